Background: an optimization exercise with open tools, aiming at small area, a short achievable clock period and few clock cycles. Do not read the settings as production practice.
Only simulation tests tie the RTL to the original design; equivalence was not proved.
The runs stand in the order in which they began. Some may have run side by side, so a run need not build on the results above it, and the first need not be the original design.
Some runs may be left out. An edit can pass the tests and still lose a function that they never use.
No activity file was given, so power comes from the tool's default toggle rates.

[flow/run.sh]
#!/bin/bash
# synth_recipe.tcl (not shown) runs the flow's synth.tcl, then flattens the netlist and writes it again
# the make line also repeats each setting of config.mk as NAME=value (left out here)
make -C /OpenROAD-flow-scripts/flow DESIGN_CONFIG=/design/flow/config.mk WORK_HOME=/design/flow/orfs CLKGATE_MAP_FILE= SYNTH_SCRIPT=/design/flow/synth_recipe.tcl finish
[flow/config.mk]
export PLATFORM = sky130hd
export DESIGN_NAME = scc
export DESIGN_NICKNAME = scc
export VERILOG_FILES = /design/flow/design.v
export SDC_FILE = /design/flow/constraint.sdc
export NUM_CORES = 4
export LEC_CHECK = 0
export CAP_MARGIN = 20
export CORE_MARGIN = 2
export CORE_UTILIZATION = 40
export SETUP_SLACK_MARGIN = 0.2
export SLEW_MARGIN = 20
[flow/constraint.sdc]
create_clock -name core_clock -period 12.0 [get_ports {clk}]
set_input_delay 2.4000 -clock core_clock [delete_from_list [all_inputs] [get_ports {clk}]]
set_output_delay 2.4000 -clock core_clock [all_outputs]
set_load 0.01 [all_outputs]
[flow/design.v]
module alu (
    input  [31:0] operand1,          
    input  [31:0] operand2,          
    input  [2:0]  alu_Instruction,   
    output reg [31:0] result,        
    output zero,                     
    output reg overflow,             
    output reg carry,                
    output negative                  
);
    localparam ADD = 1;
    localparam SUB = 2;
    localparam AND = 3;
    localparam OR  = 4;
    localparam XOR = 5;
    localparam NOT = 6;
    reg [32:0] temp_result;
    always @(*) begin
        carry = 1'b0;  
        overflow = 1'b0;
        temp_result = 33'd0;
        case (alu_Instruction)
            ADD: begin
                temp_result = {1'b0, operand1} + {1'b0, operand2};
                result = temp_result[31:0];
                carry = temp_result[32];   
                overflow = (operand1[31] == operand2[31]) && (result[31] != operand1[31]);
            end
            SUB: begin
                temp_result = {1'b0, operand1} - {1'b0, operand2};
                result = temp_result[31:0];
                carry = ~temp_result[32];   
                overflow = (operand1[31] != operand2[31]) && (result[31] != operand1[31]);
            end
            AND: result = operand1 & operand2;
            OR:  result = operand1 | operand2;
            XOR: result = operand1 ^ operand2;
            NOT: result = ~operand1;
            default: result = 32'd0;
        endcase
    end
    assign zero = (result == 32'd0);   
    assign negative = result[31];      
endmodule
module regs(
    input clk,
    input rst,
    input write_to_reg_Flag,
    input [3:0] write_reg,
    input [3:0] read_reg_1,
    input [3:0] read_reg_2,
    input [3:0] read_reg_3,
    input [31:0] write_data,
    output [31:0] read_data_1,
    output [31:0] read_data_2,
    output [31:0] read_data_3
    );
reg [31:0] rf[0:13];
integer k;
assign read_data_1 = (read_reg_1 < 4'd14) ? rf[read_reg_1] : 32'd0;
assign read_data_2 = (read_reg_2 < 4'd14) ? rf[read_reg_2] : 32'd0;
assign read_data_3 = (read_reg_3 < 4'd14) ? rf[read_reg_3] : 32'd0;
always @(posedge clk) begin
    if (rst) begin
        for (k = 0; k < 14; k = k + 1)
            rf[k] <= 32'd0;  
    end
    else if (write_to_reg_Flag && write_reg < 4'd14) begin
        rf[write_reg] <= write_data;
    end
end
endmodule
module mul_unit(
    input clk,
    input rst,
    input start,             
    input [31:0] a,          
    input [31:0] b,          
    output reg busy,         
    output done,             
    output [31:0] product
);
reg [31:0] acc;
reg [31:0] mcand;
reg [31:0] mplier;
assign done = busy && (mplier == 32'd0);
assign product = acc;
always @(posedge clk) begin
    if (rst) begin
        busy <= 1'b0;
        acc <= 32'd0;
        mcand <= 32'd0;
        mplier <= 32'd0;
    end
    else if (!busy) begin
        if (start) begin
            busy <= 1'b1;
            acc <= 32'd0;
            mcand <= a;
            mplier <= b;
        end
    end
    else if (mplier == 32'd0) begin
        busy <= 1'b0;
    end
    else begin
        if (mplier[0]) acc <= acc + mcand;
        mcand <= {mcand[30:0], 1'b0};
        mplier <= {1'b0, mplier[31:1]};
    end
end
endmodule
module scc(
    input clk,
    input rst,
    output halt_f,
    output data_memory_read,
    output data_memory_write,
    input [31:0] instruction_memory_v,
    input [31:0] data_memory_in_v,
    output [31:0] data_memory_out_v,
    output [31:0] data_memory_a,
    output [31:0] programCounter
);
reg [31:0] pc;
reg halted;
reg [3:0] nzcv;  
assign programCounter = pc;
assign halt_f = halted;
wire [31:0] instruction = instruction_memory_v;
wire [1:0] iclass = instruction[31:30];
wire alu_class_bit = instruction[29];
wire s_bit = instruction[28];
wire [2:0] op = instruction[27:25];
wire [3:0] destination_reg = instruction[24:21];
wire [3:0] op1_reg = instruction[20:17];
wire [3:0] op2_reg = instruction[16:13];
wire [15:0] immediate = instruction[15:0];
wire [31:0] immediate_extended = {{16{immediate[15]}}, immediate};
wire is_alu_imm  = (iclass == 2'd0) && alu_class_bit;
wire is_special  = (iclass == 2'd0) && !alu_class_bit;
wire is_alu_reg  = (iclass == 2'd1);
wire is_alu      = is_alu_imm || is_alu_reg;
wire is_mul      = is_alu && (op == 3'd0);
wire is_load     = (iclass == 2'd2) && !instruction[25];
wire is_store    = (iclass == 2'd2) && instruction[25];
wire is_sys      = (iclass == 2'd3);
wire is_halt     = is_sys && s_bit;
wire is_branchy  = is_sys && !s_bit && !instruction[27];
wire is_b        = is_branchy && (instruction[26:25] == 2'd0);
wire is_bcond    = is_branchy && (instruction[26:25] == 2'd1);
wire is_br       = is_branchy && (instruction[26:25] == 2'd2);
wire is_savf     = is_special && (op == 3'd6) && s_bit;
wire is_movf     = is_special && (op == 3'd6) && !s_bit;
wire [31:0] read_data_1, read_data_2, read_data_3;
wire [31:0] write_data;
wire write_to_reg_Flag;
wire write_reg_en;
regs registers(
    .clk(clk),
    .rst(rst),
    .write_to_reg_Flag(write_reg_en),
    .write_reg(destination_reg),
    .read_reg_1(op1_reg),
    .read_reg_2(op2_reg),
    .read_reg_3(destination_reg),
    .write_data(write_data),
    .read_data_1(read_data_1),
    .read_data_2(read_data_2),
    .read_data_3(read_data_3)
);
wire [31:0] operand1 = is_br ? read_data_3 : read_data_1;
wire [31:0] operand2 = is_alu_reg ? read_data_2 : immediate_extended;
wire [2:0] alu_op = (is_load || is_store) ? 3'd1 : (is_br ? 3'd2 : op);
wire [31:0] alu_Result;
wire zero, overflow, carry, negative;
alu alu_epic(
    .operand1(operand1),
    .operand2(operand2),
    .alu_Instruction(alu_op),
    .result(alu_Result),
    .zero(zero),
    .overflow(overflow),
    .carry(carry),
    .negative(negative)
);
wire [31:0] shift_Result = (op == 3'd4) ? (read_data_1 << operand2) : (read_data_1 >> operand2);
wire mul_busy, mul_done;
wire [31:0] mul_product;
wire run = !halted;
wire mul_stall = is_mul && !mul_done;
mul_unit multiplier(
    .clk(clk),
    .rst(rst),
    .start(run && is_mul),
    .a(read_data_1),
    .b(operand2),
    .busy(mul_busy),
    .done(mul_done),
    .product(mul_product)
);
reg branchTaken;
always @(*) begin
    case (destination_reg)  
        4'd0:  branchTaken = nzcv[2];                       
        4'd1:  branchTaken = ~nzcv[2];                      
        4'd2:  branchTaken = nzcv[1];                       
        4'd3:  branchTaken = ~nzcv[1];                      
        4'd4:  branchTaken = nzcv[3];                       
        4'd5:  branchTaken = ~nzcv[3];                      
        4'd6:  branchTaken = nzcv[0];                       
        4'd7:  branchTaken = ~nzcv[0];                      
        4'd8:  branchTaken = nzcv[1] & ~nzcv[2];            
        4'd9:  branchTaken = ~nzcv[1] | nzcv[2];            
        4'd10: branchTaken = (nzcv[3] == nzcv[0]);          
        4'd11: branchTaken = (nzcv[3] != nzcv[0]);          
        4'd12: branchTaken = ~nzcv[2] & (nzcv[3] == nzcv[0]);  
        4'd13: branchTaken = nzcv[2] | (nzcv[3] != nzcv[0]);   
        4'd14: branchTaken = 1'b1;                          
        default: branchTaken = 1'b0;                        
    endcase
end
reg [31:0] wb_data;
always @(*) begin
    wb_data = alu_Result;
    if (is_load) wb_data = data_memory_in_v;
    else if (is_mul) wb_data = mul_product;
    else if (is_special) begin
        case (op)
            3'd0: wb_data = {16'd0, immediate};                   
            3'd1: wb_data = {immediate, read_data_3[15:0]};       
            3'd2: wb_data = 32'd0;                                
            3'd3: wb_data = 32'hFFFFFFFF;                         
            3'd4: wb_data = shift_Result;                         
            3'd5: wb_data = shift_Result;                         
            3'd6: wb_data = {28'd0, nzcv};                        
            default: wb_data = 32'd0;
        endcase
    end
end
assign write_data = wb_data;
assign write_to_reg_Flag = is_load || (is_alu && !mul_stall) || (is_special && !is_savf);
assign write_reg_en = run && write_to_reg_Flag;
assign data_memory_a = alu_Result;
assign data_memory_out_v = read_data_3;
assign data_memory_read = !rst && run && is_load;
assign data_memory_write = !rst && run && is_store;
reg [31:0] next_pc;
always @(*) begin
    next_pc = pc + 32'd4;
    if (mul_stall || is_halt)
        next_pc = pc;
    else if (write_to_reg_Flag && destination_reg == 4'd15)
        next_pc = write_data;
    else if (is_br)
        next_pc = alu_Result;
    else if (is_b || (is_bcond && branchTaken))
        next_pc = pc + immediate_extended;
end
always @(posedge clk) begin
    if (rst) begin
        pc <= 32'd0;
        halted <= 1'b0;
        nzcv <= 4'd0;
    end
    else if (run) begin
        pc <= next_pc;
        if (is_halt) halted <= 1'b1;
        if (is_savf)
            nzcv <= read_data_3[3:0];
        else if (is_mul && mul_done && s_bit)
            nzcv <= {mul_product[31], (mul_product == 32'd0), 2'b00};
        else if (is_alu && !is_mul && s_bit)
            nzcv <= {negative, zero, carry, overflow};
    end
end
endmodule
==> flow_summary.ini, run 1 <==
[yosys]
ys_ff_latch = 582
synth-simple-area-share_pct = 15.6
muxShareOfSynthArea_pct = 19.6
synth-main-ff-cell = edfxtp_1
yosys.area_share.adder_pct = 4.34
ys_seq_area_share_pct = 33.4
synth_compound_area_share_pct = 19.9
yosys_warnings = 4
netlist_instances = 5183
synth_top_family_by_area = compound AO/OA/AOI/OAI gates
syn-mean-instance-area_um2 = 9.32
synthesis.area_um2 = 48300
synth_xor_area_share_pct = 1.61
synth_edf_count = 448
synthDistinctLibCells = 108
async_reset_ff_share_pct = 0

[grt]
grt_antenna_before_repair = 14
grt_pass1_wl_um = 353000
grt-ovfl-total = 0
grt_pass1_vias = 44500
track_usage_pct = 40.8
grt_max_degree = 66

[worst_setup_path]
critPathMaxFanout = 8
path_cells = clkdlybuf4s50_1 > buf_4 > nor2b_1 > a222oi_1 > buf_4 > nand2_1 > o21ai_0 > inv_1 > ha_1 > inv_1 > fa_1 > nand2b_1 > a21oi_1 > o31ai_1 > a21oi_1 > o21ai_0 > a2111oi_0 > buf_4 > or4_1 > a21oi_1 > nor3_1 > inv_1 > clkdlybuf4s50_1
critPathLaunchType = primary input
cpMaxStageDelayCell = nor2b_1
slowest_delay_ps = 740
path_class = primary input to primary output
endpoint = data_memory_a[26]
reg2regPathDepth = 22
regToRegSetupSlack_ps = 4590
worst_setup_path_end_kind = primary output
cp.arrival_ps = 8990
setup.worst_path.start = instruction_memory_v[20]
worst_ep_required_time_ps = 9600
rr_startpoint = registers.rf[7][0]
timing.rr.end = registers.rf[9][18]

[power_and_ir_drop]
intPower_mw = 4.54
cellPowerDensity_nw_per_um2 = 136
clkPwrFrac_pct = 33.1
p_leak_nw = 20.9
power_frac_comb_pct = 35.1
pwr-share-seq_pct = 31.8
p_sw_mw = 2.88
switching_share_pct = 38.9
max-vdd-ir-drop_mv = 0.116

[sta]
slew_headroom_pct = 16.8
period_share_pct = 94.9
maxSlewViolCount = 0
skew_ps = 45.8
hold-worst-slack_ps = 472
fmax_ghz = 0.0878
fin_setup_tns_ps = 0
setup_viol = 0
final_hold_viol_count = 0
worstMarginPinSlew_ps = 1250
final.min_clock_period_ps = 11390
rsz0062_at_grt = no

[clock_network]
htree_levels = 3
cts_root_buffer = clkbuf_16
cts.repair.resized = 0
ctsHoldBuffers = 0
postCtsSetupBuffers = 0
clock_sink_count = 582
cts_tree = built
clockBufferDepth = 3
clk_pin_slew_ps = 60
numCtsBuffers = 72
clk_latency_ps = 730

[detailed_routing]
ant_nets = 0
post-route-drc-count = 0
routed_via_density = 6.86
vias = 47400
post_drt_wl_per_cell_um = 37.2
drtIter0Drc = 7268
dr.pass1.iters = 9
routed_wl_um = 257000

[floorplanning]
fp.dieW_um = 351
coreArea_um2 = 120000
dieArea_um2 = 124000
dieHeight_um = 351
pin_count = 165
rows = 127
start_util_pct = 40.3

[place]
dp_hpwl_um = 186000
gp_congestion = 1.05
port_buffers = 164

[final_layout]
final_cell_mix = nor2_1 (733), edfxtp_1 (448), mux2i_1 (400), nand2_1 (359), a21oi_1 (309)
drive_above_1_share_pct = 15.0
final_common_cell = nor2_1
area_delta_synth_final_pct = 13.3
layout.nets = 5470

[job]
cap_violations = 0

[worst_hold_path]
hp-start = multiplier.mplier[27]
hold_class = register to register

[outcome]
status = complete, no violations
[kinds of logic after synthesis]
family | count (synthesis)
and+or+nand+nor | 1677
xor gates and xnor gates | 89
buffers and inverters | 591
DFF | 582
adders and majority gates | 165
AOI/OAI and AO/OA | 1413
muxes | 666
[state kept, by name (all words and copies together) (netlist names)]
register	cells
registers.rf	448
multiplier.acc	32
multiplier.mcand	32
multiplier.mplier	32
pc	32
nzcv	4
halted	1
multiplier.busy	1
[critical path, delay by kind of cell]
kind	cells	cell delay, ps
AOI/OAI and AO/OA	8	2130
buffers and inverters	8	2220
adders and majority gates	2	710
and+or+nand+nor	5	1510
[final cells by class]
type	count	area, um^2
Fill cell	11600	65100
Multi-Input combinational cell	4010	29700
Sequential cell	582	16100
Timing Repair Buffer	423	3680
Tap cell	1612	2020
Clock buffer	90	1920
Clock inverter	44	719
Inverter	150	567
Antenna cell	3	7.51
[cells in the mapped netlist (14+ instances only)]
cell | count | share of area, %
o21a_1 | 17 | 0.26
inv_1 | 139 | 1.1
o22a_1 | 14 | 0.25
o31a_1 | 16 | 0.29
nand4_1 | 33 | 0.43
xor2_1 | 34 | 0.62
nor2b_1 | 59 | 0.76
o31ai_1 | 29 | 0.45
buf_2 | 88 | 0.91
a211oi_1 | 96 | 1.5
nor3_1 | 105 | 1.1
nor2_1 | 735 | 5.7
a31oi_1 | 48 | 0.62
buf_1 | 49 | 0.38
mux2_2 | 44 | 1.0
buf_6 | 28 | 0.65
edfxtp_1 | 448 | 28
mux4_2 | 218 | 10
a211o_1 | 15 | 0.27
or2_2 | 18 | 0.23
nand3_1 | 118 | 1.2
o21ai_0 | 274 | 2.8
dfxtp_1 | 134 | 5.6
o22ai_1 | 92 | 1.2
buf_4 | 45 | 0.70
a221oi_1 | 43 | 0.78
a221o_1 | 26 | 0.54
mux2i_1 | 400 | 8.3
a22oi_1 | 29 | 0.45
o211ai_1 | 98 | 1.5
a21oi_1 | 311 | 3.2
xnor2_1 | 55 | 1.0
clkbuf_1 | 230 | 1.8
o221ai_1 | 56 | 1.0
ha_1 | 161 | 4.2
o21bai_1 | 19 | 0.30
and3_1 | 41 | 0.53
nand2_1 | 385 | 3.0
nand2b_1 | 36 | 0.47
or3_1 | 20 | 0.26
a21o_1 | 54 | 0.84
and2_1 | 27 | 0.35
nor4_1 | 47 | 0.61
[per-stage QoR]
stage | std cells | total power, mW | utilization (%) | area, um^2 | setup slack (ps)
finish | 6914 | 7.42 | 45.7 | 54700 | 614
global route | 6911 | 7.58 | 45.7 | 54700 | 408
CTS | 6908 | 7.31 | 45.6 | 54700 | 828
detailed placement | 6774 | 4.86 | 43.4 | 52000 | 865
global placement | 6769 | 4.87 | 43.4 | 51900 | 379
floorplan | 5183 | 3.74 | - | 48300 | 1810
[layer usage]
layer	wire (um)	global-route usage (%)
met5	175	0.706
met4	18700	25.1
met3	32100	12.9
met2	107000	59.0
met1	99400	52.8
[worst min-delay path by stage]
stage          depth (start not counted)                     to  slack [ps]
2_1_floorplan                          2  multiplier.mplier[26]         440
3_3_place_gp                           2  multiplier.mplier[27]         460
3_5_place_dp                           2  multiplier.mplier[27]         460
4_1_cts                                2  multiplier.mplier[27]         470
5_1_grt                                2  multiplier.mplier[26]         490
6_report                               2  multiplier.mplier[27]         470
[power groups by stage]
stage                     clock network (mW)  registers (mW)  logic [mW]
final                                   2.46            2.36        2.61
after floorplan                            0            2.36        1.38
after detailed placement                   0            2.39        2.47
after CTS                               2.48            2.35        2.48
after global routing                    2.55            2.36        2.67
after global placement                     0            2.39        2.48
Testbench counts, summed over its fixed seeds: cycles 82,680.
==> run 2, diff against run 1 <==
==> flow/design.v (replaced) <==
module alu(
    input  [31:0] a,
    input  [31:0] b,
    input         sub,
    output [31:0] sum,
    output        n,
    output        z,
    output        c,
    output        v
);
    wire [31:0] bx = sub ? ~b : b;
    wire [32:0] s = {1'b0, a} + {1'b0, bx} + {32'd0, sub};
    assign sum = s[31:0];
    assign c = s[32];
    assign n = s[31];
    assign v = (a[31] == bx[31]) && (s[31] != a[31]);
    wire [31:0] cin_if_zero = {a[30:0] | bx[30:0], sub};
    assign z = &(~(a ^ bx ^ cin_if_zero));
endmodule
module shifter(
    input  [31:0] a,
    input  [15:0] amt,
    input         left,
    output [31:0] y
);
    function [31:0] rev(input [31:0] x);
        integer i;
        for (i = 0; i < 32; i = i + 1) rev[i] = x[31 - i];
    endfunction
    wire [31:0] x = left ? rev(a) : a;
    wire [31:0] r = x >> amt[4:0];
    wire big = |amt[15:5];
    wire [31:0] o = left ? rev(r) : r;
    assign y = big ? 32'd0 : o;
endmodule
module regs(
    input clk,
    input rst,
    input we,
    input [3:0] wa,
    input [31:0] wd,
    input [3:0] ra1,
    input [3:0] ra2,
    output [31:0] rd1,
    output [31:0] rd2
);
reg [31:0] rf[0:13];
wire [31:0] wd_r = rst ? 32'd0 : wd;
integer k;
always @(posedge clk) begin
    for (k = 0; k < 14; k = k + 1)
        if (rst || (we && wa == k[3:0]))
            rf[k] <= wd_r;
end
assign rd1 = (ra1 < 4'd14) ? rf[ra1] : 32'd0;
assign rd2 = (ra2 < 4'd14) ? rf[ra2] : 32'd0;
endmodule
module mul_unit(
    input  [31:0] acc,
    input  [31:0] mcand,
    input  [31:0] mplier,
    input         prev,
    output [31:0] sum,
    output        last
);
    wire b1 = mplier[1], b0 = mplier[0];
    wire one = b0 ^ prev;
    wire two = (b1 & ~b0 & ~prev) | (~b1 & b0 & prev);
    wire neg = b1;
    wire [31:0] pp = one ? mcand : (two ? {mcand[30:0], 1'b0} : 32'd0);
    assign sum = acc + (pp ^ {32{neg}}) + {31'd0, neg};
    assign last = (mplier[31:1] == 31'd0) || (mplier[31:1] == {31{1'b1}});
endmodule
module scc(
    input clk,
    input rst,
    output halt_f,
    output data_memory_read,
    output data_memory_write,
    input [31:0] instruction_memory_v,
    input [31:0] data_memory_in_v,
    output [31:0] data_memory_out_v,
    output [31:0] data_memory_a,
    output [31:0] programCounter
);
reg [31:0] pc;
reg        halted;
reg [3:0]  nzcv;             
reg        ex_v;
reg        ex_add, ex_sub, ex_and, ex_or, ex_xor, ex_not, ex_mul;
reg        ex_lsl, ex_lsr, ex_pass, ex_movt, ex_movf, ex_savf;
reg        ex_ld, ex_st, ex_br, ex_halt, ex_aluS, ex_mulS;
reg        ex_wr;            
reg        ex_wpc;           
reg [3:0]  ex_rd;
reg [31:0] opA, opB;
reg [15:0] imm_ex;
reg [31:0] acc;
reg        bprev;
reg        mem_ld, mem_st, mem_we, mem_ldpc;
reg [3:0]  mem_rd;
reg [31:0] mem_res, mem_data;
assign programCounter    = pc;
assign halt_f            = halted;
assign data_memory_read  = mem_ld;
assign data_memory_write = mem_st;
assign data_memory_a     = mem_res;
assign data_memory_out_v = mem_data;
wire [31:0] ins = instruction_memory_v;
wire [1:0]  cls = ins[31:30];
wire        A   = ins[29];
wire        S   = ins[28];
wire [2:0]  op  = ins[27:25];
wire [3:0]  rd  = ins[24:21];
wire [3:0]  rn  = ins[20:17];
wire [3:0]  rm  = ins[16:13];
wire [15:0] imm = ins[15:0];
wire [31:0] simm = {{16{imm[15]}}, imm};
wire c_aluimm = (cls == 2'd0) & A;
wire c_spec   = (cls == 2'd0) & ~A;
wire c_alureg = (cls == 2'd1);
wire c_alu    = c_aluimm | c_alureg;
wire c_mem    = (cls == 2'd2);
wire c_sys    = (cls == 2'd3);
wire d_mul   = c_alu & (op == 3'd0);
wire d_add   = c_alu & (op == 3'd1);
wire d_sub   = c_alu & (op == 3'd2);
wire d_and   = c_alu & (op == 3'd3);
wire d_or    = c_alu & (op == 3'd4);
wire d_xor   = c_alu & (op == 3'd5);
wire d_not   = c_alu & (op == 3'd6);
wire d_mov   = c_spec & (op == 3'd0);
wire d_movt  = c_spec & (op == 3'd1);
wire d_set   = c_spec & (op == 3'd3);
wire d_lsl   = c_spec & (op == 3'd4);
wire d_lsr   = c_spec & (op == 3'd5);
wire d_savf  = c_spec & (op == 3'd6) & S;
wire d_movf  = c_spec & (op == 3'd6) & ~S;
wire d_pass  = c_spec & ((op == 3'd0) | (op == 3'd2) | (op == 3'd3) | (op == 3'd7));
wire d_ld    = c_mem & ~ins[25];
wire d_st    = c_mem & ins[25];
wire d_halt  = c_sys & S;
wire d_br    = c_sys & ~S & ~ins[27] & (ins[26:25] == 2'd2);
wire d_b     = c_sys & ~S & ~ins[27] & (ins[26:25] == 2'd0);
wire d_bcond = c_sys & ~S & ~ins[27] & (ins[26:25] == 2'd1);
wire d_issue = c_alu | c_spec | c_mem | d_halt | d_br;
wire d_wrd   = c_alu | (c_spec & ~d_savf) | d_ld;
wire [3:0] rb = c_alureg ? rm : rd;
wire useA = c_alu | d_lsl | d_lsr | c_mem;
wire useB = c_alureg | d_st | d_movt | d_savf | d_br;
wire [31:0] rfA, rfB;
wire [31:0] wb_data = mem_ld ? data_memory_in_v : mem_res;
regs registers(
    .clk(clk), .rst(rst),
    .we(mem_we), .wa(mem_rd), .wd(wb_data),
    .ra1(rn), .ra2(rb),
    .rd1(rfA), .rd2(rfB)
);
wire [31:0] sum;
wire an, az, ac, av;
alu alu0(.a(opA), .b(opB), .sub(ex_sub), .sum(sum), .n(an), .z(az), .c(ac), .v(av));
wire [31:0] shres;
shifter sh0(.a(opA), .amt(imm_ex), .left(ex_lsl), .y(shres));
wire [31:0] mul_sum;
wire mul_last;
mul_unit mu0(.acc(acc), .mcand(opA), .mplier(opB), .prev(bprev), .sum(mul_sum), .last(mul_last));
wire [31:0] lres = ({32{ex_and}} & (opA & opB)) |
                   ({32{ex_or}}  & (opA | opB)) |
                   ({32{ex_xor}} & (opA ^ opB)) |
                   ({32{ex_not}} & ~opA);
wire ex_arith = ex_add | ex_sub;
wire [31:0] ex_result =
    ({32{ex_arith}} & sum) |
    lres |
    ({32{ex_lsl | ex_lsr}} & shres) |
    ({32{ex_pass}} & opB) |
    ({32{ex_movt}} & {imm_ex, opB[15:0]}) |
    ({32{ex_movf}} & {28'd0, nzcv}) |
    ({32{ex_mul}}  & mul_sum);
wire        lz = ~|lres;
wire [3:0]  alu_flags = ex_arith ? {an, az, ac, av} : {lres[31], lz, 2'b00};
wire [31:0] agu_base = ex_br ? opB : opA;
wire [31:0] agu_off  = {{16{imm_ex[15]}}, imm_ex} ^ {32{ex_br}};
wire [31:0] agu      = agu_base + agu_off + {31'd0, ex_br};
wire mem_redirect = mem_ldpc;
wire mul_busy     = ex_v & ex_mul & ~mul_last;
wire ex_commit    = ex_v & ~mul_busy & ~mem_redirect;
wire ex_redirect  = ex_commit & (ex_br | ex_wpc);
wire ex_halting   = ex_commit & ex_halt;
wire [31:0] ex_target = ex_br ? agu : ex_result;
wire fa_ex  = ex_wr & (ex_rd == rn);
wire fa_mem = mem_we & (mem_rd == rn);
wire fb_ex  = ex_wr & (ex_rd == rb);
wire fb_mem = mem_we & (mem_rd == rb);
wire [31:0] fwdA = fa_ex ? ex_result : (fa_mem ? wb_data : rfA);
wire [31:0] immB = c_aluimm ? simm : (d_mov ? {16'd0, imm} : (d_set ? 32'hFFFFFFFF : 32'd0));
wire [31:0] selB = useB ? rfB : immB;
wire [31:0] fwdB = (useB & fb_ex) ? ex_result : ((useB & fb_mem) ? wb_data : selB);
wire [3:0] fl = (ex_v & ex_savf) ? opB[3:0] : ((ex_v & ex_aluS) ? alu_flags : nzcv);
reg cond;
always @(*) begin
    case (rd)
        4'd0:  cond = fl[2];
        4'd1:  cond = ~fl[2];
        4'd2:  cond = fl[1];
        4'd3:  cond = ~fl[1];
        4'd4:  cond = fl[3];
        4'd5:  cond = ~fl[3];
        4'd6:  cond = fl[0];
        4'd7:  cond = ~fl[0];
        4'd8:  cond = fl[1] & ~fl[2];
        4'd9:  cond = ~fl[1] | fl[2];
        4'd10: cond = (fl[3] == fl[0]);
        4'd11: cond = (fl[3] != fl[0]);
        4'd12: cond = ~fl[2] & (fl[3] == fl[0]);
        4'd13: cond = fl[2] | (fl[3] != fl[0]);
        4'd14: cond = 1'b1;
        default: cond = 1'b0;
    endcase
end
wire fd_taken = d_b | (d_bcond & cond);
wire load_use = ex_v & ex_ld & ex_wr &
                ((useA & (rn == ex_rd)) | (useB & (rb == ex_rd)));
wire branch_wait = d_bcond & ex_v & ex_mulS;
wire stall = mul_busy | load_use | branch_wait;
wire run = ~halted;
wire fd_go = run & ~stall & ~ex_redirect & ~mem_redirect & ~ex_halting;
wire issue = fd_go & d_issue;
wire [31:0] pc_plus4  = pc + 32'd4;
wire [31:0] pc_target = pc + simm;
reg  [31:0] pc_next;
always @(*) begin
    if (!run)                    pc_next = pc;
    else if (mem_redirect)       pc_next = data_memory_in_v;
    else if (ex_redirect)        pc_next = ex_target;
    else if (!fd_go)             pc_next = pc;
    else if (fd_taken)           pc_next = pc_target;
    else                         pc_next = pc_plus4;
end
always @(posedge clk) begin
    if (rst) begin
        pc     <= 32'd0;
        halted <= 1'b0;
        nzcv   <= 4'd0;
        ex_v   <= 1'b0;
        ex_wr  <= 1'b0;
        mem_ld <= 1'b0;
        mem_st <= 1'b0;
        mem_we <= 1'b0;
        mem_ldpc <= 1'b0;
    end else begin
        pc <= pc_next;
        if (ex_halting) halted <= 1'b1;
        if (ex_commit) begin
            if (ex_savf)
                nzcv <= opB[3:0];
            else if (ex_aluS)
                nzcv <= alu_flags;
            else if (ex_mulS)
                nzcv <= {mul_sum[31], ~|mul_sum, 2'b00};
        end
        if (!mul_busy || mem_redirect) begin
            ex_v  <= issue;
            ex_wr <= issue & d_wrd & (rd < 4'd14);
        end
        mem_ld   <= ex_commit & ex_ld;
        mem_st   <= ex_commit & ex_st;
        mem_we   <= ex_commit & ex_wr;
        mem_ldpc <= ex_commit & ex_ld & (ex_rd == 4'd15);
    end
end
always @(posedge clk) begin
    if (!mul_busy) begin
        ex_add  <= d_add;
        ex_sub  <= d_sub;
        ex_and  <= d_and;
        ex_or   <= d_or;
        ex_xor  <= d_xor;
        ex_not  <= d_not;
        ex_mul  <= d_mul;
        ex_lsl  <= d_lsl;
        ex_lsr  <= d_lsr;
        ex_pass <= d_pass;
        ex_movt <= d_movt;
        ex_movf <= d_movf;
        ex_savf <= d_savf;
        ex_ld   <= d_ld;
        ex_st   <= d_st;
        ex_br   <= d_br;
        ex_halt <= d_halt;
        ex_aluS <= c_alu & S & ~d_mul;
        ex_mulS <= d_mul & S;
        ex_wpc  <= d_wrd & (rd == 4'd15) & ~d_ld;
        ex_rd   <= rd;
        imm_ex  <= imm;
        opA     <= fwdA;
        opB     <= fwdB;
        acc     <= 32'd0;
        bprev   <= 1'b0;
    end else begin
        opA   <= {opA[29:0], 2'b00};
        opB   <= {{2{opB[31]}}, opB[31:2]};
        acc   <= mul_sum;
        bprev <= opB[1];
    end
end
always @(posedge clk) begin
    mem_rd   <= ex_rd;
    mem_res  <= (ex_ld | ex_st) ? agu : ex_result;
    mem_data <= opB;
end
endmodule
==> run 2 against run 1 <==
Compared with the run above:
- synthesized cell count down 11%
- wire length fell by 20%
- utilization grew 0.086 points
- final cell count shrank 11%
==> flow_summary.ini, run 2 <==
[sta]
fmax_ghz = 0.139
final_hold_viol_count = 0
rsz0062_at_grt = no
period_share_pct = 59.9
skew_ps = 46.4
maxSlewViolCount = 0
slew_headroom_pct = 14.5
setup_viol = 0
worstMarginPinSlew_ps = 1280
setup_ws_ps = 4820
final.min_clock_period_ps = 7180
fin_setup_tns_ps = 0

[worst_setup_path]
critPathLaunchType = primary input
cpMaxStageDelayCell = nor2b_1
slowest_delay_ps = 910
critPathMaxFanout = 16
path_cells = clkdlybuf4s50_1 > nor2b_1 > mux2i_1 > xnor2_1 > nor4_2 > a32oi_1 > o21ai_1 > nand2_1 > nand2b_1 > nor2_1 > and3_1 > a221o_1 > a211oi_1
worst_ep_required_time_ps = 12580
worst_setup_path_end_kind = register
path_class = primary input to register
setup.worst_path.start = instruction_memory_v[30]
rr_startpoint = bprev
cp.arrival_ps = 7770

[final_layout]
finalNonFillerCells = 6175
antenna_cells = 0
largest_register_ffs = 448
final_common_cell = edfxtp_1
area_delta_synth_final_pct = 13.6
fin_util_pct = 45.8
drive_above_1_share_pct = 9.22
layout.nets = 4914
final_cell_mix = edfxtp_1 (489), nand2_1 (351), nor2_1 (334), a22oi_1 (304), o21ai_0 (245)
regMostFlops = registers.rf

[yosys]
synthTopCellsByArea = edfxtp_1 (33%), dfxtp_1 (9.3%), ha_1 (6.1%), a22oi_1 (5.1%), a221oi_1 (3.0%)
syn-mean-instance-area_um2 = 9.65
yosys_warnings = 4
ys_seq_area_share_pct = 42.2
synth_edf_count = 489
synth-main-ff-cell = edfxtp_1
ys_ff_latch = 696
synth_most_common_cell = edfxtp_1
netlist_instances = 4619
yosys-top-cells-count = edfxtp_1 (489), nor2_1 (358), nand2_1 (352)
synthesis.area_um2 = 44600
synth_largest_area_cell = edfxtp_1
synth_top_area_share_pct = 32.9
synthDistinctLibCells = 96
async_reset_ff_share_pct = 0

[detailed_routing]
routed_wl_um = 205000
dr.pass1.iters = 6
post_drt_wl_per_cell_um = 33.1
post-route-drc-count = 0
vias = 42200
drtIter0Drc = 7020
ant_nets = 0
routed_via_density = 6.83

[place]
pre_cts_slack_ps = 4150
dp_cells = 6034
gp_congestion = 1.04
port_buffers = 164
dp_hpwl_um = 139000

[worst_hold_path]
hp-start = pc[0]
hold_class = register to register

[power_and_ir_drop]
cellPowerDensity_nw_per_um2 = 176
max-vdd-ir-drop_mv = 0.126
p_leak_nw = 18.7
finalPower_mw = 8.91

[clock_network]
postCtsSetupBuffers = 0
numCtsBuffers = 78
cts_tree = built
clk_pin_slew_ps = 60
clock_sink_count = 696
ctsHoldBuffers = 0
clockBufferDepth = 3
clk_latency_ps = 680
htree_levels = 3
cts.repair.resized = 0
cts_root_buffer = clkbuf_16

[grt]
track_usage_pct = 34.7
grt-ovfl-total = 0
grt_antenna_before_repair = 5
grt_pass1_vias = 38800
grt_max_degree = 78
grt_pass1_wl_um = 285000

[floorplanning]
start_util_pct = 40.3
dieArea_um2 = 114000
fp.dieW_um = 338
coreArea_um2 = 111000
rows = 122
pin_count = 165
dieHeight_um = 338

[outcome]
status = complete, no violations

[job]
cap_violations = 0
[run 2: changes by cell type after synthesis, sizes merged, moves of 81 or more]
cell    delta
buf      -158
nor2     -383
mux4     -177
a221oi   +108
xor2     +101
clkbuf    +81
a22oi    +274
mux2i    -309
[run 2: routing by layer]
metal / share of wire, % / vias to the layer above / global-route usage [%]
met4: 7.3 / 2 / 21.8
met1: 38 / 20400 / 45.7
met5: 0.0064 / - / 0
met2: 42 / 3208 / 50.7
li1: - / 17800 / -
met3: 12 / 778 / 8.72
[run 2: layout make-up]
cell class	instances	area, um^2
fill	10500	60000
multi-input combinational	3398	24200
sequential	696	18800
timing repair buffer	291	2590
clock buffer	96	2100
tap	1488	1860
inverter	161	609
clock inverter	45	490
[run 2: cells by family after synthesis]
group                      synth area share (%)
AOI/OAI and AO/OA                          24.5
and+or+nand+nor                            12.9
DFF                                        42.2
buffers and inverters                      4.50
xor gates and xnor gates                   4.58
adders and majority gates                  6.30
muxes                                      4.99
[run 2: path summary, 6_finish.rpt]
check	endpoint	slack [ps]	cells past startpoint
setup / recovery	pc[31]	4820	13
hold / removal	pc[0]	480	2
setup reg to reg	nzcv[2]	4910	18
hold reg to reg	pc[0]	480	2
[run 2: through the flow]
step	hold slack [ps]	area (um^2)
3_3_place_gp	471	48000
4_1_cts	481	50600
2_1_floorplan	354	44600
3_5_place_dp	471	48000
5_1_grt	505	50600
6_report	483	50600
[run 2: power by group]
group / switching (mW) / leakage, nW / internal (mW)
Clock: 1.08 / 1.27 / 1.39
Combinational: 1.95 / 10.7 / 1.05
Sequential: 0.435 / 6.78 / 3.01
[run 2: worst max-delay path: cells and delay by family]
family,cells,cell delay [ps]
compound gates,4,950
xor+xnor,1,160
buf+inv,1,640
mux,1,740
simple gates,6,2870
Testbench counts for the RTL of run 2, summed over its fixed seeds: cycles 68,332.
==> run 3, diff against run 2 <==
==> flow/design.v (replaced) <==
module rstgate #(parameter W = 1) (
    input rst,
    input [W-1:0] d,
    output [W-1:0] q
);
    assign q = rst ? {W{1'b0}} : d;
endmodule
module pcsel(
    input  [31:0] pc,
    input  [15:0] pc_hi_inc,
    input  [15:0] pc_hi_dec,
    input  [31:0] pc_plus4,
    input  [31:0] pc_other,
    input  [15:0] imm,
    input         take_target,
    input         take_seq,
    output [31:0] pc_next,
    output [31:0] target
);
    wire [16:0] lo = {1'b0, pc[15:0]} + {1'b0, imm};
    wire same = lo[16] == imm[15];
    wire inc  = lo[16] & ~imm[15];
    wire dec  = ~lo[16] & imm[15];
    wire [15:0] hi = ({16{same}} & pc[31:16]) | ({16{inc}} & pc_hi_inc) | ({16{dec}} & pc_hi_dec);
    assign target  = {hi, lo[15:0]};
    assign pc_next = take_target ? target : (take_seq ? pc_plus4 : pc_other);
endmodule
module add32(
    input  [31:0] a,
    input  [31:0] b,
    input         cin,
    output [31:0] s,
    output        c31,
    output        c32
);
    wire [33:0] t = {1'b0, a, cin} + {1'b0, b, cin};
    assign s   = t[32:1];
    assign c32 = t[33];
    assign c31 = s[31] ^ a[31] ^ b[31];
endmodule
module rdport(
    input  [447:0] regs,
    input  [3:0]   ra,
    output [31:0]  q
);
    assign q = (ra < 4'd14) ? regs[ra*32 +: 32] : 32'd0;
endmodule
module fdctl(
    input  [31:0] ins,
    input         fl_cond,       
    input         pend,          
    input         ex_ldw,        
    input  [3:0]  ex_rd,
    input         rdr_now,       
    input         ex_muls,
    input         mem_muls,
    input         override,
    output        fd_go,
    output        issue,
    output        take_target,
    output        take_seq
);
    wire [1:0] cls = ins[31:30];
    wire [2:0] op  = ins[27:25];
    wire [3:0] rn  = ins[20:17];
    wire [3:0] rm  = ins[16:13];
    wire c_alu    = (cls == 2'd1) | ((cls == 2'd0) & ins[29]);
    wire c_alureg = (cls == 2'd1);
    wire c_spec   = (cls == 2'd0) & ~ins[29];
    wire c_mem    = (cls == 2'd2);
    wire c_sys    = (cls == 2'd3);
    wire useA     = c_alu | (c_spec & ((op == 3'd4) | (op == 3'd5))) | c_mem;
    wire d_movf   = c_spec & (op == 3'd6) & ~ins[28];
    wire d_halt   = c_sys & ins[28];
    wire d_br     = c_sys & ~ins[28] & ~ins[27] & (ins[26:25] == 2'd2);
    wire d_b      = c_sys & ~ins[28] & ~ins[27] & (ins[26:25] == 2'd0);
    wire d_bcond  = c_sys & ~ins[28] & ~ins[27] & (ins[26:25] == 2'd1);
    wire d_issue  = c_alu | c_spec | c_mem | d_halt | d_br;
    wire load_use    = ex_ldw & ((useA & (rn == ex_rd)) | (c_alureg & (rm == ex_rd)));
    wire port_b_busy = rdr_now & c_alureg;
    wire branch_wait = (d_bcond & (ex_muls | mem_muls)) | (d_movf & ex_muls);
    wire taken = d_b | (d_bcond & (pend ? ins[15] : fl_cond));
    assign fd_go = ~override & ~load_use & ~port_b_busy & ~branch_wait;
    assign issue = fd_go & d_issue;
    assign take_target = fd_go & taken;
    assign take_seq    = fd_go & ~taken;
endmodule
module scc(
    input clk,
    input rst,
    output halt_f,
    output data_memory_read,
    output data_memory_write,
    input [31:0] instruction_memory_v,
    input [31:0] data_memory_in_v,
    output [31:0] data_memory_out_v,
    output [31:0] data_memory_a,
    output [31:0] programCounter
);
reg [31:0] pc;
reg        halted;
reg [3:0]  nzcv;             
reg        ex_v;
reg        ex_add, ex_sub, ex_and, ex_or, ex_xor, ex_not, ex_mul;
reg        ex_lsl, ex_lsr, ex_pass, ex_movt, ex_movf, ex_savf;
reg        ex_ld, ex_st, ex_br, ex_halt, ex_aluS, ex_mulS;
reg        ex_rdr;           
reg        ex_rd2;           
reg        ex_ph;            
reg        ex_wr;            
reg        ex_wpc;           
reg [3:0]  ex_rd;
reg [31:0] opA, opB;         
reg        fA_q, fB_q;       
reg        mul_started;      
reg        mul_last;         
reg        bprev;
reg  [1:0] bq_n;             
reg        mem_ld, mem_st, mem_we, mem_jmp;
reg        mem_muls;         
reg [3:0]  mem_rd;
reg [31:0] mem_res, mem_data;
assign programCounter    = pc;
assign halt_f            = halted;
assign data_memory_read  = mem_ld;
assign data_memory_write = mem_st;
assign data_memory_a     = mem_res;
assign data_memory_out_v = mem_data;
wire [31:0] ins = instruction_memory_v;
wire [1:0]  cls = ins[31:30];
wire        A   = ins[29];
wire        S   = ins[28];
wire [2:0]  op  = ins[27:25];
wire [3:0]  rd  = ins[24:21];
wire [3:0]  rn  = ins[20:17];
wire [3:0]  rm  = ins[16:13];
wire [15:0] imm = ins[15:0];
wire [31:0] simm = {{16{imm[15]}}, imm};
wire c_aluimm = (cls == 2'd0) & A;
wire c_spec   = (cls == 2'd0) & ~A;
wire c_alureg = (cls == 2'd1);
wire c_alu    = c_aluimm | c_alureg;
wire c_mem    = (cls == 2'd2);
wire c_sys    = (cls == 2'd3);
wire d_mul   = c_alu & (op == 3'd0);
wire d_add   = c_alu & (op == 3'd1);
wire d_sub   = c_alu & (op == 3'd2);
wire d_and   = c_alu & (op == 3'd3);
wire d_or    = c_alu & (op == 3'd4);
wire d_xor   = c_alu & (op == 3'd5);
wire d_not   = c_alu & (op == 3'd6);
wire d_mov   = c_spec & (op == 3'd0);
wire d_movt  = c_spec & (op == 3'd1);
wire d_set   = c_spec & (op == 3'd3);
wire d_lsl   = c_spec & (op == 3'd4);
wire d_lsr   = c_spec & (op == 3'd5);
wire d_savf  = c_spec & (op == 3'd6) & S;
wire d_movf  = c_spec & (op == 3'd6) & ~S;
wire d_pass  = c_spec & ((op == 3'd0) | (op == 3'd2) | (op == 3'd3) | (op == 3'd7));
wire d_ld    = c_mem & ~ins[25];
wire d_st    = c_mem & ins[25];
wire d_halt  = c_sys & S;
wire d_br    = c_sys & ~S & ~ins[27] & (ins[26:25] == 2'd2);
wire d_b     = c_sys & ~S & ~ins[27] & (ins[26:25] == 2'd0);
wire d_bcond = c_sys & ~S & ~ins[27] & (ins[26:25] == 2'd1);
wire d_issue = c_alu | c_spec | c_mem | d_halt | d_br;
wire d_wrd   = c_alu | (c_spec & ~d_savf) | d_ld;
wire useA = c_alu | d_lsl | d_lsr | c_mem;
wire d_rdr = d_st | d_movt | d_savf | d_br;
wire [31:0] rfA, rfB;
wire [31:0] wb_data = mem_ld ? data_memory_in_v : mem_res;
wire        rdr_now = ex_v & ex_rdr & ~ex_ph;
wire [3:0]  rb = rdr_now ? ex_rd : rm;
reg  [31:0] rf[0:13];
wire [31:0] wd_r;
rstgate #(32) wd_gate(.rst(rst), .d(wb_data), .q(wd_r));
integer k;
always @(posedge clk) begin
    for (k = 0; k < 14; k = k + 1)
        if (rst || (mem_we && mem_rd == k[3:0]))
            rf[k] <= wd_r;
end
wire [447:0] rf_flat;
genvar gi;
generate
    for (gi = 0; gi < 14; gi = gi + 1) begin : rf_pack
        assign rf_flat[gi*32 +: 32] = rf[gi];
    end
endgenerate
rdport rdA(.regs(rf_flat), .ra(rn), .q(rfA));
rdport rdB(.regs(rf_flat), .ra(rb), .q(rfB));
wire [31:0] xA = fA_q ? mem_res : opA;
wire [31:0] xB = fB_q ? mem_res : opB;
wire [31:0] xC = (mem_we & (mem_rd == ex_rd)) ? wb_data : rfB;
wire [31:0] bx = ex_sub ? ~xB : xB;
wire [31:0] sum;
wire        c31, ac;
add32 alu_add(.a(xA), .b(bx), .cin(ex_sub), .s(sum), .c31(c31), .c32(ac));
wire an = sum[31];
wire av = c31 ^ ac;
wire az = &(~(xA ^ bx ^ {xA[30:0] | bx[30:0], ex_sub}));
function [31:0] rev32(input [31:0] x);
    integer i;
    for (i = 0; i < 32; i = i + 1) rev32[i] = x[31 - i];
endfunction
wire [31:0] sh_in  = ex_lsl ? rev32(xA) : xA;
wire [31:0] sh_r   = sh_in >> xB[4:0];
wire [31:0] sh_out = ex_lsl ? rev32(sh_r) : sh_r;
wire [31:0] shres  = (|xB[31:5]) ? 32'd0 : sh_out;
wire [31:0] acc   = mul_started ? mem_res : 32'd0;
wire [1:0]  bq    = ~bq_n;
wire        b_one = bq[0] ^ bprev;
wire        b_two = (bq[1] & ~bq[0] & ~bprev) | (~bq[1] & bq[0] & bprev);
wire        b_neg = bq[1];
wire [31:0] b_pp  = b_one ? xA : (b_two ? {xA[30:0], 1'b0} : 32'd0);
wire [31:0] mul_sum;
wire        mul_c31, mul_c32;
add32 mul_add(.a(acc), .b(b_pp ^ {32{b_neg}}), .cin(b_neg), .s(mul_sum), .c31(mul_c31), .c32(mul_c32));
wire        last_after_p0   = (xB[31:1] == 31'd0) || (xB[31:1] == {31{1'b1}});
wire        last_after_step = (xB[31:3] == 29'd0) || (xB[31:3] == {29{1'b1}});
wire [31:0] lres = ({32{ex_and}} & (xA & xB)) |
                   ({32{ex_or}}  & (xA | xB)) |
                   ({32{ex_xor}} & (xA ^ xB)) |
                   ({32{ex_not}} & ~xA);
wire ex_arith = ex_add | ex_sub;
wire [31:0] ex_result =
    ({32{ex_arith}} & sum) |
    lres |
    ({32{ex_lsl | ex_lsr}} & shres) |
    ({32{ex_pass}} & xB) |
    ({32{ex_movt}} & {xB[15:0], xA[15:0]}) |
    ({32{ex_movf}} & {28'd0, nzcv}) |
    ({32{ex_mul}}  & mul_sum);
wire        lz = ~|lres;
wire [3:0]  alu_flags = ex_arith ? {an, az, ac, av} : {lres[31], lz, 2'b00};
wire mem_redirect = mem_jmp;
wire mul_busy     = ex_v & ex_mul & ~mul_last;
wire rd2_busy     = ex_v & ex_rd2 & ~ex_ph;
wire mul_p0       = ex_v & ex_mul & fB_q;
wire ex_hold      = mul_busy | rd2_busy | mul_p0;
wire ex_commit    = ex_v & ~ex_hold & ~mem_redirect;
wire ex_halting   = ex_commit & ex_halt;
wire fa_mem = mem_we & (mem_rd == rn);
wire fb_mem = mem_we & (mem_rd == rm);
wire fa_ex  = ex_wr & (ex_rd == rn);
wire fb_ex  = c_alureg & ex_wr & (ex_rd == rm);
wire [31:0] fwdA = fa_mem ? wb_data : rfA;
wire [31:0] immB = (c_aluimm | c_mem | d_br | d_movt | d_lsl | d_lsr) ? simm :
                   (d_mov ? {16'd0, imm} : (d_set ? 32'hFFFFFFFF : 32'd0));
wire [31:0] fwdB = c_alureg ? (fb_mem ? wb_data : rfB) : immB;
function condf(input [3:0] c, input [3:0] f);    
    case (c)
        4'd0:  condf = f[2];
        4'd1:  condf = ~f[2];
        4'd2:  condf = f[1];
        4'd3:  condf = ~f[1];
        4'd4:  condf = f[3];
        4'd5:  condf = ~f[3];
        4'd6:  condf = f[0];
        4'd7:  condf = ~f[0];
        4'd8:  condf = f[1] & ~f[2];
        4'd9:  condf = ~f[1] | f[2];
        4'd10: condf = (f[3] == f[0]);
        4'd11: condf = (f[3] != f[0]);
        4'd12: condf = ~f[2] & (f[3] == f[0]);
        4'd13: condf = f[2] | (f[3] != f[0]);
        4'd14: condf = 1'b1;
        default: condf = 1'b0;
    endcase
endfunction
wire [3:0] fl   = (ex_v & ex_savf) ? xA[3:0] : nzcv;
wire       pend = d_bcond & ex_v & ex_aluS & (rd[3:1] != 3'b111);
wire       pred = imm[15];
wire fl_cond = condf(rd, fl);
reg        bp_v, bp_pred;
reg  [3:0] bp_cond;
reg [31:0] bp_alt;           
wire       bp_miss = bp_v & (condf(bp_cond, nzcv) != bp_pred);
wire run = ~halted;
wire override = ~run | mem_redirect | bp_miss | ex_hold | ex_halting;
wire fd_go, issue, take_target, take_seq;
fdctl fdctl0(
    .ins(ins), .fl_cond(fl_cond), .pend(pend),
    .ex_ldw(ex_v & ex_ld & ex_wr), .ex_rd(ex_rd), .rdr_now(rdr_now),
    .ex_muls(ex_v & ex_mulS), .mem_muls(mem_muls), .override(override),
    .fd_go(fd_go), .issue(issue), .take_target(take_target), .take_seq(take_seq)
);
wire [31:0] pc_plus4  = pc + 32'd4;
wire [15:0] pc_hi_inc = pc[31:16] + 16'd1;
wire [15:0] pc_hi_dec = pc[31:16] - 16'd1;
wire [31:0] pc_other  = ~run ? pc : (mem_redirect ? wb_data : (bp_miss ? bp_alt : pc));
wire [31:0] pc_target;
wire [31:0] pc_next;
pcsel pcsel0(
    .pc(pc), .pc_hi_inc(pc_hi_inc), .pc_hi_dec(pc_hi_dec), .pc_plus4(pc_plus4),
    .pc_other(pc_other), .imm(imm),
    .take_target(take_target), .take_seq(take_seq),
    .pc_next(pc_next), .target(pc_target)
);
reg  [3:0] nzcv_n;
always @(*) begin
    nzcv_n = nzcv;
    if (ex_commit & ex_savf)
        nzcv_n = xA[3:0];
    else if (ex_commit & ex_aluS)
        nzcv_n = alu_flags;
    else if (mem_muls)
        nzcv_n = {mem_res[31], ~|mem_res, 2'b00};
end
wire ex_load  = ~ex_hold | mem_redirect;
wire ex_v_n   = ex_load ? issue : ex_v;
wire ex_wr_n  = ex_load ? (issue & d_wrd & (rd < 4'd14)) : ex_wr;
wire [44:0] st_n = {ex_commit & ex_mulS, fd_go & pend, pc_next, halted | ex_halting, nzcv_n, ex_v_n, ex_wr_n,
                    ex_commit & ex_ld, ex_commit & ex_st, ex_commit & ex_wr,
                    ex_commit & ex_wpc};
wire [44:0] st_d;
rstgate #(45) st_gate(.rst(rst), .d(st_n), .q(st_d));
always @(posedge clk) begin
    {mem_muls, bp_v, pc, halted, nzcv, ex_v, ex_wr, mem_ld, mem_st, mem_we, mem_jmp} <= st_d;
end
always @(posedge clk) begin
    bp_pred <= pred;
    bp_cond <= rd;
    bp_alt  <= pred ? pc_plus4 : pc_target;
end
always @(posedge clk) begin
    if (!ex_hold) begin
        ex_add  <= d_add | c_mem;        
        ex_sub  <= d_sub | d_br;         
        ex_and  <= d_and;
        ex_or   <= d_or;
        ex_xor  <= d_xor;
        ex_not  <= d_not;
        ex_mul  <= d_mul;
        ex_lsl  <= d_lsl;
        ex_lsr  <= d_lsr;
        ex_pass <= d_pass;
        ex_movt <= d_movt;
        ex_movf <= d_movf;
        ex_savf <= d_savf;
        ex_ld   <= d_ld;
        ex_st   <= d_st;
        ex_br   <= d_br;
        ex_halt <= d_halt;
        ex_rdr  <= d_rdr;
        ex_rd2  <= d_movt | d_savf | d_br;
        ex_ph   <= 1'b0;
        ex_aluS <= c_alu & S & ~d_mul;
        ex_mulS <= d_mul & S;
        ex_wpc  <= (d_wrd & (rd == 4'd15)) | d_br;
        ex_rd   <= rd;
        opA     <= fwdA;
        opB     <= fwdB;
        fA_q    <= fa_ex;
        fB_q    <= fb_ex;
        bq_n    <= ~fwdB[1:0];
        mul_started <= 1'b0;
        mul_last <= 1'b0;
        bprev   <= 1'b0;
    end else if (rd2_busy) begin
        opA   <= xC;
        fA_q  <= 1'b0;
        ex_ph <= 1'b1;
    end else if (mul_p0) begin
        opA   <= xA;
        opB   <= xB;
        fA_q  <= 1'b0;
        fB_q  <= 1'b0;
        bq_n  <= ~xB[1:0];
        mul_last <= last_after_p0;
    end else begin
        opA   <= {xA[29:0], 2'b00};
        opB   <= {{2{xB[31]}}, xB[31:2]};
        fA_q  <= 1'b0;
        fB_q  <= 1'b0;
        bq_n  <= ~xB[3:2];
        mul_started <= 1'b1;
        mul_last <= last_after_step;
        bprev <= xB[1];
    end
end
always @(posedge clk) begin
    mem_rd   <= ex_rd;
    mem_res  <= ex_result;
    mem_data <= xC;
end
endmodule
==> flow/flow/run.sh (new file) <==
#!/bin/bash
set -euo pipefail
bash standard.sh SETUP_SLACK_MARGIN=7.4 finish > flow_make.log 2>&1
==> flow/standard.sh (new file) <==
#!/bin/bash
# synth_recipe.tcl (not shown) runs the flow's synth.tcl, then flattens the netlist and writes it again
# the make line also repeats each setting of config.mk as NAME=value (left out here)
make -C /OpenROAD-flow-scripts/flow DESIGN_CONFIG=/design/flow/config.mk WORK_HOME=/design/flow/orfs CLKGATE_MAP_FILE= SYNTH_SCRIPT=/design/flow/synth_recipe.tcl "${@:-finish}"
--- a/flow/config.mk
+++ b/flow/config.mk
@@ -10,3 +10,5 @@
 export CORE_UTILIZATION = 40
 export SETUP_SLACK_MARGIN = 0.2
 export SLEW_MARGIN = 20
+export SYNTH_HIERARCHICAL = 1
+export SYNTH_MINIMUM_KEEP_SIZE = 0
removed: flow/run.sh
==> run 3 against run 2 <==
Compared with the run above:
- register-to-register slack improved by 2500 ps
- clock power about the same
- largest cell class unchanged
- design area increased by 15%
- critical path type unchanged
- hold slack improved by 20 ps
- combinational power increased by 99%
- utilization increased by 2.5 points
- flip-flop and latch count decreased by 1
- total power increased by 37%
- clock skew decreased by 9.3 ps
==> flow_summary.ini, run 3 <==
[final_layout]
final_cell_mix = mux2i_1 (583), edfxtp_1 (508), nand2_1 (319), o22ai_1 (281), nor2_1 (276)
largest_register_ffs = 448
regArea_um2 = 19000
finalNonFillerCells = 6830
final_common_cell = mux2i_1
regMostFlops = rf
fill_cells = 11100
multi_input_area_um2 = 28400
drive_above_1_share_pct = 16.8
area_delta_synth_final_pct = 19.4
layout.nets = 5402

[worst_setup_path]
cpMaxStageDelayCell = a21oi_1
crit_top_cell = nor2_1
worst_ep_required_time_ps = 12590
critPathMaxFanout = 7
critPathBufInv = 5
reg2regPathDepth = 15
cp.arrival_ps = 5280
slowest_delay_ps = 670
cp_top_family = simple AND/OR/NAND/NOR gates
critPathLaunchType = primary input
timing.rr.end = mem_res[31]
regToRegSetupSlack_ps = 7370
worst_setup_path_end_kind = register
rr_startpoint = mem_res[27]
path_class = primary input to register
setup.worst_path.start = instruction_memory_v[13]
path_cells = buf_6 > buf_12 > mux2_4 > buf_12 > buf_2 > or3b_4 > clkbuf_16 > o22ai_1 > or4_1 > nor2_1 > a21oi_1 > nor2_1 > nor2_1

[sta]
period_share_pct = 39.0
final.min_clock_period_ps = 4680
rsz0062_at_grt = yes
final_hold_viol_count = 0
fin_setup_tns_ps = 0
slew_headroom_pct = 21.9
skew_ps = 37.1
fmax_ghz = 0.213
setup_ws_ps = 7320
maxSlewViolCount = 0
worstMarginPinSlew_ps = 1170
setup_viol = 0

[grt]
grt-ovfl-total = 0
track_usage_pct = 33.7
grt_max_degree = 91
grt_antenna_before_repair = 15
grt_pass1_wl_um = 307000
grt_pass1_vias = 41300

[yosys]
netlist_instances = 4973
syn-mean-instance-area_um2 = 9.77
synthesis.area_um2 = 48600
yosys_warnings = 8

[detailed_routing]
routed_wl_um = 223000
routed_via_density = 6.63
post_drt_wl_per_cell_um = 32.6
dr.pass1.iters = 12
vias = 45300
ant_nets = 0
drtIter0Drc = 6723
post-route-drc-count = 0

[floorplanning]
fp.dieW_um = 353
dieHeight_um = 353
pin_count = 165
rows = 127
dieArea_um2 = 124000
coreArea_um2 = 120000
start_util_pct = 40.4

[clock_network]
clk_latency_ps = 650
htree_levels = 3
clock_sink_count = 695
cts_tree = built
clockBufferDepth = 3
clk_pin_slew_ps = 60
cts_root_buffer = clkbuf_16
numCtsBuffers = 79
ctsHoldBuffers = 0

[place]
dp_cells = 6503
pre_cts_slack_ps = 5350
port_buffers = 164
dp_hpwl_um = 144000
gp_congestion = 1.02

[job]
cap_violations = 0

[worst_hold_path]
hp-start = ex_ph
hold_path_end = ex_ph
whs_path_depth = 2
hold_class = register to register

[outcome]
status = complete, no violations

[power_and_ir_drop]
max-vdd-ir-drop_mv = 0.150
finalPower_mw = 12.2
cellPowerDensity_nw_per_um2 = 211
p_leak_nw = 23.2
run 3: what timing repair did:
item / 4_1_cts / 5_1_grt
gates resized for setup: 269 / 252
endpoints found under the setup margin: 182 / 114
hold endpoints to repair: 0 / 0
pin swaps: 54 / 66
buffers inserted: 66 / 86
gates cloned: 18 / 11
run 3: cell type report:
cell class	count	area share (%)
Clock buffer	98	3.62
Antenna cell	1	0.00431
Timing Repair Buffer	489	9.00
Multi-Input combinational cell	3700	48.9
Inverter	188	1.32
Tap cell	1612	3.48
Sequential cell	695	32.8
Clock inverter	47	0.841
run 3: report_power, final:
| part | switching [mW] | total, mW | internal [mW] |
|---|---|---|---|
| clock network | 1.07 | 2.47 | 1.40 |
| registers | 0.598 | 3.79 | 3.20 |
| logic | 3.76 | 5.98 | 2.22 |
run 3: stage by stage:
step	area [um^2]	util, %	hold slack [ps]
floorplan	48800	-	455
global placement	51600	42.9	473
detailed placement	51600	42.9	487
CTS	56200	46.7	501
global route	58000	48.2	551
finish	58000	48.2	503
run 3: worst max path at each step:
stage	cells after the start	end	slack, ps
after floorplan	13	opB[0]	7080
after global placement	12	opB[0]	5390
after detailed placement	12	opB[0]	5350
after CTS	18	mem_res[31]	7380
after global routing	18	mem_res[31]	7280
final	13	opA[1]	7320
run 3: worst register-to-register path: cells and delay by family, from the launching register on:
| kind | cells | cell delay [ps] |
|---|---|---|
| compound gates | 7 | 1670 |
| buf+inv | 2 | 690 |
| mux | 1 | 130 |
| simple gates | 3 | 550 |
| xor+xnor | 1 | 120 |
| flops | 1 | 870 |
| fa+ha+maj | 1 | 450 |
run 3: per-layer routing:
layer	up-vias	wire (um)	track usage [%]
li1	19200	-	-
met1	22000	84300	43.9
met2	3331	91800	48.5
met3	725	29800	10.3
met4	20	16400	21.0
met5	-	428	1.42
Testbench counts for the RTL of run 3, summed over its fixed seeds: cycles 70,539.
==> run 4, diff against run 3 <==
--- a/flow/design.v
+++ b/flow/design.v
@@ -85,6 +85,16 @@
     assign take_target = fd_go & taken;
     assign take_seq    = fd_go & ~taken;
 endmodule
+module late2(
+    input         sa,
+    input  [31:0] a,
+    input         sb,
+    input  [31:0] b,
+    input  [31:0] rest,
+    output [31:0] y
+);
+    assign y = ({32{sa}} & a) | ({32{sb}} & b) | rest;
+endmodule
 module scc(
     input clk,
     input rst,
@@ -223,14 +233,14 @@
                    ({32{ex_xor}} & (xA ^ xB)) |
                    ({32{ex_not}} & ~xA);
 wire ex_arith = ex_add | ex_sub;
-wire [31:0] ex_result =
-    ({32{ex_arith}} & sum) |
+wire [31:0] ex_other =
     lres |
     ({32{ex_lsl | ex_lsr}} & shres) |
     ({32{ex_pass}} & xB) |
     ({32{ex_movt}} & {xB[15:0], xA[15:0]}) |
-    ({32{ex_movf}} & {28'd0, nzcv}) |
-    ({32{ex_mul}}  & mul_sum);
+    ({32{ex_movf}} & {28'd0, nzcv});
+wire [31:0] ex_result;
+late2 res_mux(.sa(ex_arith), .a(sum), .sb(ex_mul), .b(mul_sum), .rest(ex_other), .y(ex_result));
 wire        lz = ~|lres;
 wire [3:0]  alu_flags = ex_arith ? {an, az, ac, av} : {lres[31], lz, 2'b00};
 wire mem_redirect = mem_jmp;
@@ -323,6 +333,22 @@
     bp_cond <= rd;
     bp_alt  <= pred ? pc_plus4 : pc_target;
 end
+wire mul_step = ex_hold & ~rd2_busy & ~mul_p0;
+wire [31:0] opA_rest = ({32{~ex_hold & fa_mem}} & wb_data) |
+                       ({32{ex_hold & ~rd2_busy & mul_p0}} & xA) |
+                       ({32{mul_step}} & {xA[29:0], 2'b00});
+wire [31:0] opB_rest = ({32{~ex_hold & c_alureg & fb_mem}} & wb_data) |
+                       ({32{~ex_hold & ~c_alureg}} & immB) |
+                       ({32{rd2_busy}} & opB) |
+                       ({32{ex_hold & ~rd2_busy & mul_p0}} & xB) |
+                       ({32{mul_step}} & {{2{xB[31]}}, xB[31:2]});
+wire [31:0] opA_n, opB_n;
+late2 opA_mux(.sa(~ex_hold & ~fa_mem), .a(rfA), .sb(rd2_busy), .b(xC), .rest(opA_rest), .y(opA_n));
+late2 opB_mux(.sa(~ex_hold & c_alureg & ~fb_mem), .a(rfB), .sb(1'b0), .b(32'd0), .rest(opB_rest), .y(opB_n));
+always @(posedge clk) begin
+    opA <= opA_n;
+    opB <= opB_n;
+end
 always @(posedge clk) begin
     if (!ex_hold) begin
         ex_add  <= d_add | c_mem;        
@@ -349,8 +375,6 @@
         ex_mulS <= d_mul & S;
         ex_wpc  <= (d_wrd & (rd == 4'd15)) | d_br;
         ex_rd   <= rd;
-        opA     <= fwdA;
-        opB     <= fwdB;
         fA_q    <= fa_ex;
         fB_q    <= fb_ex;
         bq_n    <= ~fwdB[1:0];
@@ -358,19 +382,14 @@
         mul_last <= 1'b0;
         bprev   <= 1'b0;
     end else if (rd2_busy) begin
-        opA   <= xC;
         fA_q  <= 1'b0;
         ex_ph <= 1'b1;
     end else if (mul_p0) begin
-        opA   <= xA;
-        opB   <= xB;
         fA_q  <= 1'b0;
         fB_q  <= 1'b0;
         bq_n  <= ~xB[1:0];
         mul_last <= last_after_p0;
     end else begin
-        opA   <= {xA[29:0], 2'b00};
-        opB   <= {{2{xB[31]}}, xB[31:2]};
         fA_q  <= 1'b0;
         fB_q  <= 1'b0;
         bq_n  <= ~xB[3:2];
==> flow/flow/run.sh (replaced) <==
#!/bin/bash
# Own flow: the standard ORFS layout (standard.sh: standard synthesis,
# floorplan, placement, CTS, routing), changed in two settings only:
#  - the port buffers that placement inserts on every input and output are
#    plain buf_4 cells instead of the delay cells ORFS picks by default.
# The SDC (clock period, I/O delays, loads) is the standard flow's, unchanged. make's
# output goes to flow_make.log; every ORFS step writes its own log under
# orfs/logs/.
set -euo pipefail
bash standard.sh SETUP_SLACK_MARGIN=7.6 "BUFFER_PORTS_ARGS=-buffer_cell sky130_fd_sc_hd__buf_4" finish > flow_make.log 2>&1
==> run 4 against run 3 <==
Compared with the run above:
- utilization is 1.8 points lower
- sequential power hardly changed
- final cell count down 4.5%
- critical path type is now register to register
- hold slack got worse by 25 ps
==> flow_summary.ini, run 4 <==
[place]
dp_hpwl_um = 140000
dpl_cell_area_um2 = 50500
port_buffers = 164
gp_congestion = 1.08

[floorplanning]
coreArea_um2 = 118000
pin_count = 165
rows = 126
dieArea_um2 = 122000
start_util_pct = 40.4
dieHeight_um = 350
fp.dieW_um = 350

[sta]
final_hold_viol_count = 0
rsz0062_at_grt = yes
maxSlewViolCount = 0
skew_ps = 35.8
final.min_clock_period_ps = 4540
setup_viol = 0
period_share_pct = 37.8
fmax_ghz = 0.220
fin_setup_tns_ps = 0
worstMarginPinSlew_ps = 1320
slew_headroom_pct = 11.7

[grt]
grt-ovfl-total = 0
grt_max_degree = 78
track_usage_pct = 32.8
grt_pass1_vias = 39600
grt_pass1_wl_um = 291000
grt_antenna_before_repair = 10

[yosys]
yosys_warnings = 8
synthesis.area_um2 = 47800
netlist_instances = 4733
syn-mean-instance-area_um2 = 10.1

[worst_setup_path]
critPathLaunchType = register
path_cells = buf_4 > buf_4 > bufbuf_16 > mux2i_1 > inv_1 > xnor2_1 > inv_1 > ha_1 > nand2_1 > o21ai_1 > o21ai_4 > o211ai_4 > nor3_2 > o31ai_4 > xor2_1 > nor2_1 > a21oi_2 > a21oi_1 > a21oi_1 > nor2b_1
cpMaxStageDelayCell = edfxtp_1
cp.arrival_ps = 5130
critPathMaxFanout = 22
worst_setup_path_end_kind = register
slowest_delay_ps = 380
worst_ep_required_time_ps = 12590
path_class = register to register

[final_layout]
regMostFlops = rf
regArea_um2 = 18700
largest_register_ffs = 448
final_cell_mix = mux2i_1 (581), edfxtp_1 (476), buf_4 (304), nand2_1 (276), o22ai_1 (241)
drive_above_1_share_pct = 15.8
multi_input_area_um2 = 27400
area_delta_synth_final_pct = 15.1
finalInstanceArea_um2 = 55000
fill_cells = 11000
final_common_cell = mux2i_1
layout.nets = 5097

[power_and_ir_drop]
p_leak_nw = 22.1
max-vdd-ir-drop_mv = 0.120
cellPowerDensity_nw_per_um2 = 209

[outcome]
status = complete, no violations

[clock_network]
clockBufferDepth = 3
cts_tree = built
ctsHoldBuffers = 0
htree_levels = 3
cts_root_buffer = clkbuf_16
numCtsBuffers = 80
clock_sink_count = 695
clk_pin_slew_ps = 60
clk_latency_ps = 690

[detailed_routing]
routed_via_density = 6.61
ant_nets = 0
post_drt_wl_per_cell_um = 32.5
vias = 43100
post-route-drc-count = 0
routed_wl_um = 212000
dr.pass1.iters = 6
drtIter0Drc = 6273

[job]
cap_violations = 0

[worst_hold_path]
hold_class = register to register
==> run 4: where the power goes <==
part / switching [mW] / total [mW] / internal, mW
sequential: 0.614 / 3.79 / 3.17
clock: 1.10 / 2.61 / 1.51
combinational: 3.28 / 5.08 / 1.80
==> run 4: cell type report <==
class / count / share of cell area, %
inverter: 196 / 1.44
multi-input combinational: 3521 / 49.9
antenna: 5 / 0.0227
sequential: 695 / 34.0
tap: 1600 / 3.64
timing repair buffer: 354 / 6.02
clock buffer: 103 / 4.02
clock inverter: 46 / 1.03
==> run 4: worst paths after layout <==
path / to / slack (ps) / depth (start not counted) / startpoint
worst max register to register: nzcv[3] / 7460 / 20 / fB_q
worst min-delay path: ex_ph / 480 / 2 / ex_ph
worst max-delay path: nzcv[3] / 7460 / 20 / fB_q
worst min register to register: ex_ph / 480 / 2 / ex_ph
==> run 4: layer usage <==
layer | global-route usage, % | wire length (um)
met1 | 43.5 | 83400
met2 | 48.9 | 89800
met3 | 7.39 | 24300
met4 | 19.5 | 14300
met5 | 0 | 21
==> run 4: timing repair <==
action,4_1_cts,5_1_grt
pin swaps,8,20
setup buffers,28,27
gates cloned,8,12
gates resized for setup,109,112
endpoints found under the setup margin,173,97
==> run 4: critical path, delay by kind of cell, from the launching register on <==
kind,cells,cell delay (ps)
adder cells (fa/ha/maj),1,350
buffers and inverters,5,910
flip-flops,1,380
AND/OR/NAND/NOR,4,450
AO/OA/AOI/OAI,7,1570
XOR/XNOR,2,500
multiplexers,1,280
==> run 4: per-stage QoR <==
step	worst slack [ps]	total power [mW]	util, %	hold WS, ps	std cells
finish	7460	11.5	46.5	477	6520
global placement	6100	8.37	42.6	451	6291
CTS	7600	11.1	45.7	476	6476
detailed placement	6030	8.39	42.6	468	6291
global route	7410	11.8	46.5	495	6515
floorplan	7160	6.43	-	447	4769
Testbench counts for the RTL of run 4, summed over its fixed seeds: cycles 70,539.
==> run 5, diff against run 4 <==
--- a/flow/design.v
+++ b/flow/design.v
@@ -33,10 +33,31 @@
     output        c31,
     output        c32
 );
-    wire [33:0] t = {1'b0, a, cin} + {1'b0, b, cin};
-    assign s   = t[32:1];
-    assign c32 = t[33];
-    assign c31 = s[31] ^ a[31] ^ b[31];
+    wire [31:0] p = a ^ b;
+    wire [31:0] g0 = (a & b) | {31'd0, p[0] & cin};
+    reg  [31:0] G [0:5];
+    reg  [31:0] P [0:5];
+    integer l, i, j;
+    always @(*) begin
+        G[0] = g0;
+        P[0] = p;
+        for (l = 0; l < 5; l = l + 1) begin
+            for (i = 0; i < 32; i = i + 1) begin
+                j = ((i >> l) << l) - 1;       
+                if (((i >> l) & 1) == 1) begin
+                    G[l+1][i] = G[l][i] | (P[l][i] & G[l][j]);
+                    P[l+1][i] = P[l][i] & P[l][j];
+                end else begin
+                    G[l+1][i] = G[l][i];
+                    P[l+1][i] = P[l][i];
+                end
+            end
+        end
+    end
+    wire [32:0] c = {G[5], cin};
+    assign s   = p ^ c[31:0];
+    assign c31 = c[31];
+    assign c32 = c[32];
 endmodule
 module rdport(
     input  [447:0] regs,
==> run 5 against run 4 <==
Compared with the run above:
- still clean on timing, DRC and antenna
- global-route usage down 0.24 points
- non-clock buffer count up 31
- combinational power down 4.5%
- hold slack better by 23 ps
- worst setup slack better by 57 ps
- critical endpoint is now nzcv[2]
- largest power group unchanged
==> flow_summary.ini, run 5 <==
[worst_setup_path]
crit_top_cell = nand4_1
slowest_delay_ps = 670
critPathMaxFanout = 11
reg2regPathDepth = 12
cp.arrival_ps = 5070
path_class = register to register
critPathLaunchType = register
setup.worst_path.start = fB_q
path_cells = buf_4 > bufbuf_16 > mux2i_2 > inv_1 > ha_1 > a221oi_1 > nand4_1 > nor4_2 > nand4_1 > o31ai_1 > a31o_2 > nor2b_1
regToRegSetupSlack_ps = 7520
worst_ep_required_time_ps = 12590
cpMaxStageDelayCell = a221oi_1
worst_setup_path_end_kind = register
timing.rr.end = nzcv[2]
rr_startpoint = fB_q

[grt]
track_usage_pct = 32.6
grt_pass1_vias = 37800
grt-ovfl-total = 0
grt_antenna_before_repair = 13
grt_max_degree = 89
grt_pass1_wl_um = 279000

[final_layout]
final_common_cell = mux2i_1
regMostFlops = rf
final_cell_mix = mux2i_1 (583), edfxtp_1 (476), buf_4 (321), o22ai_1 (286), nor2_1 (235)
largest_register_ffs = 448
fill_cells = 10500
multi_input_area_um2 = 26200
layout.nets = 4922
regArea_um2 = 18700
drive_above_1_share_pct = 16.9
area_delta_synth_final_pct = 16.7

[detailed_routing]
routed_via_density = 6.56
vias = 41000
routed_wl_um = 203000
dr.pass1.iters = 6
post-route-drc-count = 0
ant_nets = 0
post_drt_wl_per_cell_um = 32.5
drtIter0Drc = 5896

[yosys]
netlist_instances = 4496
yosys_warnings = 11
synthesis.area_um2 = 46300
syn-mean-instance-area_um2 = 10.3

[sta]
fin_setup_tns_ps = 0
final_hold_viol_count = 0
maxSlewViolCount = 0
setup_ws_ps = 7520
period_share_pct = 37.3
fmax_ghz = 0.223
slew_headroom_pct = 13.2
skew_ps = 56.6
setup_viol = 0
worstMarginPinSlew_ps = 1270
final.min_clock_period_ps = 4480
rsz0062_at_grt = yes

[power_and_ir_drop]
power_frac_comb_pct = 43.8
switching_share_pct = 42.6
cellPowerDensity_nw_per_um2 = 205
p_leak_nw = 21.8
max-vdd-ir-drop_mv = 0.120
p_sw_mw = 4.71
clkPwrFrac_pct = 22.2
finalPower_mw = 11.1
pwr-share-seq_pct = 34.0
intPower_mw = 6.35

[place]
dp_hpwl_um = 133000
gp_congestion = 1.10
pre_cts_slack_ps = 4610
port_buffers = 164

[floorplanning]
fp.dieW_um = 344
start_util_pct = 40.4
pin_count = 165
rows = 124
dieArea_um2 = 119000
coreArea_um2 = 115000
dieHeight_um = 344

[clock_network]
cts_tree = built
clockBufferDepth = 3
numCtsBuffers = 79
clk_pin_slew_ps = 60
cts_root_buffer = clkbuf_16
htree_levels = 3
clock_sink_count = 695
clk_latency_ps = 710

[worst_hold_path]
hold_path_end = ex_ph
hold_class = register to register
hp-start = ex_ph
whs_path_depth = 2

[outcome]
status = complete, no violations

[job]
cap_violations = 0
==> run 5: worst max path at each step <==
stage | endpoint | slack, ps | cells past startpoint
2_1_floorplan | bp_alt[21] | 7160 | 12
3_5_place_dp | opA[25] | 4610 | 10
4_1_cts | bp_alt[18] | 7600 | 12
6_report | nzcv[2] | 7520 | 12
5_1_grt | nzcv[0] | 7450 | 20
3_3_place_gp | opA[26] | 4710 | 10
==> run 5: area by class of cell <==
class                           instances  share of cell area (%)
Tap cell                             1512                    3.50
Timing Repair Buffer                  385                    6.97
Multi-Input combinational cell       3286                    48.5
Antenna cell                            2                 0.00926
Sequential cell                       695                    34.6
Clock buffer                          114                    4.12
Timing Repair inverter                  1                  0.0162
Inverter                              219                    1.63
Clock inverter                         34                   0.708
==> run 5: stage by stage <==
step                      instance area (um^2)  std cells  util [%]  hold slack, ps
after detailed placement                 48900       5998      42.7             494
after floorplan                          46700       4532         -             455
after CTS                                52800       6195      46.0             503
after global routing                     54100       6246      47.2             565
after global placement                   48900       5998      42.7             459
final                                    54100       6248      47.2             500
==> run 5: critical path, delay by kind of cell, from the launching register on <==
family | cells | cell delay (ps)
and+or+nand+nor | 4 | 1260
AOI/OAI and AO/OA | 3 | 1110
buffers and inverters | 3 | 740
muxes | 1 | 600
DFF | 1 | 400
adders and majority gates | 1 | 260
==> run 5: timing repair <==
action	CTS	global route
cloned	12	13
hold buffers	0	0
endpoints found under the setup margin	182	100
resized for setup	141	150
pin swaps	21	42
endpoints found under the hold margin	0	0
buffers inserted	37	38
==> run 5: power groups by stage <==
stage | Clock, mW | Sequential, mW | Combinational (mW)
after floorplan | 0 | 3.49 | 2.64
after global placement | 0 | 3.72 | 4.23
after detailed placement | 0 | 3.72 | 4.26
after CTS | 2.48 | 3.69 | 4.45
after global routing | 2.56 | 3.77 | 5.04
final | 2.45 | 3.76 | 4.85
==> run 5: routing by layer <==
layer | up-vias | routed length, um | track usage, %
li1 | 17600 | - | -
met1 | 20000 | 78800 | 42.7
met2 | 2693 | 84200 | 47.1
met3 | 637 | 24700 | 9.28
met4 | 10 | 15200 | 20.6
met5 | - | 73 | 0
Testbench counts for the RTL of run 5, summed over its fixed seeds: cycles 70,539.
==> run 6, diff against run 5 <==
--- a/flow/config.mk
+++ b/flow/config.mk
@@ -8,6 +8,8 @@
 export CAP_MARGIN = 20
 export CORE_MARGIN = 2
 export CORE_UTILIZATION = 40
+export CTS_CLUSTER_DIAMETER = 60
+export CTS_CLUSTER_SIZE = 30
 export SETUP_SLACK_MARGIN = 0.2
 export SLEW_MARGIN = 20
 export SYNTH_HIERARCHICAL = 1
==> run 6 against run 5 <==
Compared with the run above:
- still clean
- final cell count fell by 0.50%
- total power fell by 1.0%
- clock skew fell by 14 ps
- via count fell by 0.35%
- global-route usage rose by 0.079 points
- first-iteration DRC count fell by 1.6%
- combinational power fell by 1%
- design area fell by 0.77%
- utilization fell by 0.36 points
- synthesized cell count did not move
- critical path type is now primary input to register
- highest routed layer unchanged
==> flow_summary.ini, run 6 <==
[sta]
setup_viol = 0
worstMarginPinSlew_ps = 1130
period_share_pct = 37.2
slew_headroom_pct = 24.7
final_hold_viol_count = 0
maxSlewViolCount = 0
rsz0062_at_grt = yes
fmax_ghz = 0.224
skew_ps = 42.2
final.min_clock_period_ps = 4460
fin_setup_tns_ps = 0

[worst_setup_path]
path_cells = buf_8 > ha_4 > fa_2 > a211oi_4 > o21ai_1 > o211ai_1 > and2_4 > o21ai_4 > ha_4 > buf_6 > a222oi_1 > buf_4 > inv_1 > mux2_2
worst_ep_required_time_ps = 12540
critPathMaxFanout = 8
reg2regPathDepth = 12
cp.arrival_ps = 5010
critPathLaunchType = primary input
slowest_delay_ps = 400
crit_top_cell = ha_4
worst_setup_path_end_kind = register
path_class = primary input to register
cpMaxStageDelayCell = fa_2

[detailed_routing]
post_drt_wl_per_cell_um = 32.4
post-route-drc-count = 0
drtIter0Drc = 5800
routed_via_density = 6.57
ant_nets = 0
dr.pass1.iters = 7
routed_wl_um = 201000
vias = 40800

[clock_network]
clock_sink_count = 695
htree_levels = 3
numCtsBuffers = 70
clk_pin_slew_ps = 70
clockBufferDepth = 3
cts_tree = built
clk_latency_ps = 690
cts_root_buffer = clkbuf_16

[grt]
grt_max_degree = 89
grt_pass1_wl_um = 279000
grt_pass1_vias = 37800
grt_antenna_before_repair = 11
grt-ovfl-total = 0
track_usage_pct = 32.7

[yosys]
netlist_instances = 4496
yosys_warnings = 11
synthesis.area_um2 = 46300
syn-mean-instance-area_um2 = 10.3

[worst_hold_path]
whs_path_depth = 2
hold_class = register to register

[power_and_ir_drop]
power_frac_comb_pct = 43.7
p_sw_mw = 4.79
cellPowerDensity_nw_per_um2 = 204
p_leak_nw = 21.7
pwr-share-seq_pct = 34.3
clkPwrFrac_pct = 22.0
intPower_mw = 6.16
max-vdd-ir-drop_mv = 0.104
switching_share_pct = 43.8

[place]
gp_congestion = 1.10
dp_cells = 5998
port_buffers = 164
dp_hpwl_um = 133000

[final_layout]
regMostFlops = rf
finalNonFillerCells = 6217
fin_util_pct = 46.8
final_common_cell = mux2i_1
largest_register_ffs = 448
area_delta_synth_final_pct = 15.8
layout.nets = 4899
final_cell_mix = mux2i_1 (583), edfxtp_1 (476), buf_4 (312), o22ai_1 (286), nor2_1 (235)
drive_above_1_share_pct = 16.5
fill_cells = 10600

[floorplanning]
dieHeight_um = 344
fp.dieW_um = 344
dieArea_um2 = 119000
start_util_pct = 40.4
rows = 124
pin_count = 165
coreArea_um2 = 115000

[job]
cap_violations = 0

[outcome]
status = complete, no violations
[run 6: cell types whose count changed in the layout (fill, tap and decap cells not counted), sizes merged]
cell / previous run / this run
clkbuf: 126 / 81
inv: 219 / 234
buf: 367 / 356
clkinvlp: 6 / 12
clkinv: 26 / 28
diode: 2 / 4
bufbuf: 6 / 7
bufinv: 3 / 2
[run 6: per-layer routing]
metal / global-route usage (%) / part of all wire [%] / up-vias
met3: 9.69 / 12 / 653
met1: 42.7 / 39 / 19900
li1: - / - / 17500
met4: 20.5 / 7.6 / 10
met2: 47.1 / 41 / 2717
met5: 0 / 0.034 / -
[run 6: final cells by class]
class / count / area (um^2) / area share, %
multi-input cells: 3286 / 26100 / 48.6
flip-flops and latches: 695 / 18700 / 34.8
repair buffers: 371 / 3560 / 6.64
well taps: 1512 / 1890 / 3.53
clock buffers: 73 / 1780 / 3.33
inverters: 219 / 867 / 1.62
clock inverters: 56 / 756 / 1.41
diodes: 4 / 10.0 / 0.0187
repair inverters: 1 / 8.76 / 0.0163
[run 6: critical path: cells and delay by family]
family / cells / cell delay (ps)
AO/OA/AOI/OAI: 5 / 860
adder cells (fa/ha/maj): 3 / 820
buffers and inverters: 4 / 450
multiplexers: 1 / 240
AND/OR/NAND/NOR: 1 / 230
[run 6: worst paths after layout]
kind | end | startpoint | slack [ps]
max | bp_alt[31] | instruction_memory_v[0] | 7540
min | ex_ph | ex_ph | 500
max reg2reg | nzcv[2] | fB_q | 7580
min reg2reg | ex_ph | ex_ph | 500
[run 6: through the flow]
step           power, mW  hold WS [ps]  area [um^2]  worst slack (ps)
2_1_floorplan       6.13           455        46700              7160
3_3_place_gp        7.95           459        48900              4710
4_1_cts             10.6           505        52700              7580
6_report            10.9           504        53700              7540
5_1_grt             11.3           568        53600              7400
3_5_place_dp        7.98           494        48900              4610
[run 6: power by group through the flow]
| stage | clock network, mW | registers (mW) | logic, mW |
|---|---|---|---|
| final | 2.41 | 3.75 | 4.79 |
| after CTS | 2.44 | 3.68 | 4.46 |
| after global routing | 2.52 | 3.77 | 4.98 |
| after floorplan | 0 | 3.49 | 2.64 |
| after global placement | 0 | 3.72 | 4.23 |
| after detailed placement | 0 | 3.72 | 4.26 |
[run 6: timing repair]
| item | CTS | global route |
|---|---|---|
| endpoints found under the setup margin | 182 | 100 |
| hold buffers | 0 | 0 |
| setup buffers | 39 | 27 |
| hold endpoints to repair | 0 | 0 |
| gates cloned | 13 | 7 |
| pin swaps | 19 | 27 |
| gates resized for setup | 146 | 102 |

## what the ideal ports hide
Ports are ideal in the flow. The routed layouts listed here were re-timed in OpenROAD. Step 1 assumes that a clkbuf_16 drives the clock port and a buf_2 every other input. Step 2 times the ports against the registers' clock, not the clock port: input delays grow and output delays shrink by t, the midpoint of the rising clock arrivals with the driver on. a / b / c = ideal ports / drivers / drivers and shift; a / b = the first two.
| run | t (ns) | setup WS [ns] | worst setup path at the end | pins driven straight from the clock port |
|---|---|---|---|---|
| run 1 | 0.781 | 0.614 / 0.587 / 0.587 | input to output | 1 |
| run 2 | 0.738 | 4.816 / 4.835 / 4.097 | input to register | 1 |
| run 3 | 0.708 | 7.316 / 7.322 / 6.644 | input to register | 1 |
| run 4 | 0.745 | 7.462 / 7.462 / 6.854 | input to register | 1 |
| run 5 | 0.756 | 7.519 / 7.519 / 6.847 | input to register | 1 |
| run 6 | 0.744 | 7.537 / 7.574 / 6.829 | input to register | 1 |
After both steps every run listed still meets setup and hold. The setup slack of run 2, which loses most, moves by +0.019 ns with the drivers and by -0.719 ns with both steps.
